This design comes from an exercise in tuning for small area on the open sky130 flow, not from production work.
Where RTL was checked, it was by simulation tests only, not by an equivalence proof against the original.
Runs are listed by start time; runs that overlapped did not see each other's results, and the first one shown may already differ from the original design.
Some runs may be left out. An edit can pass the tests and still lose a function that they never use.
For run 8, only the layout was checked, not whether the RTL still works.
No activity file was given, so power comes from the tool's default toggle rates. No driver is modelled on the clock port, so clocking that relies on it looks cheaper here than on a real chip.

### design/flow/config.mk
export PLATFORM = sky130hd
export DESIGN_NAME = spi_dev
export DESIGN_NICKNAME = spi_dev
export VERILOG_FILES = /design/flow/design.v
export SDC_FILE = /design/flow/constraint.sdc
export NUM_CORES = 4
export LEC_CHECK = 0
export CAP_MARGIN = 20
export CORE_MARGIN = 2
export CORE_UTILIZATION = 40
export SLEW_MARGIN = 20
### design/flow/constraint.sdc
create_clock -name core_clock -period 10.0 [get_ports {clk}]
set_input_delay 2.0000 -clock core_clock [delete_from_list [all_inputs] [get_ports {clk}]]
set_output_delay 2.0000 -clock core_clock [all_outputs]
set_load 0.01 [all_outputs]
### design/flow/design.v
module spi_dev (
		input  wire        clk,         
		input  wire        reset,       
		input  wire [1:0]  address,     
		input  wire [3:0]  byteenable,  
		input  wire        chipselect,  
		input  wire        read,        
		output reg  [31:0] readdata,    
		input  wire        write,       
		input  wire [31:0] writedata,   
		output wire        sclk,        
		output wire        tx,          
		input  wire        rx,          
		output wire        cs0,         
		output wire        cs1,         
		output wire        cs2,         
		output wire        cs3          
	);
    wire [31:0] status;
    reg [31:0] control;
    reg [31:0] brd;
	 wire [31:0] RX_data_out;
	 wire [31:0] RX_data_in;
	 wire [31:0] TX_data; 
	 wire TX_FIFO_WRITE;
	 wire TX_FIFO_READ;
	 wire RX_FIFO_WRITE;
	 wire RX_FIFO_READ;
	 wire TX_CLEAR_OV;
	 wire RX_CLEAR_OV;
	 wire RX_RESET;
	 wire TX_RESET;
	 wire BAUD_CLOCK;
	 wire CS_ASSERT;
	 wire SEL_CS_AUTO, SEL_CS_ENABLE, SEL_CS;
	 wire [1:0] SEL_MODE;
	 wire [3:0] CS;
    parameter DATA_REG     = 2'b00;
    parameter STATUS_REG   = 2'b01;
    parameter CONTROL_REG  = 2'b10;
    parameter BRD_REG      = 2'b11;
    always @ (*)
    begin
        if (read & chipselect)
            case (address)
                DATA_REG: 
                    readdata = RX_data_out;
                STATUS_REG:
                    readdata = status;
                CONTROL_REG: 
                    readdata = control;
                BRD_REG: 
                    readdata = brd;
            endcase
        else
            readdata = 32'b0;
    end        
    always @ (posedge clk or posedge reset)
    begin
        if (reset)
        begin
				control[4:0] 	<= 5'b11111;	   
				control[8:5] 	<= 4'b1111;		   
				control[12:9] 	<= 4'b0000;		   
				control[14:13] <= 2'b00;		   
				control[15] 	<= 1'b1;			   
				control[17:16] <= 2'b00;		   
				control[19:18] <= 2'b00;		   
				control[21:20] <= 2'b00;		   
				control[23:22] <= 2'b00;		   
				control[31:24] <= 2'b00;		   
				brd[31:0]		<= 32'h00000280;  
        end
        else
        begin
            if (write & chipselect)
            begin
                case (address)
                    CONTROL_REG: 
                        control <= writedata;
                    BRD_REG: 
                        brd <= writedata;
                endcase
            end
        end
    end
	assign status[31:16] = 16'b0;
	assign status[7:6] = 2'b00;
	assign cs0 = ~CS[0];
	assign cs1 = ~CS[1];
	assign cs2 = ~CS[2];
	assign cs3 = ~CS[3];
	assign RX_FIFO_READ = read & chipselect & (address == DATA_REG);
	assign TX_FIFO_WRITE = write & chipselect & (address == DATA_REG);
	assign TX_CLEAR_OV = write & chipselect & (address == STATUS_REG) & writedata[3];
	assign RX_CLEAR_OV = write & chipselect & (address == STATUS_REG) & writedata[0];
	assign TX_RESET = write & chipselect & (address == STATUS_REG) & writedata[7];
	assign RX_RESET = write & chipselect & (address == STATUS_REG) & writedata[6];
	clock_generator clock_generator (.clk(clk), .reset(reset), 
												.enable(control[15]), .brd(brd), .baud_out(BAUD_CLOCK));
	edge_triggered_FIFO TX_FIFO(.Read(TX_FIFO_READ),
									    .Write(TX_FIFO_WRITE),
									    .ClearOV(TX_CLEAR_OV),
									    .Clock(clk), .Reset(reset|TX_RESET),
								       .DataIn(writedata), .DataOut(TX_data), .store_count(status[15:12]),
								       .Full(status[4]), .Empty(status[5]), .OV(status[3]));
	edge_triggered_FIFO RX_FIFO(.Read(RX_FIFO_READ),
									    .Write(RX_FIFO_WRITE),
									    .ClearOV(RX_CLEAR_OV),
									    .Clock(clk), .Reset(reset|RX_RESET),
								       .DataIn(RX_data_in), .DataOut(RX_data_out), .store_count(status[11:8]),
								       .Full(status[1]), .Empty(status[2]), .OV(status[0]));
	cs_sclk_manager manager(.SCLK_IN(BAUD_CLOCK),
									.SCLK_ENABLE(TX_FIFO_READ),
									.CS_ASSERT(CS_ASSERT),
									.MODE(control[23:16]),
									.CS_SELECT(control[14:13]),
									.CS_AUTO(control[8:5]),
									.CS_ENABLE(control[12:9]),
									.SEL_CS_AUTO(SEL_CS_AUTO),
									.SEL_CS_ENABLE(SEL_CS_ENABLE),
									.SEL_CS(SEL_CS),
									.SEL_MODE(SEL_MODE),
									.CS(CS),
									.SCLK_OUT(sclk)
									);
	serializer TX_RX_serializer(.CLK(clk),
										 .SCLK((~BAUD_CLOCK & (SEL_MODE[1] ^ SEL_MODE[0])) | (BAUD_CLOCK & ~(SEL_MODE[1] ^ SEL_MODE[0]))),
									    .RESET(reset),
									    .SEND(~status[5]),
									    .CS_AUTO(SEL_CS_AUTO),
									    .CS_ENABLE(SEL_CS_ENABLE),
									    .MODE(SEL_MODE),
									    .WORD_SIZE(control[4:0]),
										 .RX(rx),
										 .RX_FIFO_WRITE(RX_FIFO_WRITE),
										 .DATA_OUT(RX_data_in),
										 .TX(tx),
									    .TX_FIFO_READ(TX_FIFO_READ),
										 .DATA_IN(TX_data),
									    .CS_ASSERT(CS_ASSERT)
									    );
endmodule
module clock_generator(
	input clk, reset, enable,
	input[31:0] brd,
	output reg baud_out
	);
	reg clk_div_2_out;
	reg[31:0] count;
	reg[31:0] target; 
	always @ (posedge clk)
	begin
		if(reset || !enable)
		begin
			clk_div_2_out <= 1'b0;
			baud_out <= 1'b0;
			count <= 32'b0;
			target <= brd;
		end
		else
		begin
			clk_div_2_out <= !clk_div_2_out;
			count <= count + 32'b10000000;
			if (count[31:7] == target[31:7])
			begin
				 target <= target + brd;
				 baud_out <= !baud_out;
			end
		end
	end
endmodule
module edge_detect(
	input signal_in, clock,
	output reg signal_out
	);
	reg previous_state;
	always @ (posedge clock)
	begin
		if((signal_in != previous_state) & signal_in)
			signal_out <= 1;	 
		else
			signal_out <= 0;	 
		previous_state <= signal_in;
	end
endmodule
module edge_triggered_FIFO(
	input  Read, Write, Clock, Reset, ClearOV,
	input  [31:0] DataIn,
	output [31:0] DataOut,
	output [3:0] store_count,			
	output Full, Empty, OV);
	wire read_edge, write_edge, clearOV_edge;
	edge_detect read_edge_detect(.signal_in(Read), .clock(Clock),
										  .signal_out(read_edge));
	edge_detect write_edge_detect(.signal_in(Write), .clock(Clock),
											.signal_out(write_edge));
	edge_detect clearOV_edge_detect(.signal_in(ClearOV), .clock(Clock),
											  .signal_out(clearOV_edge));
	FIFO FIFO(.Read(read_edge), .Write(write_edge), 
				 .Clock(Clock), .Reset(Reset), .ClearOV(clearOV_edge),
				 .DataIn(DataIn), .DataOut(DataOut), .store_count(store_count),
				 .Full(Full), .Empty(Empty), .OV(OV));
endmodule
module FIFO(
	input  Read, Write, Clock, Reset, ClearOV,
	input  [31:0] DataIn,
	output wire [31:0] DataOut,
	output reg [3:0] store_count,
	output wire Full, Empty, OV
	);
	reg [31:0] Stack [15:0];  
	reg [1:0] state;
	reg [3:0] ReadPtr, WritePtr;
	parameter EMPTY = 2'b00, NEUTRAL = 2'b01, FULL = 2'b10, OVR = 2'b11;
	assign Empty = state==EMPTY;
	assign Full = (state==FULL)|(state==OVR);
	assign OV = state==OVR;
	assign DataOut = Stack[ReadPtr];
	reg [1:0] n_state;
	reg [3:0] n_ReadPtr, n_WritePtr, n_count;
	reg we_a, we_b;
	always @ (*)
	begin
		n_state = state; n_ReadPtr = ReadPtr; n_WritePtr = WritePtr; n_count = store_count;
		we_a = 1'b0; we_b = 1'b0;
		case(state)
			EMPTY:
			begin
				if(Read)  begin n_state = EMPTY; end																												   
				if(Write) begin n_state = NEUTRAL; we_a = 1'b1; n_WritePtr = n_WritePtr+1'b1; n_count = n_count+1'b1; end  
			end
			NEUTRAL:
			begin
				if(Read  && (n_count == 1))  begin n_state = EMPTY; n_ReadPtr = n_ReadPtr+1'b1; n_count = n_count-1'b1; end 									  
				if(Write && (n_count < 14))  begin n_state = NEUTRAL; we_a = 1'b1; n_WritePtr = n_WritePtr+1'b1; n_count = n_count+1'b1; end  
				if(Read  && (n_count > 1))   begin n_state = NEUTRAL; n_ReadPtr  = n_ReadPtr+1'b1; n_count = n_count-1'b1; end 								  
				if(Write && (n_count == 14)) begin n_state = FULL; if (we_a) we_b = 1'b1; else we_a = 1'b1; n_WritePtr = n_WritePtr+1'b1; n_count = n_count+1'b1; end     
			end
			FULL: 
			begin
				if(Read)  begin n_state = NEUTRAL; n_ReadPtr = n_ReadPtr+1'b1; n_count = n_count-1'b1; end  
				if(Write) begin n_state = OVR; end																				    
			end
			OVR: 
			begin
				if(Read || Write) begin n_state = OVR; end   
				if(ClearOV) 		begin n_state = FULL; end  
			end
		endcase
	end
	always @ (posedge Clock, posedge Reset)
	begin 
		if(Reset)
		begin
			state <= EMPTY;
			ReadPtr <= 4'd0; WritePtr <= 4'd0; store_count <= 4'd0;
		end
		else
		begin
			state <= n_state;
			ReadPtr <= n_ReadPtr; WritePtr <= n_WritePtr; store_count <= n_count;
		end
	end
	always @ (posedge Clock)
	begin
		if(!Reset)
		begin
			if(we_a) Stack[WritePtr] <= DataIn;
			if(we_b) Stack[WritePtr+4'd1] <= DataIn;
		end
	end
endmodule
module cs_sclk_manager(
	input SCLK_IN,
	input SCLK_ENABLE,
	input CS_ASSERT,
	input [7:0] MODE,
	input [1:0] CS_SELECT,
	input [3:0] CS_AUTO, CS_ENABLE,
	output reg SEL_CS_AUTO, SEL_CS_ENABLE, SEL_CS,
	output reg [1:0] SEL_MODE,
	output reg [3:0] CS,
	output SCLK_OUT
	);
	parameter DEV0 = 2'b00, DEV1 = 2'b01, DEV2 = 2'b10, DEV3 = 2'b11;
	integer i;
	always @ (*)
	begin
		for (i = 0; i < 4; i = i + 1)
		begin 
			CS[i] = (CS_ENABLE[i] & ~CS_AUTO[i]) | (CS_AUTO[i] & CS_ASSERT & (i == CS_SELECT));
		end
		case(CS_SELECT)
			DEV0: begin SEL_CS_AUTO = CS_AUTO[0]; SEL_CS_ENABLE = CS_ENABLE[0]; SEL_CS = CS[0]; SEL_MODE = MODE[1:0]; end
			DEV1: begin SEL_CS_AUTO = CS_AUTO[1]; SEL_CS_ENABLE = CS_ENABLE[1]; SEL_CS = CS[1]; SEL_MODE = MODE[3:2]; end
			DEV2: begin SEL_CS_AUTO = CS_AUTO[2]; SEL_CS_ENABLE = CS_ENABLE[2]; SEL_CS = CS[2]; SEL_MODE = MODE[5:4]; end
			DEV3: begin SEL_CS_AUTO = CS_AUTO[3]; SEL_CS_ENABLE = CS_ENABLE[3]; SEL_CS = CS[3]; SEL_MODE = MODE[7:6]; end	
		endcase
	end
	assign SCLK_OUT = (((SCLK_IN & SCLK_ENABLE) & ~SEL_MODE[1]) | (~(SCLK_IN & SCLK_ENABLE) & SEL_MODE[1]));
endmodule
module serializer(
	input CLK, SCLK, RESET, SEND,
	input CS_AUTO, CS_ENABLE,
	input [1:0] MODE,
	input [4:0] WORD_SIZE,
	input [31:0] DATA_IN,
	input RX,
	output RX_FIFO_WRITE,
	output reg [31:0] DATA_OUT,
	output reg TX_FIFO_READ,
	output reg TX,
	output reg CS_ASSERT
	);
	reg [4:0] count;
	reg [31:0] latch_data;
	reg [1:0] state;
	reg last_sclk;
	parameter IDLE_STATE = 2'b00, CS_ASSERT_STATE = 2'b01, TX_RX_STATE = 2'b10;
	assign RX_FIFO_WRITE = ~TX_FIFO_READ;
	always @ (posedge CLK)
	begin
		if(RESET)
		begin
		state <= IDLE_STATE;
		TX_FIFO_READ <= 1'b0; CS_ASSERT <= 1'b0; TX <= 1'b0; DATA_OUT <= 32'b0;
		end
		else
		begin
			if (SCLK != last_sclk)
			begin
				if (SCLK)
				begin
					case(state)
						IDLE_STATE:
						begin
							TX_FIFO_READ <= 0; count <= WORD_SIZE; CS_ASSERT <= 0; latch_data <= DATA_IN;
							if(SEND & CS_AUTO) begin state <= CS_ASSERT_STATE; end
							if(SEND & ~CS_AUTO) begin state <= TX_RX_STATE; end
						end
						CS_ASSERT_STATE:
						begin
							TX_FIFO_READ <= 0; count <= WORD_SIZE; CS_ASSERT <= 1;
							state <= TX_RX_STATE;
						end
						TX_RX_STATE: 
						begin
							DATA_OUT[count] <= RX; TX_FIFO_READ <= 1; CS_ASSERT <= 1;
							if(count == 0) begin state <= IDLE_STATE; end
							else begin state <= TX_RX_STATE; count <= count-1'b1; end
						end
						default:
						begin
							state <= IDLE_STATE;
						end
					endcase
				end
				else
				begin
					if(state == TX_RX_STATE) begin TX <= latch_data[count]; end
						else begin TX <= 0; end
				end
			end
		end
		last_sclk <= SCLK;
	end
endmodule
### design/flow/run.sh
#!/bin/bash
# synth_recipe.tcl (not shown) runs the flow's synth.tcl, then flattens the netlist and writes it again
# the make line also repeats each setting of config.mk as NAME=value (left out here)
make -C /OpenROAD-flow-scripts/flow DESIGN_CONFIG=/design/flow/config.mk WORK_HOME=/design/flow/orfs CLKGATE_MAP_FILE= SYNTH_SCRIPT=/design/flow/synth_recipe.tcl finish
==> impl_results.md, run 1 <==
- P_int: 10380 uW
- P_sw: 4476 uW
- Area delta synth->final: 13.49%
- Least-Margin Pin Slew: 1.072 ns
- Post-synth EDFFs: 1093
- Setup Buffers After CTS: 0
- Hold Buf Count CTS: 0
- Die width: 369.2 microns
- Max-slew violations: 0
- Register area share after synthesis: 68.72%
- Outcome: complete, no violations
- Startpoint Class: flop
- DRC: 0
- Setup violations, final: 0
- Cts bufs inserted: 120
- Yosys reg bits: 1261
- Vias: 27920
- Synth top area share: 61.52%
- FF/Latch Area: 36680 sq um
- Clk pwr share: 31.1%
- CP cell instances: ha_1, and4bb_1, a32oi_1, or2_2, and2_1, xnor2_1, ha_1, and2_1, o31ai_4, mux2i_1, ha_1, nand3_1, a211o_4, a211oi_2, o21ai_2, buf_4, o32ai_4, buf_4
- Largest net degree at the start of global routing: 96
- Post-synth ARST share: 7.296%
- Core footprint: 133000 sq um
- Critical path arrival: 7.48 ns
- Most used cell, CP: ha_1
- Die Span Y: 369.2 microns
- Vias/cell: 5.635
- HPWL after detailed placement: 74.03 mm
- Routed WL: 128.7 mm
- Fillers: 11340
- Vias in the first global route: 27970
- I/O Pins: 82
- Peak supply drop: 0.1638 mV
- Most frequent cells in the layout: edfxtp_1, mux4_2, nand2_1, clkbuf_16, nor2_1
- Share of power burned in registers: 43.4%
- Top_reg_cell synth: edfxtp_1
- Clock slew at reported path FFs: 0.06 ns
- Multi-input gate area: 16120 sq um
- Layout cells sized above 1: 23.90%
- Cells after Synth: 2970
- Cts repair resizes: 0
- Htree depth: 3
- Worst-path fanout max: 19
- Critical Path Sink Type: flop
- Kind of critical path: reg2reg
- Layout Cells excl Fill: 4954
- Commonest non-fill, non-tap cell in the layout: edfxtp_1
- Worst path slowest cell: o32ai_4
- Worst-Skew Late Latency: 0.73 ns
- Mapped cell area: 53350 sq um
- Fin nets: 3208
- # placed instances: 4723
- GRT Residual Overflow: 0
- Initial Util: 40.13%
- CTS root buf: clkbuf_16
- Post-synthesis cell type count: 84
- Routed wire per std cell: 25.98 microns
- Critical path required time: 10.36 ns
- Highest cell delay on the worst timing path: 0.92 ns
- PD cells: 245.4 nW/um^2
- Synth area leader: edfxtp_1
- Total leakage power: 0.01852 uW
- Sw Ratio: 30.12%
- Yosys warnings: 6
- FMAX: 140.5 MHz
- Iter 0 DRT Violations: 2403
- Maximum capacitance violations: 0
- Post-Syn Nets: 3101
- Hold WC Path Type: reg2reg
- Fin Clk Skew: 0.02267 ns
- GRT Util Overall: 18.93%
- Hold Vio Cnt, Final: 0
- Routed Antenna Nets: 0
- Port-buffer cells: 77
- Max clock buf depth: 3
- Final Wtd Congestion: 0.8376
- TritonRoute pass-1 iters: 7
- RSZ-0062 raised after global routing: false
- Die footprint: 136300 sq um
- Mean Syn Cell Area: 17.96 sq um
- Slew headroom: 27.75%
- Clock sink total: 1261
- Setup TNS: 0 ns
- Synth top area cells: edfxtp_1, mux4_2, dfrtp_1, dfxtp_1, ha_1
- Comb pwr share: 25.5%
- First-pass GRT wire length: 189.5 mm
- Tcrit/Tclk final: 71.18%
- CTS tree: built
- Post-layout min period: 7.118 ns
- Initial antenna violation count: 10
- Row count: 134
[Yosys cell counts (all sizes together), types with 19 or more instances]
library cell,instances
xnor2,55
nor3,32
nand3,37
ha,86
dfrtp,80
nor2b,30
a32o,26
mux4,342
mux2i,19
inv,66
a22oi,21
xor2,50
nor2,120
o21ai,76
a21oi,85
dfxtp,76
clkbuf,98
buf,57
edfxtp,1093
mux2,84
nand2,152
[final cells by class]
class	instances	share of cell area [%]
clock inverter	80	1.256
inverter	68	0.4257
sequential	1261	60.58
clock buffer	149	5.375
multi-input combinational	1486	26.62
antenna	2	0.008266
timing repair buffer	140	2.079
tap	1768	3.654
[routing by layer]
layer	global-route usage (%)	up-vias	share of wire, %
met2	31.16	772	49
met1	25.81	14710	42
li1	-	12230	-
met4	4.466	8	2.2
met5	0	-	0.044
met3	3.969	200	7.2
[power groups by stage]
stage               combinational (uW)  clock (uW)  sequential, uW
floorplan                         2960           0            6250
global placement                  3780           0            6570
detailed placement                3800           0            6580
CTS                               3820        4700            6470
global route                      4120        4910            6510
finish                            3790        4620            6450
[sequential cells by signal, summed over array words and instances, names as in the netlist, 5 cells and up]
signal and cells:
clock_generator.target 32, clock_generator.count 25, brd 32, TX_RX_serializer.DATA_OUT 32, TX_RX_serializer.count 5, RX_FIFO.FIFO.Stack 512
control 32, TX_RX_serializer.latch_data 32, TX_FIFO.FIFO.Stack 512
[kinds of logic after synthesis]
| family | synth area share, % |
|---|---|
| xor gates and xnor gates | 1.815 |
| DFF | 68.72 |
| and+or+nand+nor | 4.219 |
| AOI/OAI and AO/OA | 4.960 |
| buffers and inverters | 1.667 |
| muxes | 16.57 |
| adders and majority gates | 2.054 |
[critical path: cells and delay by family (launching register included)]
family	cells	cell delay [ns]
buf+inv	2	0.81
xor+xnor	1	0.21
simple gates	5	1.58
fa+ha+maj	3	0.74
compound gates	6	2.30
flops	1	0.67
mux	1	0.38
[worst paths after layout]
path / from / endpoint / slack, ns / cells past startpoint
setup / recovery: RX_FIFO.FIFO.store_count[0] / RX_FIFO.FIFO.Stack[4][13] / 2.88 / 18
hold / removal: TX_FIFO.read_edge_detect.previous_state / TX_FIFO.read_edge_detect.signal_out / 0.39 / 1
setup reg to reg: RX_FIFO.FIFO.store_count[0] / RX_FIFO.FIFO.Stack[4][13] / 2.88 / 18
hold reg to reg: TX_FIFO.read_edge_detect.previous_state / TX_FIFO.read_edge_detect.signal_out / 0.39 / 1
max in group asynchronous: reset / brd[18] / 6.93 / 4
min in group asynchronous: reset / brd[11] / 1.84 / 3
[stage by stage]
step / util, % / setup WS (ns) / area (sq um) / hold slack (ns) / power (uW)
CTS: 45.53 / 2.870 / 60540 / 0.3894 / 14990
global placement: 42.51 / 3.053 / 56520 / 0.3683 / 10340
global route: 45.53 / 2.562 / 60540 / 0.4027 / 15540
floorplan: - / 2.693 / 53350 / 0.3627 / 9208
detailed placement: 42.51 / 2.923 / 56520 / 0.3770 / 10380
finish: 45.54 / 2.883 / 60540 / 0.3878 / 14860
==> run 2, diff against run 1 <==
==> design/flow/design.v (replaced) <==
module spi_dev (
		input  wire        clk,
		input  wire        reset,
		input  wire [1:0]  address,
		input  wire [3:0]  byteenable,
		input  wire        chipselect,
		input  wire        read,
		output reg  [31:0] readdata,
		input  wire        write,
		input  wire [31:0] writedata,
		output wire        sclk,
		output wire        tx,
		input  wire        rx,
		output wire        cs0,
		output wire        cs1,
		output wire        cs2,
		output wire        cs3
	);
	reg  [31:0] control;
	reg  [31:0] brd;
	wire wr = write & chipselect;
	wire rd = read & chipselect;
	always @ (posedge clk or posedge reset)
	begin
		if (reset)
		begin
			control <= 32'h000081FF;
			brd     <= 32'h00000280;
		end
		else
		begin
			if (wr & (address == 2'd2)) control <= writedata;
			if (wr & (address == 2'd3)) brd <= writedata;
		end
	end
	wire TX_FIFO_WRITE = wr & (address == 2'd0);
	wire RX_FIFO_READ  = rd & (address == 2'd0);
	wire st_wr         = wr & (address == 2'd1);
	wire TX_CLEAR_OV   = st_wr & writedata[3];
	wire RX_CLEAR_OV   = st_wr & writedata[0];
	wire TX_RESET      = st_wr & writedata[7];
	wire RX_RESET      = st_wr & writedata[6];
	reg [24:0] bg_e;
	reg [6:0]  bg_f;
	reg        BAUD_CLOCK;
	wire       bg_match = (bg_e == 25'd0);
	wire [7:0] bg_s = {1'b0, brd[6:0]} + {1'b0, bg_f};
	always @ (posedge clk)
	begin
		if (reset | ~control[15])
		begin
			bg_e <= brd[31:7];
			bg_f <= brd[6:0];
			BAUD_CLOCK <= 1'b0;
		end
		else if (bg_match)
		begin
			bg_e <= brd[31:7] - {24'd0, ~bg_s[7]};
			bg_f <= bg_s[6:0];
			BAUD_CLOCK <= ~BAUD_CLOCK;
		end
		else
			bg_e <= bg_e - 25'd1;
	end
	wire        TX_FIFO_READ;
	wire [31:0] TX_data;
	wire [31:0] RX_data_in;
	wire [31:0] RX_rd;
	wire [3:0]  tx_cnt, rx_cnt;
	wire        tx_full, tx_empty, tx_ov, rx_full, rx_empty, rx_ov;
	fifo TX_FIFO(.clk(clk), .areset(reset | TX_RESET),
		.rd_in(TX_FIFO_READ), .wr_in(TX_FIFO_WRITE), .clr_in(TX_CLEAR_OV),
		.din(writedata), .oe(1'b1), .dout(TX_data), .count(tx_cnt),
		.full(tx_full), .empty(tx_empty), .ov(tx_ov));
	fifo RX_FIFO(.clk(clk), .areset(reset | RX_RESET),
		.rd_in(RX_FIFO_READ), .wr_in(~TX_FIFO_READ), .clr_in(RX_CLEAR_OV),
		.din(RX_data_in), .oe(RX_FIFO_READ), .dout(RX_rd), .count(rx_cnt),
		.full(rx_full), .empty(rx_empty), .ov(rx_ov));
	wire [31:0] status = {16'd0, tx_cnt, rx_cnt, 2'b00, tx_empty, tx_full, tx_ov, rx_empty, rx_full, rx_ov};
	always @ (*)
	begin
		readdata = RX_rd
			| (status  & {32{rd & (address == 2'd1)}})
			| (control & {32{rd & (address == 2'd2)}})
			| (brd     & {32{rd & (address == 2'd3)}});
	end
	wire [1:0] CS_SELECT = control[14:13];
	wire [3:0] CS_AUTO   = control[8:5];
	wire [3:0] CS_ENABLE = control[12:9];
	wire       CS_ASSERT;
	reg  [1:0] SEL_MODE;
	reg        SEL_CS_AUTO, SEL_CS_ENABLE;
	wire [3:0] CS;
	genvar g;
	generate
		for (g = 0; g < 4; g = g + 1)
		begin : csg
			assign CS[g] = (CS_ENABLE[g] & ~CS_AUTO[g]) | (CS_AUTO[g] & CS_ASSERT & (CS_SELECT == g));
		end
	endgenerate
	always @ (*)
	begin
		case (CS_SELECT)
			2'd0: begin SEL_CS_AUTO = CS_AUTO[0]; SEL_CS_ENABLE = CS_ENABLE[0]; SEL_MODE = control[17:16]; end
			2'd1: begin SEL_CS_AUTO = CS_AUTO[1]; SEL_CS_ENABLE = CS_ENABLE[1]; SEL_MODE = control[19:18]; end
			2'd2: begin SEL_CS_AUTO = CS_AUTO[2]; SEL_CS_ENABLE = CS_ENABLE[2]; SEL_MODE = control[21:20]; end
			default: begin SEL_CS_AUTO = CS_AUTO[3]; SEL_CS_ENABLE = CS_ENABLE[3]; SEL_MODE = control[23:22]; end
		endcase
	end
	assign cs0 = ~CS[0];
	assign cs1 = ~CS[1];
	assign cs2 = ~CS[2];
	assign cs3 = ~CS[3];
	assign sclk = (BAUD_CLOCK & TX_FIFO_READ) ^ SEL_MODE[1];
	wire SCLK = BAUD_CLOCK ^ SEL_MODE[1] ^ SEL_MODE[0];
	reg [4:0]  ser_count;
	reg [31:0] latch_data;
	reg [1:0]  ser_state;
	reg        last_sclk;
	reg        TX_FIFO_READ_r, CS_ASSERT_r, TX_r;
	reg [31:0] DATA_OUT;
	assign TX_FIFO_READ = TX_FIFO_READ_r;
	assign CS_ASSERT = CS_ASSERT_r;
	assign tx = TX_r;
	assign RX_data_in = DATA_OUT;
	localparam IDLE_STATE = 2'b00, CS_ASSERT_STATE = 2'b01, TX_RX_STATE = 2'b10;
	always @ (posedge clk)
	begin
		if (reset)
		begin
			ser_state <= IDLE_STATE;
			TX_FIFO_READ_r <= 1'b0; CS_ASSERT_r <= 1'b0; TX_r <= 1'b0; DATA_OUT <= 32'b0;
		end
		else if (SCLK != last_sclk)
		begin
			if (SCLK)
			begin
				case (ser_state)
					IDLE_STATE:
					begin
						TX_FIFO_READ_r <= 1'b0; ser_count <= control[4:0]; CS_ASSERT_r <= 1'b0; latch_data <= TX_data;
						if (~tx_empty & SEL_CS_AUTO) ser_state <= CS_ASSERT_STATE;
						if (~tx_empty & ~SEL_CS_AUTO) ser_state <= TX_RX_STATE;
					end
					CS_ASSERT_STATE:
					begin
						TX_FIFO_READ_r <= 1'b0; ser_count <= control[4:0]; CS_ASSERT_r <= 1'b1;
						ser_state <= TX_RX_STATE;
					end
					TX_RX_STATE:
					begin
						DATA_OUT[ser_count] <= rx; TX_FIFO_READ_r <= 1'b1; CS_ASSERT_r <= 1'b1;
						if (ser_count == 5'd0) ser_state <= IDLE_STATE;
						else ser_count <= ser_count - 5'd1;
					end
					default:
						ser_state <= IDLE_STATE;
				endcase
			end
			else
			begin
				if (ser_state == TX_RX_STATE) TX_r <= latch_data[ser_count];
				else TX_r <= 1'b0;
			end
		end
		last_sclk <= SCLK;
	end
endmodule
module fifo(
	input  clk, areset,
	input  rd_in, wr_in, clr_in,
	input  [31:0] din,
	input  oe,
	output [31:0] dout,
	output reg [3:0] count,
	output full, empty, ov
	);
	reg rd_p, wr_p, clr_p, Read, Write, ClearOV;
	always @ (posedge clk)
	begin
		rd_p <= rd_in; wr_p <= wr_in; clr_p <= clr_in;
		Read <= rd_in & ~rd_p;
		Write <= wr_in & ~wr_p;
		ClearOV <= clr_in & ~clr_p;
	end
	localparam EMPTY = 2'b00, NEUTRAL = 2'b01, FULL = 2'b10, OVR = 2'b11;
	reg [1:0]  state;
	reg [3:0]  rp;
	reg [3:0]  wp;
	assign empty = state == EMPTY;
	assign full  = state[1];
	assign ov    = state == OVR;
	reg [1:0] n_state;
	reg [3:0] n_count;
	reg       n_rinc, n_winc, we_a, we_b;
	always @ (*)
	begin
		n_state = state; n_count = count; n_rinc = 1'b0; n_winc = 1'b0;
		we_a = 1'b0; we_b = 1'b0;
		case (state)
			EMPTY:
			begin
				if (Write) begin n_state = NEUTRAL; we_a = 1'b1; n_count = n_count + 1'b1; end
			end
			NEUTRAL:
			begin
				if (Read  && (n_count == 1))  begin n_state = EMPTY; n_rinc = 1'b1; n_count = n_count - 1'b1; end
				if (Write && (n_count < 14))  begin n_state = NEUTRAL; we_a = 1'b1; n_count = n_count + 1'b1; end
				if (Read  && (n_count > 1))   begin n_state = NEUTRAL; n_rinc = 1'b1; n_count = n_count - 1'b1; end
				if (Write && (n_count == 14)) begin n_state = FULL; if (we_a) we_b = 1'b1; else we_a = 1'b1; n_count = n_count + 1'b1; end
			end
			FULL:
			begin
				if (Read)  begin n_state = NEUTRAL; n_rinc = 1'b1; n_count = n_count - 1'b1; end
				if (Write) begin n_state = OVR; end
			end
			OVR:
			begin
				if (ClearOV) n_state = FULL;
			end
		endcase
	end
	always @ (posedge clk or posedge areset)
	begin
		if (areset)
		begin
			state <= EMPTY; count <= 4'd0; wp <= 4'd0; rp <= 4'd0;
		end
		else
		begin
			state <= n_state; count <= n_count;
			wp <= wp + {3'b000, we_a} + {3'b000, we_b};
			rp <= rp + n_rinc;
		end
	end
	reg [511:0] st;
	wire [15:0] wdec = 16'd1 << wp;
	wire [15:0] wen  = ({16{we_a}} & wdec) | ({16{we_b}} & {wdec[14:0], wdec[15]});
	genvar i;
	generate
		for (i = 0; i < 16; i = i + 1)
		begin : row
			always @ (posedge clk)
				if (wen[i] & ~areset) st[i*32 +: 32] <= din;
		end
	endgenerate
	wire [15:0] rsel = (16'd1 << rp) & {16{oe}};
	reg  [31:0] d;
	integer k;
	always @ (*)
	begin
		d = 32'd0;
		for (k = 0; k < 16; k = k + 1)
			d = d | (st[k*32 +: 32] & {32{rsel[k]}});
	end
	assign dout = d;
endmodule
--- a/design/flow/config.mk
+++ b/design/flow/config.mk
@@ -9,3 +9,4 @@
 export CORE_MARGIN = 2
 export CORE_UTILIZATION = 40
+export CTS_BUF_LIST = sky130_fd_sc_hd__clkbuf_4
 export SLEW_MARGIN = 20
==> run 2 against run 1 <==
Clock-buffer cell count is 307 higher. Register-to-register slack improved by 0.22 ns. Final cell count increased by 6.1%. Via count increased by 11%. Sequential share of layout area increased by 3.5 points. Synthesized area shrank 8.4%. Maximum frequency down 13%. Design area fell by 7.5%. Worst hold slack worse by 0.015 ns. Critical path type is now in2out. First-iteration DRC count is 36% higher. Still clean. Global-route usage increased by 3.7 points.
==> impl_results.md, run 2 <==
- Register area share after synthesis: 73.47% (+4.8 points)
- Mapped cell area: 48870 sq um (-8.4%)
- Post-synthesis cell type count: 91 (+8.3%)
- Clock slew at reported path FFs: 0.06 ns (about the same)
- Mux share of post-synthesis cell area: 3.868% (-13 points)
- Fin nets: 3528 (+10%)
- Layout cells sized above 1: 21.79% (-2.1 points)
- Cells after Synth: 3102 (+4.4%)
- Critical Path Sink Type: output pin
- DRC: 0 (unchanged)
- Top_reg_cell synth: edfxtp_1
- Yosys reg bits: 1236 (-2.0%)
- TritonRoute pass-1 iters: 6 (-1)
- Synth top area share: 65.62% (+4.1 points)
- Comb pwr share: 19.2% (-6.3 points)
- Clk pwr share: 32.2% (+1.1 points)
- I/O Pins: 82 (unchanged)
- Final Wtd Congestion: 0.8477 (+1.2%)
- Mean Syn Cell Area: 15.76 sq um (-12%)
- Placed inst area: 52200 sq um (-7.7%)
- Synth area leader: edfxtp_1
- Largest net degree at the start of global routing: 66 (-31%)
- Routed Antenna Nets: 0 (unchanged)
- HPWL after detailed placement: 80.81 mm (+9.2%)
- Hold WC Path Type: reg2reg
- Met1 WL: 58.47 mm (+8.6%)
- P_sw: 3854 uW (-14%)
- Hold Vio Cnt, Final: 0 (unchanged)
- Fin Clk Skew: 0.09010 ns (+0.06743 ns)
- GRT Util Overall: 22.67% (+3.7 points)
- RSZ-0062 raised after global routing: false
- Simple-Gate Fraction of Synth Area: 6.372% (+2.2 points)
- Startpoint Class: input pin
- Port-buffer cells: 77 (unchanged)
- Post-synth EDFFs: 1068 (-2.3%)
- Die width: 353.5 microns (-4.2%)
- Synth Area in Compound Gates: 12.15% (+7.2 points)
- Routed wire per std cell: 27.26 microns (+4.9%)
- Area delta synth->final: 14.60%
- Clock sink total: 1236 (-2.0%)
- Least-Margin Pin Slew: 1.102 ns (+0.02920 ns)
- Kind of critical path: in2out
- Vias: 30960 (+11%)
- Hold slack: 0.3730 ns (-0.01479 ns)
- Main combinational cell family by area after synthesis: compound AO/OA/AOI/OAI gates
- Sw Ratio: 29.91% (-0.21 points)
- Setup violations, final: 0 (unchanged)
- Initial Util: 40.21% (+0.080 points)
- Commonest non-fill, non-tap cell in the layout: edfxtp_1
- Slew headroom: 26.56% (-1.2 points)
- Core footprint: 121600 sq um (-8.6%)
- GRT Residual Overflow: 0 (unchanged)
- Yosys warnings: 2 (-4)
- Synth top area cells: edfxtp_1, dfrtp_1, dfxtp_1, a22o_1, a221oi_1
- Initial antenna violation count: 8 (-2)
- DR WL met2: 69.68 mm (+11%)
- Synth Area in XOR/XNOR: 0.9140% (-0.90 points)
- Area share of fa/ha/maj cells after synthesis: 1.454% (-0.60 points)
- First-pass GRT wire length: 207.3 mm (+9.4%)
- Peak supply drop: 0.1205 mV (-26%)
- Post-layout min period: 8.213 ns (+1.095 ns)
- Routed WL: 143.3 mm (+11%)
- PD cells: 230.0 nW/um^2 (-6.3%)
- Htree depth: 5 (+2)
- Vias/cell: 5.888 (+4.5%)
- Routed met3 length: 11.88 mm (+28%)
- Synth cell count leaders: edfxtp_1, nor2_1, a22o_1
- Largest regs: RX_FIFO.st x512, TX_FIFO.st x512
- Critical path required time: 8.00 ns (-2.36 ns)
- Share of power burned in registers: 48.6% (+5.2 points)
- Critical path arrival: 6.21 ns (-1.27 ns)
- Post-synth ARST share: 7.443% (+0.15 points)
- Max-slew violations: 0 (unchanged)
- Worst-path fanout max: 24 (+5)
- Hold Buf Count CTS: 0 (unchanged)
- CTS root buf: clkbuf_4
- Count leader, synth: edfxtp_1
- Iter 0 DRT Violations: 3258 (+36%)
- CTS tree: built
- Vias in the first global route: 30350 (+8.5%)
- Outcome: complete, no violations
- Cell area after layout: 56010 sq um (-7.5%)
- Tcrit/Tclk final: 82.13% (+11 points)
- Cts repair resizes: 0 (unchanged)
- Maximum capacitance violations: 0 (unchanged)
- P_int: 9030 uW (-13%)
- Row count: 128 (-4.5%)
- Worst-Skew Late Latency: 1.24 ns (+0.51 ns)
- Cts bufs inserted: 320 (+170%)
- Setup Buffers After CTS: 0 (unchanged)
- Setup TNS: 0 ns (unchanged)
- Die footprint: 125000 sq um (-8.3%)
- FMAX: 121.8 MHz (-13%)
- Highest metal used: met5
- Post-Syn Nets: 3201 (+3.2%)
- Die Span Y: 353.5 microns (-4.2%)
- Max clock buf depth: 4 (+1)
- Most frequent cells in the layout: edfxtp_1, clkbuf_4, a22o_1, a221oi_1, nor2_1
- Total leakage power: 0.01864 uW (+0.68%)
## run 2: changes by cell type in the layout (fill, tap and decap cells not counted), sizes merged, moves of 28 or more
| cell | before | now |
|---|---|---|
| clkbuf | 149 | 456 |
| nor2 | 120 | 167 |
| mux2i | 19 | 50 |
| buf | 65 | 93 |
| a222oi | 0 | 33 |
| mux4 | 342 | 16 |
| a22oi | 21 | 131 |
| ha | 86 | 52 |
| nor3 | 32 | 61 |
| a22o | 18 | 161 |
| nand4 | 16 | 58 |
| a221oi | 4 | 147 |
## run 2: final timing paths
| path | start | end | slack [ns] | cells after the start |
|---|---|---|---|---|
| min in group asynchronous | reset | TX_FIFO.rp[0] | 1.26 | 4 |
| max in group asynchronous | chipselect | RX_FIFO.rp[0] | 6.86 | 6 |
| min reg2reg | TX_FIFO.rd_p | TX_FIFO.Read | 0.37 | 1 |
| min | TX_FIFO.rd_p | TX_FIFO.Read | 0.37 | 1 |
| max | address[1] | readdata[27] | 1.79 | 11 |
| max reg2reg | TX_FIFO.count[1] | TX_FIFO.st[348] | 3.10 | 19 |
## run 2: metrics by stage
stage,worst slack [ns],util [%],cells,power [uW]
floorplan,1.945,-,3102,7839
global placement,1.730,42.92,4730,8784
detailed placement,1.951,42.94,4732,8818
CTS,1.931,46.04,5250,12950
global route,1.639,46.07,5255,13450
finish,1.787,46.07,5258,12880
## run 2: power by group through the flow
stage / Sequential (uW) / Clock [uW] / Combinational (uW)
CTS: 6250 / 4230 / 2470
global placement: 6360 / 0 / 2430
global route: 6290 / 4490 / 2670
floorplan: 6150 / 0 / 1690
detailed placement: 6360 / 0 / 2450
finish: 6260 / 4150 / 2470
## run 2: cell type report
cell class | count | area (sq um)
antenna | 8 | 20.02
clock buffer | 456 | 3423
clock inverter | 62 | 346.6
fill | 10690 | 65550
inverter | 62 | 232.7
multi-input combinational | 1640 | 12570
sequential | 1236 | 35910
tap | 1625 | 2033
timing repair buffer | 169 | 1461
## run 2: worst max-delay path, stage by stage
cell             delay, ns
clkdlybuf4s50_1       0.68
nand4bb_1             0.34
inv_1                 0.15
nand3b_1              0.38
nor3_2                0.07
buf_4                 0.31
a222oi_1              0.45
nand4_1               0.21
a2111oi_0             0.82
nand3_1               0.24
clkdlybuf4s50_1       0.55
## run 2: logic make-up (layout without fill, tap and decap cells)
kind of cell | Yosys count | count (layout)
flops | 1236 | 1236
compound gates | 762 | 762
simple gates | 616 | 616
buf+inv | 226 | 749
mux | 156 | 156
fa+ha+maj | 55 | 55
xor+xnor | 51 | 51
other cells | 0 | 8
## run 2: per-layer routing
layer	track usage (%)	vias to the layer above
li1	-	13440
met1	30.12	15850
met2	37.45	1428
met3	4.237	238
met4	7.711	6
met5	0	-
==> run 3, diff against run 2 <==
==> design/flow/config.mk (replaced) <==
export PLATFORM = sky130hd
export DESIGN_NAME = spi_dev
export DESIGN_NICKNAME = spi_dev
export VERILOG_FILES = /design/flow/design.v
export SDC_FILE = /design/flow/constraint.sdc
export NUM_CORES = 4
export LEC_CHECK = 0
export CAP_MARGIN = 10
export CORE_MARGIN = 2
export CORE_UTILIZATION = 65
export CTS_BUF_LIST = sky130_fd_sc_hd__clkbuf_16
export CTS_CLUSTER_DIAMETER = 100
export CTS_CLUSTER_SIZE = 25
export SLEW_MARGIN = 10
==> run 3 against run 2 <==
Sequential power is essentially flat. Critical path type unchanged. Largest power group unchanged. Maximum frequency shrank 1.4%. Synthesized cell count unchanged. Via count is 4.1% lower. Wire length fell by 7.8%. Non-clock buffer count decreased by 4. Combinational power about the same.
==> impl_results.md, run 3 <==
- Vias: 29700 (-4.1%)
- Vias in the first global route: 28750 (-5.3%)
- Setup violations, final: 0 (unchanged)
- Initial Util: 65.65% (+25 points)
- GRT Util Overall: 34.26% (+12 points)
- Hold WC Path Type: reg2reg
- Largest regs: RX_FIFO.st x512, TX_FIFO.st x512
- Cts bufs inserted: 55 (-83%)
- Synth Area in XOR/XNOR: 0.9140% (unchanged)
- Synth top area cells: edfxtp_1, dfrtp_1, dfxtp_1, a22o_1, a221oi_1
- Post-layout min period: 8.332 ns (+0.1189 ns)
- Layout Cells excl Fill: 4179 (-21%)
- Yosys warnings: 2 (unchanged)
- Layout cells sized above 1: 11.57% (-10 points)
- DRC: 0 (unchanged)
- Final Wtd Congestion: 0.8751 (+3.2%)
- Startpoint Class: input pin
- Maximum capacitance violations: 0 (unchanged)
- RSZ-0062 raised after global routing: false
- Fin Clk Skew: 0.05634 ns (-0.03376 ns)
- Comb pwr share: 21.9% (+2.7 points)
- Pre-CTS setup slack: 1.735 ns (-0.2163 ns)
- Top_reg_cell synth: edfxtp_1
- Kind of critical path: in2out
- Least-Margin Pin Slew: 1.215 ns (+0.1132 ns)
- First-pass GRT wire length: 192.6 mm (-7.1%)
- # placed instances: 4072 (-14%)
- HPWL after detailed placement: 78.33 mm (-3.1%)
- Fin nets: 3259 (-7.6%)
- Slew headroom: 18.84% (-7.7 points)
- Clock sink total: 1236 (unchanged)
- Synth area leader: edfxtp_1
- Initial antenna violation count: 6 (-2)
- Share of power burned in registers: 55.5% (+6.9 points)
- Critical Path Sink Type: output pin
- Max-slew violations: 0 (unchanged)
- Die footprint: 77400 sq um (-38%)
- Largest net degree at the start of global routing: 65 (-1.5%)
- Critical path arrival: 6.33 ns (+0.12 ns)
- Hold Buf Count CTS: 0 (unchanged)
- Routed WL: 132.1 mm (-7.8%)
- R2R setup slack: 3.18 ns (+0.08 ns)
- Register area share after synthesis: 73.47% (unchanged)
- Post-synthesis cell type count: 91 (unchanged)
- Area delta synth->final: 8.323%
- Setup Buffers After CTS: 0 (unchanged)
- FMAX: 120.0 MHz (-1.4%)
- Fillers: 4748 (-56%)
- Setup TNS: 0 ns (unchanged)
- Post-Syn Nets: 3201 (unchanged)
- Final total power: 11240 uW (-13%)
- GRT Residual Overflow: 0 (unchanged)
- Post-synth ARST share: 7.443% (unchanged)
- Die width: 278.2 microns (-21%)
- Hold slack: 0.3920 ns (+0.01896 ns)
- Clock slew at reported path FFs: 0.10 ns (+0.04 ns)
- I/O Pins: 82 (unchanged)
- Die Span Y: 278.2 microns (-21%)
- Synth Area in Compound Gates: 12.15% (unchanged)
- Total leakage power: 0.01730 uW (-7.2%)
- Worst-Skew Late Latency: 0.68 ns (-0.56 ns)
- Simple-Gate Fraction of Synth Area: 6.372% (unchanged)
- Outcome: complete, no violations
- Synth cell count leaders: edfxtp_1, nor2_1, a22o_1
- CTS root buf: clkbuf_16
- Mapped cell area: 48870 sq um (unchanged)
- FF/Latch Area: 35910 sq um (unchanged)
- Routed wire per std cell: 31.61 microns (+16%)
- Yosys reg bits: 1236 (unchanged)
- Critical path required time: 8.00 ns (about the same)
- Commonest non-fill, non-tap cell in the layout: edfxtp_1
- Max clock buf depth: 3 (-1)
- R2r worst-path depth: 19 (unchanged)
- Cts repair resizes: 0 (unchanged)
- Routed Antenna Nets: 0 (unchanged)
- Htree depth: 2 (-3)
- Count leader, synth: edfxtp_1
- Iter 0 DRT Violations: 4081 (+25%)
- TritonRoute pass-1 iters: 8 (+2)
- Clk pwr share: 22.6% (-9.6 points)
- Sw Ratio: 30.11% (+0.19 points)
- Multi-input gate area: 12550 sq um (-0.19%)
- Main combinational cell family by area after synthesis: compound AO/OA/AOI/OAI gates
- Row count: 100 (-22%)
- Hold Vio Cnt, Final: 0 (unchanged)
- Peak supply drop: 0.1705 mV (+42%)
- Cells after Synth: 3102 (unchanged)
- Area share of fa/ha/maj cells after synthesis: 1.454% (unchanged)
- Synth top area share: 65.62% (unchanged)
- PD cells: 212.4 nW/um^2 (-7.7%)
- Mean Syn Cell Area: 15.76 sq um (unchanged)
- Tcrit/Tclk final: 83.32% (+1.2 points)
- Core footprint: 74450 sq um (-39%)
- Vias/cell: 7.108 (+21%)
- WHS Path Cells: 1 (unchanged)
- PnR worst setup slack: 1.668 ns (-0.1189 ns)
- CTS tree: built
- Post-synth EDFFs: 1068 (unchanged)
- Mux share of post-synthesis cell area: 3.868% (unchanged)
- Worst-path fanout max: 19 (-21%)
- P_sw: 3385 uW (-12%)
- Port-buffer cells: 77 (unchanged)
- P_int: 7860 uW (-13%)
- Most frequent cells in the layout: edfxtp_1, a22o_1, a221oi_1, nor2_1, nand2_1
==> run 3: cell counts after synthesis <==
No cell type changed its count.
==> run 3: worst max-delay path, cell delays in order <==
cell and delay [ns]:
clkdlybuf4s50_1 0.68, nand4bb_1 0.29, inv_1 0.13, nand3b_1 0.90, nor2_2 0.27, buf_4 0.36
a2111oi_0 0.96, nand3_1 0.17, clkdlybuf4s50_1 0.55
==> run 3: path summary, 6_finish.rpt <==
kind,start,endpoint
setup / recovery,address[0],readdata[14]
hold / removal,RX_FIFO.wr_p,RX_FIFO.Write
setup reg to reg,TX_FIFO.count[1],TX_FIFO.st[166]
hold reg to reg,RX_FIFO.wr_p,RX_FIFO.Write
max in group asynchronous,chipselect,RX_FIFO.rp[0]
min in group asynchronous,reset,TX_FIFO.count[3]
==> run 3: layout make-up <==
class / count / area share, %
clock inverters: 48 / 0.4112
inverters: 62 / 0.4396
repair buffers: 165 / 2.694
flip-flops and latches: 1236 / 67.84
diodes: 4 / 0.01891
clock buffers: 55 / 2.600
multi-input cells: 1640 / 23.71
well taps: 969 / 2.290
==> run 3: power by group through the flow <==
stage                     combinational, uW  clock, uW  sequential, uW
after floorplan                        1690          0            6150
after global placement                 2370          0            6330
after detailed placement               2420          0            6350
after CTS                              2440       2550            6230
after global routing                   2640       2720            6280
final                                  2460       2540            6240
==> run 3: layer usage <==
metal | global-route usage, % | up-vias | share of wire (%)
met3 | 4.483 | 268 | 8.6
met4 | 10.05 | 4 | 3.2
met2 | 59.96 | 1603 | 51
met1 | 45.35 | 15210 | 37
met5 | 0 | - | 0.020
li1 | - | 12610 | -
==> run 3: logic make-up (layout without fill, tap and decap cells) <==
group,after synthesis,after routing
XOR/XNOR,51,51
other,0,4
AND/OR/NAND/NOR,616,616
multiplexers,156,156
adder cells (fa/ha/maj),55,55
buffers and inverters,226,330
flip-flops,1236,1236
AO/OA/AOI/OAI,762,762
==> run 3: metrics by stage <==
stage          utilization, %  area, sq um
6_report                71.11        52940
2_1_floorplan               -        48870
4_1_cts                 71.09        52920
3_5_place_dp            68.95        51330
5_1_grt                 71.11        52940
3_3_place_gp            68.95        51330
==> run 4, diff against run 3 <==
--- a/design/flow/config.mk
+++ b/design/flow/config.mk
@@ -6,9 +6,9 @@
 export NUM_CORES = 4
 export LEC_CHECK = 0
-export CAP_MARGIN = 10
+export CAP_MARGIN = 20
 export CORE_MARGIN = 2
-export CORE_UTILIZATION = 65
+export CORE_UTILIZATION = 40
 export CTS_BUF_LIST = sky130_fd_sc_hd__clkbuf_16
 export CTS_CLUSTER_DIAMETER = 100
 export CTS_CLUSTER_SIZE = 25
-export SLEW_MARGIN = 10
+export SLEW_MARGIN = 20
==> run 4 against run 3 <==
Global-route usage shrank 12 points. Critical path depth rose by 2. First-iteration DRC count fell by 16%. Sequential share of layout area decreased by 1.1 points. Clock power is 3% higher. Worst setup slack got worse by 0.034 ns. Register-to-register slack worse by 0.07 ns. Via count is 1.5% lower. Total power is 0.91% higher. Largest power group unchanged.
==> impl_results.md, run 4 <==
- Outcome: complete, no violations
- Fin nets: 3263 (+0.12%)
- Clock sink total: 1236 (unchanged)
- TritonRoute pass-1 iters: 6 (-2)
- Synth cell count leaders: edfxtp_1, nor2_1, a22o_1
- Final total power: 11350 uW (+0.91%)
- Post-synthesis cell type count: 91 (unchanged)
- Area delta synth->final: 10.16%
- CTS root buf: clkbuf_16
- Die Span Y: 353.5 microns (+27%)
- Iter 0 DRT Violations: 3425 (-16%)
- Kind of critical path: in2out
- Synth area leader: edfxtp_1
- Mean Syn Cell Area: 15.76 sq um (unchanged)
- Yosys reg bits: 1236 (unchanged)
- Cell area after layout: 53840 sq um (+1.7%)
- Critical path required time: 8.00 ns (about the same)
- Die width: 353.5 microns (+27%)
- Post-layout min period: 8.366 ns (+0.03433 ns)
- Initial Util: 40.21% (-25 points)
- Total leakage power: 0.01732 uW (+0.16%)
- Max-slew violations: 0 (unchanged)
- Initial antenna violation count: 8 (+2)
- Synth top area share: 65.62% (unchanged)
- Startpoint Class: input pin
- Yosys warnings: 2 (unchanged)
- Worst-path fanout max: 24 (+5)
- Commonest non-fill, non-tap cell in the layout: edfxtp_1
- PD cells: 210.8 nW/um^2 (-0.77%)
- Die footprint: 125000 sq um (+61%)
- Setup TNS: 0 ns (unchanged)
- Critical Path Sink Type: output pin
- Core footprint: 121600 sq um (+63%)
- FMAX: 119.5 MHz (-0.41%)
- Synth top area cells: edfxtp_1, dfrtp_1, dfxtp_1, a22o_1, a221oi_1
- Post-Syn Nets: 3201 (unchanged)
- Top_reg_cell synth: edfxtp_1
- Routed WL: 140.4 mm (+6.3%)
- CTS tree: built
- Vias: 29260 (-1.5%)
- Peak supply drop: 0.1371 mV (-20%)
- Routed Antenna Nets: 0 (unchanged)
- Clock slew at reported path FFs: 0.09 ns (about the same)
- First-pass GRT wire length: 201.8 mm (+4.8%)
- Hold Vio Cnt, Final: 0 (unchanged)
- Most frequent cells in the layout: edfxtp_1, a22o_1, a221oi_1, nor2_1, nand2_1
- Maximum capacitance violations: 0 (unchanged)
- GRT Util Overall: 21.93% (-12 points)
- Hold Buf Count CTS: 0 (unchanged)
- Post-synth EDFFs: 1068 (unchanged)
- Critical path arrival: 6.37 ns (+0.04 ns)
- RSZ-0062 raised after global routing: false
- Largest net degree at the start of global routing: 66 (+1.5%)
- Htree depth: 2 (unchanged)
- Setup Buffers After CTS: 0 (unchanged)
- Mapped cell area: 48870 sq um (unchanged)
- Row count: 128 (+28%)
- Register area share after synthesis: 73.47% (unchanged)
- Max clock buf depth: 3 (unchanged)
- GRT Residual Overflow: 0 (unchanged)
- Tcrit/Tclk final: 83.66% (+0.34 points)
- Routed wire per std cell: 29.01 microns (-8.2%)
- Count leader, synth: edfxtp_1
- Cts bufs inserted: 55 (unchanged)
- I/O Pins: 82 (unchanged)
- Fin Clk Skew: 0.02060 ns (-0.03574 ns)
- DRC: 0 (unchanged)
- Setup violations, final: 0 (unchanged)
- Layout cells sized above 1: 11.84% (+0.27 points)
- Vias in the first global route: 28100 (-2.3%)
- Vias/cell: 6.043 (-15%)
- Hold slack: 0.3853 ns (-0.006689 ns)
- Placed inst area: 52200 sq um (+1.7%)
- Post-synth ARST share: 7.443% (unchanged)
- Least-Margin Pin Slew: 1.149 ns (-0.06632 ns)
- Hold WC Path Type: reg2reg
- Cts repair resizes: 0 (unchanged)
- Port-buffer cells: 77 (unchanged)
- Worst-Skew Late Latency: 0.68 ns (about the same)
- Slew headroom: 22.84% (+4.0 points)
- Cells after Synth: 3102 (unchanged)
- Largest regs: RX_FIFO.st x512, TX_FIFO.st x512
- HPWL after detailed placement: 80.81 mm (+3.2%)
- Final Wtd Congestion: 0.8477 (-3.1%)
## run 4: cell counts after synthesis
No cell type changed its count.
## run 4: logic make-up after synthesis
kind of cell	synth area share (%)
buf+inv	1.769
mux	3.868
xor+xnor	0.9140
compound gates	12.15
flops	73.47
fa+ha+maj	1.454
simple gates	6.372
## run 4: power breakdown
part | internal (uW) | switching (uW)
sequential | 5890 | 359
clock | 1040 | 1580
combinational | 954 | 1520
## run 4: path summary, 6_finish.rpt
path / startpoint / end / slack (ns) / cells past startpoint
hold / removal: TX_FIFO.rd_p / TX_FIFO.Read / 0.39 / 1
hold reg to reg: TX_FIFO.rd_p / TX_FIFO.Read / 0.39 / 1
min in group asynchronous: reset / TX_FIFO.count[3] / 1.80 / 4
setup reg to reg: TX_FIFO.count[1] / TX_FIFO.st[342] / 3.11 / 19
setup / recovery: address[1] / readdata[27] / 1.63 / 11
max in group asynchronous: chipselect / RX_FIFO.rp[0] / 6.34 / 6
## run 4: per-stage QoR
stage / setup slack [ns] / std cells / utilization [%]
finish: 1.634 / 4842 / 44.29
floorplan: 1.945 / 3102 / -
global placement: 1.730 / 4730 / 42.92
detailed placement: 1.951 / 4732 / 42.94
CTS: 1.900 / 4835 / 44.26
global route: 1.587 / 4836 / 44.28
## run 4: area by class of cell
class,instances,area [sq um]
Antenna cell,7,17.52
Multi-Input combinational cell,1640,12570
Fill cell,10720,67720
Clock inverter,46,185.2
Sequential cell,1236,35910
Timing Repair Buffer,169,1461
Clock buffer,57,1426
Inverter,62,232.7
Tap cell,1625,2033
## run 4: per-layer routing
layer / vias up / wire length, microns / global-route usage, %
li1: 12610 / - / -
met1: 15330 / 58530 / 30.24
met2: 1135 / 68700 / 37.16
met3: 171 / 10490 / 3.088
met4: 8 / 2677 / 4.366
met5: - / 45 / 0
## run 4: worst max-delay path: stages
cell and delay [ns]:
clkdlybuf4s50_1 0.68, nand4bb_1 0.35, inv_1 0.15, nand3b_1 0.38, nor3_2 0.07, buf_4 0.31, a222oi_1 0.46, nand4_1 0.22
a2111oi_0 0.96, nand3_1 0.21, clkdlybuf4s50_1 0.55
==> run 5, diff against run 4 <==
--- a/design/flow/design.v
+++ b/design/flow/design.v
@@ -46,9 +46,12 @@
 	wire       bg_match = (bg_e == 25'd0);
 	wire [7:0] bg_s = {1'b0, brd[6:0]} + {1'b0, bg_f};
+	wire       bg_rst = reset | ~control[15];
+	wire [24:0] bg_x = (bg_rst | bg_match) ? brd[31:7] : bg_e;
+	wire       bg_b = ~bg_rst & ~(bg_match & bg_s[7]);
 	always @ (posedge clk)
 	begin
-		if (reset | ~control[15])
-		begin
-			bg_e <= brd[31:7];
+		bg_e <= bg_x - {24'd0, bg_b};
+		if (bg_rst)
+		begin
 			bg_f <= brd[6:0];
 			BAUD_CLOCK <= 1'b0;
@@ -56,10 +59,7 @@
 		else if (bg_match)
 		begin
-			bg_e <= brd[31:7] - {24'd0, ~bg_s[7]};
 			bg_f <= bg_s[6:0];
 			BAUD_CLOCK <= ~BAUD_CLOCK;
 		end
-		else
-			bg_e <= bg_e - 25'd1;
 	end
 	wire        TX_FIFO_READ;
==> design/flow/flow/run.sh (new file) <==
#!/bin/bash
# The standard layout (standard.sh), with three changes:
#  - synthesis maps logic with flow/abc_area.script in place of ORFS's abc speed script
#    (synth_recipe.tcl is sourced unchanged; only the abc call's -script is swapped)
#  - clock-tree synthesis without dummy loads, with larger sink clusters of clkbuf_16
#  - port buffers are buf_1
set -euo pipefail
HERE=$PWD
cat > my_synth.tcl <<EOF
proc abc {args} {
  set i [lsearch -exact \$args -script]
  if {\$i >= 0} { lset args [expr {\$i + 1}] $HERE/flow/abc_area.script }
  yosys abc {*}\$args
}
source $HERE/synth_recipe.tcl
EOF
sed "s#SYNTH_SCRIPT=[^ ]*#SYNTH_SCRIPT=$HERE/my_synth.tcl#" standard.sh > my_standard.sh
export CTS_ARGS="-sink_clustering_enable -repair_clock_nets -dont_use_dummy_load -sink_clustering_size 25 -sink_clustering_max_diameter 100 -buf_list sky130_fd_sc_hd__clkbuf_16"
export BUFFER_PORTS_ARGS="-buffer_cell sky130_fd_sc_hd__buf_1"
bash my_standard.sh > standard.log 2>&1
==> design/flow/flow/abc_area.script (new file) <==
&get -n
&st
&syn2
&dch
&nf -R 1000
&st
&syn2
&dch
&nf -R 1000
&st
&syn2
&dch
&nf -R 1000
&put
topo
dnsize -c
==> design/flow/standard.sh (new file) <==
#!/bin/bash
# synth_recipe.tcl (not shown) runs the flow's synth.tcl, then flattens the netlist and writes it again
# the make line also repeats each setting of config.mk as NAME=value (left out here)
make -C /OpenROAD-flow-scripts/flow DESIGN_CONFIG=/design/flow/config.mk WORK_HOME=/design/flow/orfs CLKGATE_MAP_FILE= SYNTH_SCRIPT=/design/flow/synth_recipe.tcl "${@:-finish}"
removed: design/flow/run.sh
==> run 5 against run 4 <==
Non-clock buffer count is 12 lower. Design area decreased by 4.9%. Clock skew grew 0.027 ns. Global-route usage fell by 0.10 points. Sequential share of layout area increased by 3.4 points. Sequential power rose by 4.5%. Synthesized cell count decreased by 11%. Flip-flop and latch count did not move. Core utilization shrank 0.055 points. Synthesized area fell by 4.8%. Final cell count shrank 7.2%. Critical endpoint is now RX_FIFO.st[204]. Largest cell class unchanged. Highest routed layer unchanged.
==> impl_results.md, run 5 <==
- Final Wtd Congestion: 0.8491 (+0.17%)
- Maximum capacitance violations: 0 (unchanged)
- PD cells: 226.1 nW/um^2 (+7.3%)
- Post-synth EDFFs: 1068 (unchanged)
- Iter 0 DRT Violations: 4006 (+17%)
- Fin nets: 3060 (-6.2%)
- CTS root buf: clkbuf_16
- Setup violations, final: 0 (unchanged)
- Clock slew at reported path FFs: 0.10 ns (about the same)
- Hold Vio Cnt, Final: 0 (unchanged)
- Routed Antenna Nets: 0 (unchanged)
- Post-synth ARST share: 7.443% (unchanged)
- Die width: 345.1 microns (-2.4%)
- Post-Syn Nets: 2846 (-11%)
- Synth cell count leaders: edfxtp_1, a222oi_1, nand2_1
- Cts bufs inserted: 55 (unchanged)
- Largest net degree at the start of global routing: 67 (+1.5%)
- Kind of critical path: reg2reg
- Peak supply drop: 0.1420 mV (+3.6%)
- I/O Pins: 82 (unchanged)
- Share of power burned in registers: 56.4% (+1.3 points)
- Vias/cell: 6.176 (+2.2%)
- HPWL after detailed placement: 72.77 mm (-10%)
- P_sw: 3593 uW (+3.9%)
- Most frequent cells in the layout: edfxtp_1, a222oi_1, nand2_1, nor2_1
- Vias in the first global route: 26410 (-6.0%)
- Critical Path Sink Type: flop
- First-pass GRT wire length: 191.1 mm (-5.3%)
- Row count: 125 (-2.3%)
- Core footprint: 115700 sq um (-4.8%)
- Met3 Use GR: 2.946% (-0.14 points)
- Worst-Skew Late Latency: 0.68 ns (about the same)
- Htree depth: 2 (unchanged)
- Post-layout min period: 7.255 ns (-1.111 ns)
- Total leakage power: 0.01595 uW (-8.0%)
- Routed WL: 133.2 mm (-5.2%)
- Highest cell delay on the worst timing path: 0.58 ns (-0.38 ns)
- Area delta synth->final: 10.03%
- Met1 usage: 30.22% (about the same)
- Synth top area share: 68.92% (+3.3 points)
- Critical path required time: 10.31 ns (+2.31 ns)
- Commonest non-fill, non-tap cell in the layout: edfxtp_1
- Max clock buf depth: 3 (unchanged)
- Critical path arrival: 7.57 ns (+1.20 ns)
- Post-synthesis cell type count: 58 (-36%)
- TritonRoute pass-1 iters: 6 (unchanged)
- Hold Buf Count CTS: 0 (unchanged)
- DRC: 0 (unchanged)
- Mean Syn Cell Area: 16.93 sq um (+7.4%)
- Outcome: complete, no violations
- Routed wire per std cell: 29.66 microns (+2.2%)
- Startpoint Class: flop
- FMAX: 137.8 MHz (+15%)
- Synth area leader: edfxtp_1
- Layout cells sized above 1: 7.497% (-4.3 points)
- Port-buffer cells: 77 (unchanged)
- Slew headroom: 23.87% (+1.0 points)
- Setup Buffers After CTS: 0 (unchanged)
- Vias: 27740 (-5.2%)
- CTS tree: built
- Setup TNS: 0 ns (unchanged)
- Cells after Synth: 2749 (-11%)
- Synth top area cells: edfxtp_1, a222oi_1, dfrtp_1, dfxtp_1, mux2_1
- Global route hottest layer: met2
- P_int: 7984 uW (+1.2%)
- GRT Residual Overflow: 0 (unchanged)
- Final total power: 11580 uW (+2.0%)
- Register area share after synthesis: 77.17% (+3.7 points)
- Sw Ratio: 31.04% (+0.55 points)
- Initial antenna violation count: 7 (-1)
- RSZ-0062 raised after global routing: false
- Tcrit/Tclk final: 72.55% (-11 points)
- Fin Clk Skew: 0.04799 ns (+0.02739 ns)
- Top_reg_cell synth: edfxtp_1
- GRT Util Overall: 21.82% (-0.10 points)
- Yosys reg bits: 1236 (unchanged)
- Most used cell, CP: nand2_1
- Worst path slowest cell: nor2_4
- Clk pwr share: 21.5% (-1.6 points)
- Count leader, synth: edfxtp_1
- Least-Margin Pin Slew: 1.138 ns (-0.01088 ns)
- Fillers: 10170 (-5.1%)
- Die Span Y: 345.1 microns (-2.4%)
- Worst-path fanout max: 19 (-21%)
- Max-slew violations: 0 (unchanged)
- Die footprint: 119100 sq um (-4.7%)
- Met2 Resource Use GR: 36.78% (-0.38 points)
- Clock sink total: 1236 (unchanged)
- Initial Util: 40.20% (about the same)
- Comb pwr share: 22.0% (+0.2 points)
- Largest regs: RX_FIFO.st x512, TX_FIFO.st x512
- Cts repair resizes: 0 (unchanged)
- Hold WC Path Type: reg2reg
- Yosys warnings: 2 (unchanged)
- Mapped cell area: 46530 sq um (-4.8%)
-- run 5: changes by cell type after synthesis, sizes merged, moves of 20 or more --
cell / before / now
buf: 27 / 0
a222oi: 33 / 222
mux2: 90 / 64
a21oi: 85 / 57
and3: 5 / 25
clkbuf: 137 / 0
and4: 1 / 29
a22o: 161 / 55
a22oi: 131 / 78
a221oi: 147 / 60
nand2: 137 / 178
clkinv: 0 / 50
inv: 62 / 0
-- run 5: cell families after synthesis --
group / count (synthesis) / share of synthesized area [%]
fa+ha+maj: 53 / 1.474
flops: 1236 / 77.17
buf+inv: 50 / 0.4033
simple gates: 637 / 6.631
compound gates: 620 / 10.92
mux: 98 / 2.361
xor+xnor: 55 / 1.035
-- run 5: routing by layer --
layer | routed length (microns) | share of wire [%]
met1 | 54890 | 41
met2 | 64850 | 49
met3 | 10760 | 8.1
met4 | 2678 | 2.0
met5 | 13 | 0.0098
-- run 5: power by group through the flow --
stage	sequential, uW	clock [uW]	combinational [uW]
floorplan	6520	0	1530
global placement	6640	0	2510
detailed placement	6650	0	2540
CTS	6530	2530	2550
global route	6590	2690	2770
finish	6530	2490	2550
-- run 5: path summary, 6_finish.rpt --
kind	from	endpoint	slack [ns]	depth (start not counted)
min in group asynchronous	writedata[6]	RX_FIFO.count[3]	1.66	4
min	TX_FIFO.rd_p	TX_FIFO.Read	0.38	1
max	RX_FIFO.count[1]	RX_FIFO.st[204]	2.74	25
min reg2reg	TX_FIFO.rd_p	TX_FIFO.Read	0.38	1
max in group asynchronous	reset	control[14]	7.44	4
max reg2reg	RX_FIFO.count[1]	RX_FIFO.st[204]	2.74	25
-- run 5: area by class of cell --
type,instances,area (sq um),area share (%)
inverter,50,187.7,0.3666
multi-input combinational,1463,10910,21.31
tap,1524,1907,3.724
sequential,1236,35910,70.14
timing repair buffer,157,890.9,1.740
clock buffer,55,1376,2.688
antenna,6,15.01,0.02933
-- run 5: per-stage QoR --
step / hold slack [ns] / utilization (%) / std cells / setup WS [ns] / instance area (sq um)
after CTS: 0.3835 / 44.22 / 4485 / 2.773 / 51180
final: 0.3823 / 44.24 / 4491 / 2.745 / 51200
after global routing: 0.3981 / 44.23 / 4487 / 2.007 / 51190
after global placement: 0.3688 / 43.04 / 4430 / 2.873 / 49810
after floorplan: 0.3627 / - / 2749 / 0.7188 / 46530
after detailed placement: 0.3692 / 43.04 / 4430 / 2.837 / 49810
-- run 5: worst max-delay path: cells and delay by family, from the launching register on --
family | cells | cell delay (ns)
buf+inv | 3 | 0.76
fa+ha+maj | 3 | 0.63
flops | 1 | 0.50
xor+xnor | 1 | 0.39
compound gates | 7 | 2.11
simple gates | 11 | 2.46
==> run 6, diff against run 5 <==
--- a/design/flow/config.mk
+++ b/design/flow/config.mk
@@ -12,3 +12,4 @@
 export CTS_CLUSTER_DIAMETER = 100
 export CTS_CLUSTER_SIZE = 25
+export GPL_TIMING_DRIVEN = 0
 export SLEW_MARGIN = 20
==> run 6 against run 5 <==
Still clean. Non-clock buffer count up 98. Synthesized area unchanged. Maximum frequency down 0.53%. Via count up 1.9%. Die area unchanged. Clock power about the same. Clock skew up 0.017 ns. Largest cell class unchanged.
==> impl_results.md, run 6 <==
- Outcome: complete, no violations
- Simple-Gate Fraction of Synth Area: 6.631% (unchanged)
- Top_reg_cell synth: edfxtp_1
- Max clock buf depth: 3 (unchanged)
- Cell area after layout: 53280 sq um (+4.1%)
- Clock sink total: 1236 (unchanged)
- Iter 0 DRT Violations: 3899 (-2.7%)
- Die Span Y: 345.1 microns (unchanged)
- CTS root buf: clkbuf_16
- Critical path arrival: 5.29 ns (-2.28 ns)
- Htree depth: 2 (unchanged)
- Mapped cell area: 46530 sq um (unchanged)
- PD cells: 221.4 nW/um^2 (-2.1%)
- Total leakage power: 0.01685 uW (+5.7%)
- Layout cells sized above 1: 10.52% (+3.0 points)
- Kind of critical path: in2out
- Routed Antenna Nets: 0 (unchanged)
- Critical Path Sink Type: output pin
- Hold WC Path Type: reg2reg
- Vias/cell: 6.162 (-0.23%)
- Synth top area cells: edfxtp_1, a222oi_1, dfrtp_1, dfxtp_1, mux2_1
- FMAX: 137.1 MHz (-0.53%)
- Worst-path fanout max: 7 (-12)
- Synth area leader: edfxtp_1
- Core footprint: 115700 sq um (unchanged)
- Hold Vio Cnt, Final: 0 (unchanged)
- I/O Pins: 82 (unchanged)
- Post-layout min period: 7.294 ns (+0.03890 ns)
- Largest regs: RX_FIFO.st x512, TX_FIFO.st x512
- Cells after Synth: 2749 (unchanged)
- Register area share after synthesis: 77.17% (unchanged)
- Mux share of post-synthesis cell area: 2.361% (unchanged)
- Count leader, synth: edfxtp_1
- Worst-Skew Late Latency: 0.67 ns (about the same)
- Synth Area in Compound Gates: 10.92% (unchanged)
- Maximum capacitance violations: 0 (unchanged)
- Post-synthesis cell type count: 58 (unchanged)
- Cts repair resizes: 0 (unchanged)
- Layout Cells excl Fill: 4589 (+2.2%)
- RSZ-0062 raised after global routing: false
- Initial Util: 40.20% (unchanged)
- HPWL after detailed placement: 92.05 mm (+27%)
- Post-synth ARST share: 7.443% (unchanged)
- Fin Clk Skew: 0.06486 ns (+0.01686 ns)
- Area delta synth->final: 14.50%
- # placed instances: 4528 (+2.2%)
- First-pass GRT wire length: 192.3 mm (+0.63%)
- Mean Syn Cell Area: 16.93 sq um (unchanged)
- Fin nets: 3159 (+3.2%)
- Startpoint Class: input pin
- Die footprint: 119100 sq um (unchanged)
- Largest net degree at the start of global routing: 68 (+1.5%)
- Final Wtd Congestion: 0.8250 (-2.8%)
- Max-slew violations: 0 (unchanged)
- Hold Buf Count CTS: 0 (unchanged)
- Least-Margin Pin Slew: 1.123 ns (-0.01461 ns)
- Yosys reg bits: 1236 (unchanged)
- Tcrit/Tclk final: 72.94% (+0.39 points)
- Area share of fa/ha/maj cells after synthesis: 1.474% (unchanged)
- Synth top area share: 68.92% (unchanged)
- Vias: 28280 (+1.9%)
- Vias in the first global route: 26790 (+1.4%)
- Post-Syn Nets: 2846 (unchanged)
- Setup Buffers After CTS: 0 (unchanged)
- Yosys warnings: 2 (unchanged)
- Row count: 125 (unchanged)
- PnR worst setup slack: 2.706 ns (-0.03890 ns)
- Routed wire per std cell: 29.43 microns (-0.76%)
- Initial antenna violation count: 12 (+5)
- Synth Area in XOR/XNOR: 1.035% (unchanged)
- Pre-CTS setup slack: 2.758 ns (-0.07892 ns)
- Post-synth EDFFs: 1068 (unchanged)
- Port-buffer cells: 77 (unchanged)
- Setup TNS: 0 ns (unchanged)
- TritonRoute pass-1 iters: 9 (+3)
- Most frequent cells in the layout: edfxtp_1, a222oi_1, nand2_1, nor2_1, dfrtp_1
- Setup violations, final: 0 (unchanged)
- Commonest non-fill, non-tap cell in the layout: edfxtp_1
- Peak supply drop: 0.1688 mV (+19%)
- Final Core Density: 46.03% (+1.8 points)
- Main combinational cell family by area after synthesis: compound AO/OA/AOI/OAI gates
- DRC: 0 (unchanged)
- GRT Residual Overflow: 0 (unchanged)
- Routed WL: 135.1 mm (+1.4%)
- Cts bufs inserted: 56 (+1.8%)
- Critical path required time: 8.00 ns (-2.31 ns)
- Slew headroom: 25.13% (+1.3 points)
- Synth cell count leaders: edfxtp_1, a222oi_1, nand2_1
- Die width: 345.1 microns (unchanged)
- CTS tree: built
- Placed inst area: 51860 sq um (+4.1%)
- Clock slew at reported path FFs: 0.10 ns (about the same)
- GRT Util Overall: 22.03% (+0.21 points)
-- run 6: cell counts after synthesis --
No cell type changed its count.
-- run 6: routing by layer --
| metal | vias up | track usage (%) | share of wire [%] |
|---|---|---|---|
| li1 | 12110 | - | - |
| met1 | 14540 | 29.34 | 39 |
| met2 | 1391 | 37.13 | 49 |
| met3 | 226 | 3.878 | 9.2 |
| met4 | 12 | 6.194 | 2.7 |
| met5 | - | 0 | 0.053 |
-- run 6: logic make-up (layout without fill, tap and decap cells) --
family,count (synthesis),in the layout
mux,98,98
fa+ha+maj,53,53
other cells,0,5
flops,1236,1236
compound gates,620,620
simple gates,637,637
buf+inv,50,361
xor+xnor,55,55
-- run 6: worst paths after layout --
path                                   from               end  slack, ns  cells after the start
max in group asynchronous      writedata[7]  TX_FIFO.state[1]       7.61                      3
min                            RX_FIFO.rd_p      RX_FIFO.Read       0.39                      1
min reg2reg                    RX_FIFO.rd_p      RX_FIFO.Read       0.39                      1
max                              chipselect      readdata[21]       2.71                     12
min in group asynchronous             write  RX_FIFO.count[1]       1.58                      4
max reg2reg                RX_FIFO.count[1]   RX_FIFO.st[347]       2.80                     27
-- run 6: stage by stage --
stage / hold slack, ns / power [uW]
3_3_place_gp: 0.3720 / 9087
6_report: 0.3876 / 11790
5_1_grt: 0.4228 / 12260
2_1_floorplan: 0.3627 / 8044
4_1_cts: 0.3876 / 11820
3_5_place_dp: 0.3721 / 9387
-- run 6: critical path, cell delays in order --
cell,delay [ns]
buf_1,0.24
nand2_1,0.28
or3_1,0.43
or3_1,0.49
nor3_2,0.59
buf_4,0.33
buf_6,0.16
a22o_1,0.13
a221oi_1,0.05
and4_1,0.24
nand3_1,0.16
buf_1,0.17
-- run 6: power breakdown --
group | switching, uW | internal (uW) | leakage (uW)
clock | 1490 | 1000 | 0.000690
combinational | 1760 | 995 | 0.00491
sequential | 385 | 6160 | 0.0113
-- run 6: layout make-up --
cell class / count / area [sq um]
Tap cell: 1524 / 1907
Fill cell: 9835 / 62460
Timing Repair Buffer: 255 / 2929
Inverter: 50 / 192.7
Sequential cell: 1236 / 35910
Clock buffer: 56 / 1401
Multi-Input combinational cell: 1463 / 10920
Antenna cell: 5 / 12.51
==> run 7, diff against run 6 <==
--- a/design/flow/flow/run.sh
+++ b/design/flow/flow/run.sh
@@ -16,5 +16,5 @@
 EOF
 sed "s#SYNTH_SCRIPT=[^ ]*#SYNTH_SCRIPT=$HERE/my_synth.tcl#" standard.sh > my_standard.sh
-export CTS_ARGS="-sink_clustering_enable -repair_clock_nets -dont_use_dummy_load -sink_clustering_size 25 -sink_clustering_max_diameter 100 -buf_list sky130_fd_sc_hd__clkbuf_16"
+export CTS_ARGS="-sink_clustering_enable -repair_clock_nets -dont_use_dummy_load -sink_clustering_size 30 -sink_clustering_max_diameter 100 -buf_list sky130_fd_sc_hd__clkbuf_16"
 export BUFFER_PORTS_ARGS="-buffer_cell sky130_fd_sc_hd__buf_1"
 bash my_standard.sh > standard.log 2>&1
--- a/design/flow/config.mk
+++ b/design/flow/config.mk
@@ -8,8 +8,8 @@
 export CAP_MARGIN = 20
 export CORE_MARGIN = 2
-export CORE_UTILIZATION = 40
+export CORE_UTILIZATION = 55
 export CTS_BUF_LIST = sky130_fd_sc_hd__clkbuf_16
 export CTS_CLUSTER_DIAMETER = 100
 export CTS_CLUSTER_SIZE = 25
-export GPL_TIMING_DRIVEN = 0
+export PLACE_DENSITY = 0.75
 export SLEW_MARGIN = 20
==> run 7 against run 6 <==
Combinational power is 8.3% lower. Synthesized cell count stayed put. Design area is 5.3% lower. Clock skew is 0.034 ns lower. Clock-buffer cell count is 9 lower. Maximum frequency is 1.8% higher. First-iteration DRC count is 15% higher. Total power is 3.7% lower. Largest cell class unchanged. Largest power group unchanged.
==> impl_results.md, run 7 <==
- Outcome: complete, no violations
- Routed wire per std cell: 30.96 microns (+5.2%)
- Fin Clk Skew: 0.03040 ns (-0.03446 ns)
- Initial antenna violation count: 7 (-5)
- GRT Util Overall: 28.96% (+6.9 points)
- Max clock buf depth: 3 (unchanged)
- Htree depth: 2 (unchanged)
- Critical path arrival: 5.16 ns (-0.13 ns)
- Worst-path fanout max: 18 (+11)
- Synth Area in XOR/XNOR: 1.035% (unchanged)
- Mux share of post-synthesis cell area: 2.361% (unchanged)
- Port-buffer cells: 77 (unchanged)
- R2R setup slack: 3.21 ns (+0.41 ns)
- Vias in the first global route: 27690 (+3.4%)
- Main combinational cell family by area after synthesis: compound AO/OA/AOI/OAI gates
- Hold Buf Count CTS: 0 (unchanged)
- GRT Residual Overflow: 0 (unchanged)
- Setup violations, final: 0 (unchanged)
- Layout cells sized above 1: 7.153% (-3.4 points)
- Iter 0 DRT Violations: 4502 (+15%)
- Die width: 294.9 microns (-15%)
- Critical Path Sink Type: output pin
- Die footprint: 86950 sq um (-27%)
- Startpoint Class: input pin
- Area share of fa/ha/maj cells after synthesis: 1.474% (unchanged)
- Initial Util: 55.60% (+15 points)
- First-pass GRT wire length: 182.7 mm (-5.0%)
- Cts repair resizes: 0 (unchanged)
- Cts bufs inserted: 47 (-16%)
- Area delta synth->final: 8.457%
- Simple-Gate Fraction of Synth Area: 6.631% (unchanged)
- Post-Syn Nets: 2846 (unchanged)
- Maximum capacitance violations: 0 (unchanged)
- Die Span Y: 294.9 microns (-15%)
- Synth Area in Compound Gates: 10.92% (unchanged)
- Setup TNS: 0 ns (unchanged)
- Post-synth EDFFs: 1068 (unchanged)
- Peak supply drop: 0.1686 mV (-0.13%)
- Critical path required time: 8.00 ns (about the same)
- Post-layout min period: 7.164 ns (-0.1305 ns)
- Register area share after synthesis: 77.17% (unchanged)
- Vias: 28350 (+0.24%)
- Hold slack: 0.3861 ns (-0.001421 ns)
- Post-synth ARST share: 7.443% (unchanged)
- R2R Path End: RX_FIFO.st[216]
- Slew headroom: 28.93% (+3.8 points)
- Top delay family on crit path: simple AND/OR/NAND/NOR gates
- CP cell instances: buf_1, nand2_1, or3_1, or3_1, nor2_4, buf_4, a22o_1, a221oi_1, and4_1, nand3_1, buf_1
- Most frequent cells in the layout: edfxtp_1, a222oi_1, nand2_1, nor2_1, dfrtp_1
- Hold_sp: RX_FIFO.rd_p
- CTS tree: built
- TritonRoute pass-1 iters: 9 (unchanged)
- Final total power: 11360 uW (-3.7%)
- HPWL after detailed placement: 69.69 mm (-24%)
- Mapped cell area: 46530 sq um (unchanged)
- Count leader, synth: edfxtp_1
- RR Startpoint: RX_FIFO.count[0]
- Clock sink total: 1236 (unchanged)
- Hold Vio Cnt, Final: 0 (unchanged)
- Worst-Skew Late Latency: 0.65 ns (-0.02 ns)
- Setup Buffers After CTS: 0 (unchanged)
- Least-Margin Pin Slew: 1.066 ns (-0.05699 ns)
- RSZ-0062 raised after global routing: false
- Largest net degree at the start of global routing: 67 (-1.5%)
- Final Wtd Congestion: 0.8931 (+8.3%)
- Yosys reg bits: 1236 (unchanged)
- CTS root buf: clkbuf_16
- Clock slew at reported path FFs: 0.09 ns (about the same)
- Worst path slowest cell: nor2_4
- I/O Pins: 82 (unchanged)
- R2r worst-path depth: 24 (-11%)
- Cells after Synth: 2749 (unchanged)
- Hold WC Path Type: reg2reg
- Post-synthesis cell type count: 58 (unchanged)
- DRC: 0 (unchanged)
- Vias/cell: 6.935 (+13%)
- Mean Syn Cell Area: 16.93 sq um (unchanged)
- Row count: 106 (-15%)
- Tcrit/Tclk final: 71.64% (-1.3 points)
- CP Buf/Inv Count: 3 (-1)
- Synth cell count leaders: edfxtp_1, a222oi_1, nand2_1
- Max-slew violations: 0 (unchanged)
- Largest regs: RX_FIFO.st x512, TX_FIFO.st x512
- WHS Path Cells: 1 (unchanged)
- Kind of critical path: in2out
- Hold Path Sink: RX_FIFO.Read
- Routed WL: 126.6 mm (-6.3%)
- Synth area leader: edfxtp_1
- Top_reg_cell synth: edfxtp_1
- Routed Antenna Nets: 0 (unchanged)
- Total leakage power: 0.01583 uW (-6.0%)
- Yosys warnings: 2 (unchanged)
- Core footprint: 83690 sq um (-28%)
- Commonest non-fill, non-tap cell in the layout: edfxtp_1
- Highest cell delay on the worst timing path: 0.53 ns (-0.06 ns)
- PD cells: 225.1 nW/um^2 (+1.7%)
- FMAX: 139.6 MHz (+1.8%)
- Fin nets: 3049 (-3.5%)
- Synth top area share: 68.92% (unchanged)
- Synth top area cells: edfxtp_1, a222oi_1, dfrtp_1, dfxtp_1, mux2_1
==> run 7: changes by cell type in the layout (fill, tap and decap cells not counted), sizes merged <==
cell	change
diode	-2
clkbuf	-8
inv	+1
clkinv	-1
buf	-102
==> run 7: area by class of cell <==
| cell class | instances | area (sq um) |
|---|---|---|
| antenna | 3 | 7.507 |
| clock buffer | 47 | 1176 |
| fill | 5977 | 33220 |
| inverter | 50 | 187.7 |
| multi-input combinational | 1463 | 10900 |
| sequential | 1236 | 35910 |
| tap | 1134 | 1419 |
| timing repair buffer | 154 | 868.3 |
==> run 7: cell families (layout without fill, tap and decap cells) <==
kind of cell / Yosys count / in the layout
other: 0 / 3
buffers and inverters: 50 / 251
adder cells (fa/ha/maj): 53 / 53
AO/OA/AOI/OAI: 620 / 620
AND/OR/NAND/NOR: 637 / 637
multiplexers: 98 / 98
flip-flops: 1236 / 1236
XOR/XNOR: 55 / 55
==> run 7: worst max path at each step <==
stage	start	endpoint	slack, ns	cells past startpoint
after detailed placement	chipselect	readdata[31]	2.93	11
after global routing	RX_FIFO.count[0]	RX_FIFO.st[216]	2.62	24
after floorplan	reset	bg_e[24]	0.72	15
after CTS	chipselect	readdata[31]	2.92	11
after global placement	chipselect	readdata[31]	2.97	11
final	chipselect	readdata[31]	2.84	11
==> run 7: where the power goes <==
part	leakage (uW)	internal, uW	switching (uW)
combinational	0.00400	831	1700
sequential	0.0113	6170	377
clock	0.000579	850	1430
==> run 7: layer usage <==
layer | GRT usage (%) | wire length [microns] | vias to the layer above | share of wire (%)
li1 | - | - | 11850 | -
met1 | 37.65 | 44350 | 14270 | 35
met2 | 50.31 | 62940 | 1920 | 50
met5 | 0 | 23 | - | 0.018
met4 | 9.731 | 4398 | 4 | 3.5
met3 | 4.080 | 14840 | 308 | 12
==> run 7: per-stage QoR <==
stage | std cells | util [%] | setup slack, ns | area (sq um)
CTS | 4084 | 60.29 | 2.920 | 50460
detailed placement | 4037 | 58.89 | 2.933 | 49280
floorplan | 2749 | - | 0.7188 | 46530
global placement | 4037 | 58.89 | 2.974 | 49280
global route | 4086 | 60.30 | 2.621 | 50460
finish | 4087 | 60.30 | 2.836 | 50470
==> run 8, diff against run 7 <==
--- a/design/flow/design.v
+++ b/design/flow/design.v
@@ -245,5 +245,5 @@
 		end
 	endgenerate
-	wire [15:0] rsel = (16'd1 << rp) & {16{oe}};
+	wire [15:0] rsel = 16'd1 << rp;
 	reg  [31:0] d;
 	integer k;
@@ -254,4 +254,4 @@
 			d = d | (st[k*32 +: 32] & {32{rsel[k]}});
 	end
-	assign dout = d;
+	assign dout = d & {32{oe}};
 endmodule
--- a/design/flow/flow/run.sh
+++ b/design/flow/flow/run.sh
@@ -16,5 +16,5 @@
 EOF
 sed "s#SYNTH_SCRIPT=[^ ]*#SYNTH_SCRIPT=$HERE/my_synth.tcl#" standard.sh > my_standard.sh
-export CTS_ARGS="-sink_clustering_enable -repair_clock_nets -dont_use_dummy_load -sink_clustering_size 30 -sink_clustering_max_diameter 100 -buf_list sky130_fd_sc_hd__clkbuf_16"
+export CTS_ARGS="-sink_clustering_enable -repair_clock_nets -dont_use_dummy_load -sink_clustering_size 25 -sink_clustering_max_diameter 100 -buf_list sky130_fd_sc_hd__clkbuf_16"
 export BUFFER_PORTS_ARGS="-buffer_cell sky130_fd_sc_hd__buf_1"
 bash my_standard.sh > standard.log 2>&1
--- a/design/flow/config.mk
+++ b/design/flow/config.mk
@@ -8,8 +8,7 @@
 export CAP_MARGIN = 20
 export CORE_MARGIN = 2
-export CORE_UTILIZATION = 55
+export CORE_UTILIZATION = 40
 export CTS_BUF_LIST = sky130_fd_sc_hd__clkbuf_16
 export CTS_CLUSTER_DIAMETER = 100
 export CTS_CLUSTER_SIZE = 25
-export PLACE_DENSITY = 0.75
 export SLEW_MARGIN = 20
==> run 8 against run 7 <==
Still clean. Non-clock buffer count rose by 12. Clock power rose by 9.2%. Clock skew rose by 0.0051 ns. Synthesized cell count fell by 0.18%. Total power rose by 5.8%. Die area rose by 37%. Maximum frequency rose by 7.7%. Highest routed layer unchanged.
==> impl_results.md, run 8 <==
- Critical Path Sink Type: flop
- DRC: 0 (unchanged)
- Cts bufs inserted: 55 (+17%)
- I/O Pins: 82 (unchanged)
- Largest net degree at the start of global routing: 67 (unchanged)
- Fin Clk Skew: 0.03552 ns (+0.005115 ns)
- Setup Buffers After CTS: 0 (unchanged)
- Share of power burned in registers: 54.0% (-3.6 points)
- Die Span Y: 345.3 microns (+17%)
- Highest cell delay on the worst timing path: 0.56 ns (+0.03 ns)
- Post-synth ARST share: 7.443% (unchanged)
- Mean Syn Cell Area: 16.98 sq um (+0.32%)
- Critical path arrival: 6.92 ns (+1.76 ns)
- Routed WL: 134.2 mm (+6.0%)
- Routed met3 length: 12.48 mm (-16%)
- Hold Vio Cnt, Final: 0 (unchanged)
- Max-slew violations: 0 (unchanged)
- Met1 WL: 53.49 mm (+21%)
- Hold Buf Count CTS: 0 (unchanged)
- Clock sink total: 1236 (unchanged)
- Synth top area cells: edfxtp_1, dfrtp_1, a222oi_1, dfxtp_1, a22oi_1
- Port-buffer cells: 77 (unchanged)
- GRT Residual Overflow: 0 (unchanged)
- Most frequent cells in the layout: edfxtp_1, a222oi_1, nand2_1, a22oi_1, nor2_1
- FMAX: 150.3 MHz (+7.7%)
- # placed instances: 4433 (+9.8%)
- Layout Cells excl Fill: 4491 (+9.9%)
- Total leakage power: 0.01652 uW (+4.3%)
- Slew headroom: 29.78% (+0.86 points)
- Post-synth EDFFs: 1068 (unchanged)
- PnR worst setup slack: 3.346 ns (+0.5102 ns)
- Largest regs: RX_FIFO.st x512, TX_FIFO.st x512
- Die footprint: 119200 sq um (+37%)
- Die width: 345.3 microns (+17%)
- Vias/cell: 6.162 (-11%)
- Top_reg_cell synth: edfxtp_1
- Vias: 27670 (-2.4%)
- Setup TNS: 0 ns (unchanged)
- Worst-path fanout max: 23 (+5)
- Outcome: complete, no violations
- Max clock buf depth: 3 (unchanged)
- Iter 0 DRT Violations: 3917 (-13%)
- Row count: 125 (+18%)
- Post-layout min period: 6.654 ns (-0.5102 ns)
- Yosys reg bits: 1236 (unchanged)
- Core footprint: 115900 sq um (+38%)
- P_sw: 3902 uW (+11%)
- TritonRoute pass-1 iters: 6 (-3)
- Vias in the first global route: 26710 (-3.6%)
- Highest metal used: met5
- Routed Antenna Nets: 0 (unchanged)
- Critical path required time: 10.27 ns (+2.27 ns)
- Count leader, synth: edfxtp_1
- Routed wire per std cell: 29.88 microns (-3.5%)
- Top delay family on crit path: simple AND/OR/NAND/NOR gates
- Cells after Synth: 2744 (-0.18%)
- CTS root buf: clkbuf_16
- Setup violations, final: 0 (unchanged)
- Commonest non-fill, non-tap cell in the layout: edfxtp_1
- PD cells: 234.1 nW/um^2 (+4.0%)
- Peak supply drop: 0.2081 mV (+23%)
- CP Buf/Inv Count: 4 (+1)
- RSZ-0062 raised after global routing: false
- Layout cells sized above 1: 8.061% (+0.91 points)
- Area delta synth->final: 10.13%
- Startpoint Class: flop
- First-pass GRT wire length: 191.2 mm (+4.7%)
- Clk pwr share: 20.7% (+0.6 points)
- Comb pwr share: 25.3% (+3.0 points)
- Worst-Skew Late Latency: 0.66 ns (about the same)
- Pre-CTS setup slack: 3.449 ns (+0.5165 ns)
- Final total power: 12010 uW (+5.8%)
- Post-Syn Nets: 2841 (-0.18%)
- Kind of critical path: reg2reg
- Maximum capacitance violations: 0 (unchanged)
- Hold slack: 0.3928 ns (+0.006712 ns)
- Cts repair resizes: 0 (unchanged)
- Initial antenna violation count: 2 (-5)
- GRT Util Overall: 21.99% (-7.0 points)
- Least-Margin Pin Slew: 1.053 ns (-0.01285 ns)
- Final Wtd Congestion: 0.8052 (-9.8%)
- Mapped cell area: 46600 sq um (+0.14%)
- Synth area leader: edfxtp_1
- HPWL after detailed placement: 71.70 mm (+2.9%)
- Register area share after synthesis: 77.07% (-0.11 points)
- DR WL met2: 65.27 mm (+3.7%)
- Post-synthesis cell type count: 56 (-3.4%)
- Synth cell count leaders: edfxtp_1, a222oi_1, nand2_1
- Worst path slowest cell: buf_4
- Most used cell, CP: nand2_1
- Tcrit/Tclk final: 66.54% (-5.1 points)
- Clock slew at reported path FFs: 0.10 ns (about the same)
- Synth top area share: 68.83% (-0.096 points)
- P_int: 8111 uW (+3.4%)
- CTS tree: built
- Initial Util: 40.21% (-15 points)
- Fin nets: 3064 (+0.49%)
- Sw Ratio: 32.48% (+1.6 points)
- Htree depth: 2 (unchanged)
- Hold WC Path Type: reg2reg
- Yosys warnings: 2 (unchanged)
## run 8: changes by cell type in the layout (fill, tap and decap cells not counted), sizes merged, moves of 9 or more
cell / previous run / this run
buf: 153 / 164
nor2: 160 / 142
nand3: 71 / 46
a22oi: 78 / 136
a221oi: 60 / 47
clkbuf: 48 / 57
nor3: 47 / 64
a22o: 55 / 45
o21ai: 61 / 76
nand2: 178 / 167
a222oi: 222 / 197
a221o: 1 / 10
## run 8: through the flow
step | instance area, sq um | util, %
2_1_floorplan | 46600 | -
6_report | 51320 | 44.28
3_3_place_gp | 49920 | 43.08
4_1_cts | 51300 | 44.26
5_1_grt | 51310 | 44.28
3_5_place_dp | 49920 | 43.08
## run 8: layout make-up
cell class / count / area [sq um]
timing repair buffer: 166 / 958.4
multi-input combinational: 1461 / 10980
tap: 1524 / 1907
antenna: 2 / 5.005
sequential: 1236 / 35910
inverter: 47 / 176.4
fill: 10070 / 64580
clock buffer: 55 / 1376
## run 8: cell families (layout without fill, tap and decap cells)
logic type / after synthesis / count (layout) / share of synthesized area, %
XOR/XNOR: 56 / 56 / 1.053
multiplexers: 98 / 98 / 2.570
adder cells (fa/ha/maj): 53 / 53 / 1.472
AO/OA/AOI/OAI: 664 / 664 / 11.32
other: 0 / 2 / 0
AND/OR/NAND/NOR: 590 / 590 / 6.146
buffers and inverters: 47 / 268 / 0.3786
flip-flops: 1236 / 1236 / 77.07
## run 8: final timing paths
kind | startpoint | end | slack, ns | cells past startpoint
min in group asynchronous | writedata[6] | RX_FIFO.state[0] | 1.65 | 4
setup / recovery | RX_FIFO.count[1] | RX_FIFO.st[248] | 3.35 | 25
setup reg to reg | RX_FIFO.count[1] | RX_FIFO.st[248] | 3.35 | 25
hold / removal | RX_FIFO.clr_p | RX_FIFO.ClearOV | 0.39 | 1
max in group asynchronous | reset | brd[26] | 7.42 | 4
hold reg to reg | RX_FIFO.clr_p | RX_FIFO.ClearOV | 0.39 | 1
## run 8: worst register-to-register path: stages (launching register included)
cell and delay [ns]:
dfrtp_1 0.50, clkinv_1 0.12, ha_1 0.17, nand2_1 0.07, nor3_1 0.50, nor2_1 0.09
a21oi_1 0.35, nand2b_1 0.19, o21a_1 0.26, xnor2_1 0.34, clkinv_1 0.16, ha_1 0.20
o211ai_1 0.17, nand2_1 0.18, nand2_1 0.10, o21ai_0 0.14, clkinv_1 0.10, ha_1 0.14
nand3_1 0.09, nor2b_1 0.46, and3_1 0.34, o21ai_0 0.10, a21oi_1 0.17, nand2_1 0.24
nor2_4 0.50, buf_4 0.57
## run 8: per-layer routing
metal / global-route usage [%] / up-vias
met5: 0 / -
met4: 5.227 / 2
met3: 4.556 / 174
met2: 36.85 / 1248
met1: 29.39 / 14370
li1: - / 11880
## run 8: power by group through the flow
| stage | Clock [uW] | Sequential (uW) | Combinational, uW |
|---|---|---|---|
| floorplan | 0 | 6490 | 1750 |
| global placement | 0 | 6590 | 3000 |
| detailed placement | 0 | 6610 | 3010 |
| CTS | 2510 | 6490 | 3020 |
| global route | 2680 | 6540 | 3260 |
| finish | 2490 | 6490 | 3040 |
==> run 9, diff against run 8 <==
--- a/design/flow/design.v
+++ b/design/flow/design.v
@@ -245,5 +245,5 @@
 		end
 	endgenerate
-	wire [15:0] rsel = 16'd1 << rp;
+	wire [15:0] rsel = (16'd1 << rp) & {16{oe}};
 	reg  [31:0] d;
 	integer k;
@@ -254,4 +254,4 @@
 			d = d | (st[k*32 +: 32] & {32{rsel[k]}});
 	end
-	assign dout = d & {32{oe}};
+	assign dout = d;
 endmodule
--- a/design/flow/flow/run.sh
+++ b/design/flow/flow/run.sh
@@ -16,5 +16,5 @@
 EOF
 sed "s#SYNTH_SCRIPT=[^ ]*#SYNTH_SCRIPT=$HERE/my_synth.tcl#" standard.sh > my_standard.sh
-export CTS_ARGS="-sink_clustering_enable -repair_clock_nets -dont_use_dummy_load -sink_clustering_size 25 -sink_clustering_max_diameter 100 -buf_list sky130_fd_sc_hd__clkbuf_16"
+export CTS_ARGS="-sink_clustering_enable -repair_clock_nets -dont_use_dummy_load -sink_clustering_size 30 -sink_clustering_max_diameter 100 -buf_list sky130_fd_sc_hd__clkbuf_16"
 export BUFFER_PORTS_ARGS="-buffer_cell sky130_fd_sc_hd__buf_1"
 bash my_standard.sh > standard.log 2>&1
--- a/design/flow/config.mk
+++ b/design/flow/config.mk
@@ -6,9 +6,10 @@
 export NUM_CORES = 4
 export LEC_CHECK = 0
-export CAP_MARGIN = 20
+export CAP_MARGIN = 5
 export CORE_MARGIN = 2
-export CORE_UTILIZATION = 40
+export CORE_UTILIZATION = 55
 export CTS_BUF_LIST = sky130_fd_sc_hd__clkbuf_16
 export CTS_CLUSTER_DIAMETER = 100
 export CTS_CLUSTER_SIZE = 25
-export SLEW_MARGIN = 20
+export PLACE_DENSITY = 0.75
+export SLEW_MARGIN = 5
==> run 9 against run 8 <==
Die area shrank 27%. Design area shrank 1.7%. Clock skew shrank 0.0051 ns. First-iteration DRC count grew 15%. Clock power shrank 8.4%. Final cell count shrank 9.0%. Core utilization grew 16 points. Flip-flop and latch count is the same. Worst hold slack lost 0.0067 ns. Clock-buffer cell count shrank 8. Non-clock buffer count shrank 12. Wire length shrank 5.7%. Critical endpoint is now readdata[31]. Largest power group unchanged.
==> impl_results.md, run 9 <==
- Outcome: complete, no violations
- Die footprint: 86950 sq um (-27%)
- Clock sink total: 1236 (unchanged)
- Top_reg_cell synth: edfxtp_1
- Routed Antenna Nets: 0 (unchanged)
- Critical path arrival: 5.16 ns (-1.76 ns)
- Routed wire per std cell: 30.96 microns (+3.6%)
- Core footprint: 83690 sq um (-28%)
- Yosys warnings: 2 (unchanged)
- PD cells: 225.1 nW/um^2 (-3.9%)
- # placed instances: 4037 (-8.9%)
- Post-layout min period: 7.164 ns (+0.5102 ns)
- Synth area leader: edfxtp_1
- Row count: 106 (-15%)
- Count leader, synth: edfxtp_1
- Crit path from: chipselect
- Final total power: 11360 uW (-5.5%)
- Setup violations, final: 0 (unchanged)
- RR Startpoint: RX_FIFO.count[0]
- Post-synth ARST share: 7.443% (unchanged)
- Register area share after synthesis: 77.17% (+0.11 points)
- Worst-path fanout max: 18 (-22%)
- Final Wtd Congestion: 0.8931 (+11%)
- Htree depth: 2 (unchanged)
- Startpoint Class: input pin
- Worst-Skew Late Latency: 0.65 ns (about the same)
- Clock slew at reported path FFs: 0.09 ns (about the same)
- Tcrit/Tclk final: 71.64% (+5.1 points)
- Fin nets: 3049 (-0.49%)
- Hold WC Path Type: reg2reg
- Commonest non-fill, non-tap cell in the layout: edfxtp_1
- First-pass GRT wire length: 182.7 mm (-4.5%)
- Setup TNS: 0 ns (unchanged)
- Kind of critical path: in2out
- Synth cell count leaders: edfxtp_1, a222oi_1, nand2_1
- Layout Cells excl Fill: 4087 (-9.0%)
- Port-buffer cells: 77 (unchanged)
- Most frequent cells in the layout: edfxtp_1, a222oi_1, nand2_1, nor2_1, dfrtp_1
- I/O Pins: 82 (unchanged)
- DRC: 0 (unchanged)
- Critical Path Sink Type: output pin
- Maximum capacitance violations: 0 (unchanged)
- Vias: 28350 (+2.4%)
- Slew headroom: 28.93% (-0.86 points)
- Post-Syn Nets: 2846 (+0.18%)
- Cells after Synth: 2749 (+0.18%)
- Vias in the first global route: 27690 (+3.7%)
- Total leakage power: 0.01583 uW (-4.1%)
- Hold Buf Count CTS: 0 (unchanged)
- Synth top area share: 68.92% (+0.096 points)
- Die Span Y: 294.9 microns (-15%)
- Fin Clk Skew: 0.03040 ns (-0.005115 ns)
- Hold Vio Cnt, Final: 0 (unchanged)
- Cts bufs inserted: 47 (-15%)
- Least-Margin Pin Slew: 1.066 ns (+0.01285 ns)
- Critical path required time: 8.00 ns (-2.27 ns)
- Mean Syn Cell Area: 16.93 sq um (-0.32%)
- FMAX: 139.6 MHz (-7.1%)
- HPWL after detailed placement: 69.69 mm (-2.8%)
- GRT Residual Overflow: 0 (unchanged)
- RSZ-0062 raised after global routing: false
- Largest regs: RX_FIFO.st x512, TX_FIFO.st x512
- Vias/cell: 6.935 (+13%)
- Layout cells sized above 1: 7.153% (-0.91 points)
- Worst path slowest cell: nor2_4
- Mapped cell area: 46530 sq um (-0.14%)
- Area delta synth->final: 8.457%
- Post-synthesis cell type count: 58 (+3.6%)
- Largest net degree at the start of global routing: 67 (unchanged)
- Die width: 294.9 microns (-15%)
- Routed WL: 126.6 mm (-5.7%)
- Hold_sp: RX_FIFO.rd_p
- Max-slew violations: 0 (unchanged)
- Max clock buf depth: 3 (unchanged)
- Post-synth EDFFs: 1068 (unchanged)
- Peak supply drop: 0.1686 mV (-19%)
- CP cell instances: buf_1, nand2_1, or3_1, or3_1, nor2_4, buf_4, a22o_1, a221oi_1, and4_1, nand3_1, buf_1
- GRT Util Overall: 28.96% (+7.0 points)
- Hold slack: 0.3861 ns (-0.006712 ns)
- Initial Util: 55.60% (+15 points)
- CTS tree: built
- Yosys reg bits: 1236 (unchanged)
- Setup Buffers After CTS: 0 (unchanged)
- Highest cell delay on the worst timing path: 0.53 ns (-0.03 ns)
- Synth top area cells: edfxtp_1, a222oi_1, dfrtp_1, dfxtp_1, mux2_1
- TritonRoute pass-1 iters: 9 (+3)
- CTS root buf: clkbuf_16
- Cts repair resizes: 0 (unchanged)
- Iter 0 DRT Violations: 4502 (+15%)
- Initial antenna violation count: 7 (+5)
-- run 9: kinds of logic after synthesis --
group                      Yosys count  share of synthesized area (%)
AOI/OAI and AO/OA                  620                          10.92
xor gates and xnor gates            55                          1.035
adders and majority gates           53                          1.474
buffers and inverters               50                         0.4033
DFF                               1236                          77.17
muxes                               98                          2.361
and+or+nand+nor                    637                          6.631
-- run 9: report_power, final --
part | switching, uW | internal (uW) | total [uW] | leakage, uW
clock | 1430 | 850 | 2280 | 0.000579
combinational | 1700 | 831 | 2530 | 0.00400
sequential | 377 | 6170 | 6540 | 0.0113
-- run 9: worst paths after layout --
kind | end | slack (ns) | cells past startpoint
min | RX_FIFO.Read | 0.39 | 1
max reg2reg | RX_FIFO.st[216] | 3.21 | 24
max in group asynchronous | TX_FIFO.wp[1] | 7.37 | 4
min reg2reg | RX_FIFO.Read | 0.39 | 1
min in group asynchronous | RX_FIFO.wp[2] | 1.85 | 3
max | readdata[31] | 2.84 | 11
-- run 9: critical path: cells and delay by family --
family                 cells  cell delay, ns
AND/OR/NAND/NOR            6            2.02
AO/OA/AOI/OAI              2            0.23
buffers and inverters      3            0.85
-- run 9: per-layer routing --
metal  GRT usage (%)  vias to the layer above  share of wire [%]
met3           4.080                      308                 12
met5               0                        -              0.018
met2           50.31                     1920                 50
met4           9.731                        4                3.5
li1                -                    11850                  -
met1           37.65                    14270                 35
-- run 9: cell type report --
cell class                      instances  area, sq um
Antenna cell                            3        7.507
Clock buffer                           47         1176
Fill cell                            5977        33220
Inverter                               50        187.7
Multi-Input combinational cell       1463        10900
Sequential cell                      1236        35910
Tap cell                             1134         1419
Timing Repair Buffer                  154        868.3
-- run 9: per-stage QoR --
step / area [sq um] / util, % / setup slack, ns
2_1_floorplan: 46530 / - / 0.7188
3_3_place_gp: 49280 / 58.89 / 2.974
3_5_place_dp: 49280 / 58.89 / 2.933
4_1_cts: 50460 / 60.29 / 2.920
5_1_grt: 50460 / 60.30 / 2.621
6_report: 50470 / 60.30 / 2.836
==> run 10, diff against run 9 <==
==> design/flow/flow/abc_area.script (replaced) <==
&get -n
&st
&syn2
&dch
&nf -R 1000
&st
&syn2
&dch
&nf -R 1000
&st
&syn2
&dch
&nf -R 1000
&put
buffer -c
topo
stime -c
upsize -c
dnsize -c
--- a/design/flow/config.mk
+++ b/design/flow/config.mk
@@ -6,5 +6,5 @@
 export NUM_CORES = 4
 export LEC_CHECK = 0
-export CAP_MARGIN = 5
+export CAP_MARGIN = 20
 export CORE_MARGIN = 2
 export CORE_UTILIZATION = 55
@@ -13,3 +13,3 @@
 export CTS_CLUSTER_SIZE = 25
 export PLACE_DENSITY = 0.75
-export SLEW_MARGIN = 5
+export SLEW_MARGIN = 20
==> run 10 against run 9 <==
Still clean. Clock skew rose by 0.050 ns. Via count rose by 0.38%. Clock power barely moved. Total power rose by 0.32%. Maximum frequency rose by 2.6%. Sequential share of layout area fell by 0.20 points. Synthesized area rose by 1.6%. Clock-buffer cell count did not move. Critical endpoint is now readdata[26]. Largest cell class unchanged. Largest power group unchanged.
==> impl_results.md, run 10 <==
- GRT Residual Overflow: 0 (unchanged)
- First-pass GRT wire length: 184.7 mm (+1.1%)
- Max clock buf depth: 3 (unchanged)
- Core footprint: 85150 sq um (+1.7%)
- Kind of critical path: in2out
- Post-synthesis cell type count: 81 (+40%)
- Yosys warnings: 2 (unchanged)
- Critical path arrival: 4.98 ns (-0.18 ns)
- Routed WL: 126.8 mm (+0.23%)
- Comb pwr share: 22.6% (+0.3 points)
- Synth top area cells: edfxtp_1, a222oi_1, dfrtp_1, dfxtp_1, mux2_2
- Maximum capacitance violations: 0 (unchanged)
- Fin nets: 3050 (+0.033%)
- Max-slew violations: 0 (unchanged)
- Setup Buffers After CTS: 0 (unchanged)
- CTS tree: built
- Fin Clk Skew: 0.08082 ns (+0.05042 ns)
- P_sw: 3522 uW (+0.34%)
- Worst-path fanout max: 19 (+1)
- Post-Syn Nets: 3002 (+5.5%)
- I/O Pins: 82 (unchanged)
- Die footprint: 88330 sq um (+1.6%)
- Fillers: 6193 (+3.6%)
- Clk pwr share: 19.9% (-0.2 points)
- GRT Util Overall: 28.32% (-0.64 points)
- Peak supply drop: 0.1718 mV (+1.9%)
- Most frequent cells in the layout: edfxtp_1, a222oi_1, nand2_1, nor2_1, dfrtp_1
- Post-synth EDFFs: 1068 (unchanged)
- Yosys reg bits: 1236 (unchanged)
- Vias in the first global route: 27840 (+0.53%)
- Initial antenna violation count: 3 (-4)
- Post-synth ARST share: 7.443% (unchanged)
- Register area share after synthesis: 75.95% (-1.2 points)
- Mean Syn Cell Area: 16.28 sq um (-3.8%)
- Routed wire per std cell: 30.96 microns (about the same)
- Cts repair resizes: 0 (unchanged)
- CTS root buf: clkbuf_16
- Sw Ratio: 30.91% (about the same)
- Htree depth: 2 (unchanged)
- Routed Antenna Nets: 0 (unchanged)
- Critical Path Sink Type: output pin
- Port-buffer cells: 77 (unchanged)
- Commonest non-fill, non-tap cell in the layout: edfxtp_1
- Initial Util: 55.53% (-0.071 points)
- Cts bufs inserted: 47 (unchanged)
- Hold Path Sink: TX_FIFO.ClearOV
- Synth top area share: 67.83% (-1.1 points)
- Vias/cell: 6.945 (+0.14%)
- Share of power burned in registers: 57.5% (about the same)
- Setup TNS: 0 ns (unchanged)
- Total leakage power: 0.01605 uW (+1.4%)
- RSZ-0062 raised after global routing: false
- PnR worst setup slack: 3.017 ns (+0.1806 ns)
- Synth cell count leaders: edfxtp_1, a222oi_1, nand2_1
- Multi-input gate area: 11020 sq um (+1.1%)
- Worst-Skew Late Latency: 0.66 ns (about the same)
- Slew headroom: 21.38% (-7.5 points)
- Die Span Y: 297.2 microns (+0.79%)
- Setup violations, final: 0 (unchanged)
- WHS Path Cells: 1 (unchanged)
- Largest net degree at the start of global routing: 74 (+10%)
- Critical path required time: 8.00 ns (about the same)
- Area delta synth->final: 7.029%
- Synth area leader: edfxtp_1
- Count leader, synth: edfxtp_1
- Pre-CTS setup slack: 3.053 ns (+0.1201 ns)
- Top_reg_cell synth: edfxtp_1
- Row count: 107 (+0.94%)
- Iter 0 DRT Violations: 4824 (+7.2%)
- R2R setup slack: 3.86 ns (+0.65 ns)
- Mapped cell area: 47280 sq um (+1.6%)
- RR Startpoint: RX_FIFO.count[0]
- Layout cells sized above 1: 10.30% (+3.1 points)
- Hold slack: 0.3922 ns (+0.006059 ns)
- Hold_sp: TX_FIFO.clr_p
- P_int: 7872 uW (+0.31%)
- Die width: 297.2 microns (+0.79%)
- Final total power: 11390 uW (+0.32%)
- R2r worst-path depth: 22 (-8.3%)
- FF/Latch Area: 35910 sq um (unchanged)
- Tcrit/Tclk final: 69.83% (-1.8 points)
- Cells after Synth: 2905 (+5.7%)
- Post-layout min period: 6.983 ns (-0.1806 ns)
- Clock sink total: 1236 (unchanged)
- Outcome: complete, no violations
- PD cells: 225.2 nW/um^2 (about the same)
- TritonRoute pass-1 iters: 10 (+1)
- Hold WC Path Type: reg2reg
- Clock slew at reported path FFs: 0.12 ns (+0.03 ns)
- HPWL after detailed placement: 69.89 mm (+0.29%)
- Vias: 28450 (+0.38%)
- Final Wtd Congestion: 0.8908 (-0.26%)
- Hold Buf Count CTS: 0 (unchanged)
- DRC: 0 (unchanged)
- Hold Vio Cnt, Final: 0 (unchanged)
- Startpoint Class: input pin
- FMAX: 143.2 MHz (+2.6%)
- Largest regs: RX_FIFO.st x512, TX_FIFO.st x512
- Least-Margin Pin Slew: 1.179 ns (+0.1131 ns)
- R2R Path End: RX_FIFO.st[272]
run 10: cell count changes in the layout (fill, tap and decap cells not counted), moves of 47 or more:
cell and delta:
mux2_1 -64, clkinv_1 -48, inv_1 +47, mux2_2 +64
run 10: final cells by class:
cell class | count | share of cell area, %
Antenna cell | 2 | 0.009890
Sequential cell | 1236 | 70.96
Clock buffer | 47 | 2.324
Inverter | 50 | 0.3709
Timing Repair Buffer | 155 | 1.726
Multi-Input combinational cell | 1463 | 21.78
Tap cell | 1144 | 2.829
run 10: stage by stage:
stage | util, % | instance area, sq um | std cells
6_report | 59.43 | 50600 | 4097
2_1_floorplan | - | 47280 | 2905
3_5_place_dp | 58.05 | 49420 | 4048
3_3_place_gp | 58.04 | 49420 | 4047
4_1_cts | 59.43 | 50600 | 4095
5_1_grt | 59.43 | 50600 | 4096
run 10: layer usage:
metal	routed length [microns]	vias to the layer above	part of all wire [%]	global-route usage, %
met1	44650	14310	35	37.67
met4	5227	2	4.1	10.61
met3	15040	317	12	4.207
met5	13	-	0.010	0
li1	-	11860	-	-
met2	61920	1963	49	47.65
run 10: worst max-delay path by stage:
stage	start	to	slack [ns]
6_report	chipselect	readdata[26]	3.02
5_1_grt	chipselect	readdata[17]	2.91
2_1_floorplan	reset	bg_e[24]	2.86
3_3_place_gp	chipselect	readdata[26]	3.07
3_5_place_dp	chipselect	readdata[26]	3.05
4_1_cts	chipselect	readdata[26]	3.04
run 10: power groups by stage:
| stage | clock network [uW] | logic [uW] | registers, uW |
|---|---|---|---|
| after floorplan | 0 | 1660 | 6460 |
| after global placement | 0 | 2430 | 6610 |
| after detailed placement | 0 | 2520 | 6650 |
| after CTS | 2270 | 2540 | 6540 |
| after global routing | 2440 | 2750 | 6600 |
| final | 2270 | 2580 | 6550 |
run 10: critical path, cell delays in order:
cell and delay [ns]:
buf_1 0.14, nand2_1 0.14, or3_1 0.43, inv_1 0.13, nand3_1 0.27, nor2_4 0.54, buf_4 0.45, a222oi_1 0.31
and4_1 0.27, nand4_1 0.12, buf_1 0.17
run 10: cell families after synthesis:
family                   after synthesis  synth area share [%]
buffers and inverters                206                 1.694
multiplexers                          98                 2.323
AO/OA/AOI/OAI                        620                 10.78
XOR/XNOR                              55                 1.035
AND/OR/NAND/NOR                      637                 6.767
flip-flops                          1236                 75.95
adder cells (fa/ha/maj)               53                 1.450
==> run 11, diff against run 10 <==
==> design/flow/flow/abc_area.script (replaced) <==
&get -n
&st
&syn2
&dch
&nf -R 1000
&st
&syn2
&dch
&nf -R 1000
&st
&syn2
&dch
&nf -R 1000
&put
topo
dnsize -c
--- a/design/flow/config.mk
+++ b/design/flow/config.mk
@@ -8,8 +8,8 @@
 export CAP_MARGIN = 20
 export CORE_MARGIN = 2
-export CORE_UTILIZATION = 55
+export CORE_UTILIZATION = 60
 export CTS_BUF_LIST = sky130_fd_sc_hd__clkbuf_16
 export CTS_CLUSTER_DIAMETER = 100
 export CTS_CLUSTER_SIZE = 25
-export PLACE_DENSITY = 0.75
+export PLACE_DENSITY = 0.85
 export SLEW_MARGIN = 20
==> run 11 against run 10 <==
Synthesized area down 1.6%. Flip-flop and latch count unchanged. Non-clock buffer count down 2. Via count up 2.1%.
==> impl_results.md, run 11 <==
- Post-synthesis cell type count: 58 (-28%)
- GRT Util Overall: 31.67% (+3.3 points)
- Hold Vio Cnt, Final: 0 (unchanged)
- Routed WL: 126.5 mm (-0.28%)
- Initial Util: 60.36% (+4.8 points)
- Register area share after synthesis: 77.17% (+1.2 points)
- # placed instances: 3942 (-2.6%)
- Critical path required time: 8.00 ns (about the same)
- R2r worst-path depth: 24 (+9.1%)
- Max-slew violations: 0 (unchanged)
- Commonest non-fill, non-tap cell in the layout: edfxtp_1
- WHS Path Cells: 1 (unchanged)
- Yosys warnings: 2 (unchanged)
- Initial antenna violation count: 8 (+5)
- RSZ-0062 raised after global routing: false
- Worst-Skew Late Latency: 0.64 ns (-0.02 ns)
- Worst-path fanout max: 20 (+1)
- Routed wire per std cell: 31.66 microns (+2.3%)
- Die Span Y: 282.5 microns (-5.0%)
- FMAX: 138.7 MHz (-3.1%)
- Total leakage power: 0.01582 uW (-1.4%)
- Hold Buf Count CTS: 0 (unchanged)
- Vias: 29060 (+2.1%)
- Critical path arrival: 5.21 ns (+0.23 ns)
- Setup Buffers After CTS: 0 (unchanged)
- CTS tree: built
- Cells after Synth: 2749 (-5.4%)
- Cts bufs inserted: 47 (unchanged)
- First-pass GRT wire length: 183.0 mm (-0.93%)
- Vias/cell: 7.273 (+4.7%)
- Post-synth EDFFs: 1068 (unchanged)
- Multi-input gate area: 10830 sq um (-1.8%)
- Fillers: 5014 (-19%)
- Vias in the first global route: 28650 (+2.9%)
- Startpoint Class: input pin
- Layout cells sized above 1: 7.121% (-3.2 points)
- Die footprint: 79800 sq um (-9.7%)
- Post-Syn Nets: 2846 (-5.2%)
- Routed Antenna Nets: 0 (unchanged)
- PnR worst setup slack: 2.791 ns (-0.2258 ns)
- Cts repair resizes: 0 (unchanged)
- Mean Syn Cell Area: 16.93 sq um (+4.0%)
- Hold WC Path Type: reg2reg
- Max clock buf depth: 3 (unchanged)
- CTS root buf: clkbuf_16
- Iter 0 DRT Violations: 5356 (+11%)
- I/O Pins: 82 (unchanged)
- Post-synth ARST share: 7.443% (unchanged)
- Most frequent cells in the layout: edfxtp_1, a222oi_1, nand2_1, nor2_1, dfrtp_1
- Synth top area cells: edfxtp_1, a222oi_1, dfrtp_1, dfxtp_1, mux2_1
- Mapped cell area: 46530 sq um (-1.6%)
- Outcome: complete, no violations
- Least-Margin Pin Slew: 1.157 ns (-0.02227 ns)
- Fin Clk Skew: 0.04257 ns (-0.03824 ns)
- Critical Path Sink Type: output pin
- Layout Cells excl Fill: 3995 (-2.5%)
- Tcrit/Tclk final: 72.09% (+2.3 points)
- Largest regs: RX_FIFO.st x512, TX_FIFO.st x512
- DRC: 0 (unchanged)
- Setup violations, final: 0 (unchanged)
- Row count: 102 (-4.7%)
- Maximum capacitance violations: 0 (unchanged)
- PD cells: 225.8 nW/um^2 (+0.31%)
- Fin nets: 3048 (-0.066%)
- Clock slew at reported path FFs: 0.12 ns (about the same)
- Pre-CTS setup slack: 2.849 ns (-0.2033 ns)
- GRT Residual Overflow: 0 (unchanged)
- Synth cell count leaders: edfxtp_1, a222oi_1, nand2_1
- Setup TNS: 0 ns (unchanged)
- Top_reg_cell synth: edfxtp_1
- TritonRoute pass-1 iters: 8 (-2)
- Yosys reg bits: 1236 (unchanged)
- Slew headroom: 22.79% (+1.4 points)
- Final Wtd Congestion: 0.8682 (-2.5%)
- Kind of critical path: in2out
- Clock sink total: 1236 (unchanged)
- FF/Latch Area: 35910 sq um (unchanged)
- Die width: 282.5 microns (-5.0%)
- Post-layout min period: 7.209 ns (+0.2258 ns)
- Htree depth: 2 (unchanged)
- Peak supply drop: 0.2351 mV (+37%)
- Count leader, synth: edfxtp_1
- Port-buffer cells: 77 (unchanged)
- HPWL after detailed placement: 69.66 mm (-0.33%)
- Synth top area share: 68.92% (+1.1 points)
- Largest net degree at the start of global routing: 67 (-9.5%)
- Synth area leader: edfxtp_1
- Area delta synth->final: 8.053%
- Core footprint: 77080 sq um (-9.5%)
-- run 11: path summary, 6_finish.rpt --
check	startpoint	to	slack, ns
max	chipselect	readdata[16]	2.79
min	TX_FIFO.clr_p	TX_FIFO.ClearOV	0.38
max reg2reg	RX_FIFO.count[0]	RX_FIFO.st[201]	3.07
min reg2reg	TX_FIFO.clr_p	TX_FIFO.ClearOV	0.38
max in group asynchronous	writedata[7]	TX_FIFO.rp[0]	7.19
min in group asynchronous	writedata[6]	RX_FIFO.wp[1]	1.70
-- run 11: power by group --
part	internal, uW	total (uW)	switching (uW)
sequential	6170	6550	386
clock	850	2260	1410
combinational	829	2540	1720
total	7850	11400	3510
-- run 11: critical path: stages --
cell,delay (ns)
buf_1,0.14
nand2_1,0.14
or3_1,0.43
nor2_1,0.12
nand2_1,0.19
nor2_2,0.77
buf_4,0.52
a22o_1,0.20
a221oi_1,0.05
and4_1,0.28
nand3_1,0.18
buf_1,0.18
-- run 11: per-layer routing --
layer  up-vias  wire (microns)  track usage (%)  part of all wire (%)
li1      11860               -                -                     -
met1     14130           40610            40.30                    32
met2      2547           60610            52.46                    48
met3       511           18120            6.319                    14
met4         6            7114            15.53                   5.6
met5         -              40                0                 0.032
-- run 11: cells by family (layout without fill, tap and decap cells) --
family	count (synthesis)	count (layout)	share of synthesized area, %
flops	1236	1236	77.17
simple gates	637	637	6.631
compound gates	620	620	10.92
mux	98	98	2.361
xor+xnor	55	55	1.035
fa+ha+maj	53	53	1.474
buf+inv	50	250	0.4033
other cells	0	6	0
-- run 11: through the flow --
stage,util [%],hold WS [ns],area (sq um),total power [uW]
2_1_floorplan,-,0.3627,46530,8044
3_3_place_gp,63.68,0.3730,49090,8950
3_5_place_dp,63.68,0.3731,49090,9106
4_1_cts,65.21,0.3723,50260,11270
5_1_grt,65.22,0.3811,50270,11690
6_report,65.23,0.3764,50280,11360
-- run 11: layout make-up --
cell class	count	share of cell area, %
Inverter	50	0.3733
Tap cell	1040	2.588
Sequential cell	1236	71.42
Antenna cell	6	0.02986
Clock buffer	47	2.339
Timing Repair Buffer	153	1.712
Multi-Input combinational cell	1463	21.54
==> run 12, diff against run 11 <==
--- a/design/flow/config.mk
+++ b/design/flow/config.mk
@@ -8,8 +8,8 @@
 export CAP_MARGIN = 20
 export CORE_MARGIN = 2
-export CORE_UTILIZATION = 60
+export CORE_UTILIZATION = 70
 export CTS_BUF_LIST = sky130_fd_sc_hd__clkbuf_16
 export CTS_CLUSTER_DIAMETER = 100
 export CTS_CLUSTER_SIZE = 25
-export PLACE_DENSITY = 0.85
+export PLACE_DENSITY = 0.92
 export SLEW_MARGIN = 20
==> run 12 against run 11 <==
Still clean. Sequential power barely moved. Synthesized area is the same. Final cell count down 4.5%. Global-route usage increased by 7.1 points. First-iteration DRC count grew 18%. Clock-buffer cell count is the same. Clock skew increased by 0.0042 ns. Worst setup slack got worse by 0.20 ns. Via count is 2.4% higher. Critical path type unchanged.
==> impl_results.md, run 12 <==
- Layout Cells excl Fill: 3817 (-4.5%)
- Largest regs: RX_FIFO.st x512, TX_FIFO.st x512
- Setup Buffers After CTS: 0 (unchanged)
- Die footprint: 68550 sq um (-14%)
- Startpoint Class: input pin
- Commonest non-fill, non-tap cell in the layout: edfxtp_1
- FF/Latch Area: 35910 sq um (unchanged)
- Count leader, synth: edfxtp_1
- Initial antenna violation count: 5 (-3)
- Setup TNS: 0 ns (unchanged)
- Initial Util: 70.77% (+10 points)
- Register area share after synthesis: 77.17% (unchanged)
- Clock sink total: 1236 (unchanged)
- Final Wtd Congestion: 0.8814 (+1.5%)
- Critical Path Sink Type: output pin
- PnR worst setup slack: 2.592 ns (-0.1990 ns)
- Peak supply drop: 0.1703 mV (-28%)
- Pre-CTS setup slack: 2.801 ns (-0.04796 ns)
- Critical path arrival: 5.41 ns (+0.20 ns)
- Post-synthesis cell type count: 58 (unchanged)
- Post-layout min period: 7.408 ns (+0.1990 ns)
- Max clock buf depth: 3 (unchanged)
- Hold Vio Cnt, Final: 0 (unchanged)
- Hold Buf Count CTS: 0 (unchanged)
- CTS tree: built
- Layout cells sized above 1: 7.090% (-0.032 points)
- Core footprint: 65750 sq um (-15%)
- Hold WC Path Type: reg2reg
- Outcome: complete, no violations
- HPWL after detailed placement: 72.70 mm (+4.4%)
- Vias: 29770 (+2.4%)
- Worst-Skew Late Latency: 0.65 ns (about the same)
- Synth top area share: 68.92% (unchanged)
- Fillers: 3309 (-34%)
- Most frequent cells in the layout: edfxtp_1, a222oi_1, nand2_1, nor2_1, dfrtp_1
- Mapped cell area: 46530 sq um (unchanged)
- Multi-input gate area: 10830 sq um (about the same)
- Vias/cell: 7.798 (+7.2%)
- TritonRoute pass-1 iters: 13 (+5)
- Synth cell count leaders: edfxtp_1, a222oi_1, nand2_1
- Top_reg_cell synth: edfxtp_1
- Fin nets: 3047 (-0.033%)
- Iter 0 DRT Violations: 6323 (+18%)
- PD cells: 229.3 nW/um^2 (+1.5%)
- Routed Antenna Nets: 0 (unchanged)
- # placed instances: 3765 (-4.5%)
- Routed wire per std cell: 34.55 microns (+9.1%)
- Fin Clk Skew: 0.04680 ns (+0.004227 ns)
- Slew headroom: 21.31% (-1.5 points)
- Synth area leader: edfxtp_1
- Maximum capacitance violations: 0 (unchanged)
- RSZ-0062 raised after global routing: false
- Area delta synth->final: 7.569%
- Cts bufs inserted: 47 (unchanged)
- CTS root buf: clkbuf_16
- Final total power: 11480 uW (+1.1%)
- Post-Syn Nets: 2846 (unchanged)
- Least-Margin Pin Slew: 1.180 ns (+0.02345 ns)
- FMAX: 135.0 MHz (-2.7%)
- Row count: 94 (-7.8%)
- Total leakage power: 0.01582 uW (about the same)
- Clock slew at reported path FFs: 0.12 ns (about the same)
- GRT Residual Overflow: 0 (unchanged)
- I/O Pins: 82 (unchanged)
- Worst-path fanout max: 18 (-10%)
- Die Span Y: 261.8 microns (-7.3%)
- Cells after Synth: 2749 (unchanged)
- GRT Util Overall: 38.79% (+7.1 points)
- Largest net degree at the start of global routing: 74 (+10%)
- Critical path required time: 8.00 ns (about the same)
- Die width: 261.8 microns (-7.3%)
- Cts repair resizes: 0 (unchanged)
- DRC: 0 (unchanged)
- Kind of critical path: in2out
- Synth top area cells: edfxtp_1, a222oi_1, dfrtp_1, dfxtp_1, mux2_1
- Htree depth: 2 (unchanged)
- Vias in the first global route: 29820 (+4.1%)
- Tcrit/Tclk final: 74.08% (+2.0 points)
- Yosys warnings: 2 (unchanged)
- Routed WL: 131.9 mm (+4.2%)
- Post-synth ARST share: 7.443% (unchanged)
- First-pass GRT wire length: 190.6 mm (+4.1%)
- Mean Syn Cell Area: 16.93 sq um (unchanged)
- Yosys reg bits: 1236 (unchanged)
- Port-buffer cells: 77 (unchanged)
- Setup violations, final: 0 (unchanged)
- Post-synth EDFFs: 1068 (unchanged)
- Max-slew violations: 0 (unchanged)
run 12: cell counts after synthesis:
Identical to the previous run, type by type.
run 12: stage by stage:
stage / cell area (sq um) / hold WS [ns] / utilization, %
2_1_floorplan: 46530 / 0.3627 / -
3_3_place_gp: 48850 / 0.3695 / 74.30
3_5_place_dp: 48860 / 0.3734 / 74.32
4_1_cts: 50040 / 0.3790 / 76.10
5_1_grt: 50050 / 0.4010 / 76.12
6_report: 50050 / 0.3677 / 76.13
run 12: worst paths after layout:
kind                            cells after the start             start                to  slack [ns]
worst min register to register                      1     TX_FIFO.clr_p   TX_FIFO.ClearOV        0.37
min in group asynchronous                           4      writedata[6]     RX_FIFO.rp[2]        1.65
max in group asynchronous                           2      writedata[7]  TX_FIFO.count[1]        7.26
worst max register to register                     24  RX_FIFO.count[0]   RX_FIFO.st[200]        2.98
worst max-delay path                               11        chipselect      readdata[30]        2.59
worst min-delay path                                1     TX_FIFO.clr_p   TX_FIFO.ClearOV        0.37
run 12: kinds of logic (layout without fill, tap and decap cells):
group	after synthesis	count (layout)	share of synthesized area, %
AO/OA/AOI/OAI	620	620	10.92
XOR/XNOR	55	55	1.035
adder cells (fa/ha/maj)	53	53	1.474
buffers and inverters	50	249	0.4033
flip-flops	1236	1236	77.17
multiplexers	98	98	2.361
other	0	5	0
AND/OR/NAND/NOR	637	637	6.631
run 12: where the power goes:
part           leakage [uW]  internal, uW  total [uW]  switching (uW)
sequential           0.0113          6170        6570             403
combinational       0.00399           833        2610            1780
clock              0.000579           851        2290            1440
run 12: routing by layer:
layer / global-route usage, % / up-vias / wire length [microns]
li1: - / 11860 / -
met1: 47.72 / 14220 / 38930
met2: 64.15 / 2985 / 63390
met3: 8.690 / 698 / 20770
met4: 22.33 / 2 / 8753
met5: 0 / - / 22
run 12: cell type report:
type | instances | share of cell area (%)
diodes | 5 | 0.02500
clock buffers | 47 | 2.350
well taps | 864 | 2.160
multi-input cells | 1463 | 21.64
repair buffers | 152 | 1.705
flip-flops and latches | 1236 | 71.74
inverters | 50 | 0.3750
run 12: worst max-delay path: stages:
cell and delay, ns:
buf_1 0.15, nand2_1 0.15, or3_1 0.43, or3_1 0.51, nor2_4 0.75, buf_4 0.43, a22o_1 0.19, a221oi_1 0.05
and4_1 0.26, nand4_1 0.26, buf_1 0.20
==> run 13, diff against run 12 <==
==> design/flow/flow/abc_area.script (replaced) <==
&get -n
&st
&syn2
&dch
&nf -R 1000 -p -F 8 -A 4 -C 32
&st
&syn2
&dch
&nf -R 1000 -p -F 8 -A 4 -C 32
&put
topo
dnsize -c
--- a/design/flow/config.mk
+++ b/design/flow/config.mk
@@ -8,8 +8,8 @@
 export CAP_MARGIN = 20
 export CORE_MARGIN = 2
-export CORE_UTILIZATION = 70
+export CORE_UTILIZATION = 60
 export CTS_BUF_LIST = sky130_fd_sc_hd__clkbuf_16
 export CTS_CLUSTER_DIAMETER = 100
 export CTS_CLUSTER_SIZE = 25
-export PLACE_DENSITY = 0.92
+export PLACE_DENSITY = 0.85
 export SLEW_MARGIN = 20
==> run 13 against run 12 <==
Flip-flop and latch count stayed put. Still clean. Design area rose by 0.29%. Clock power about the same. Worst setup slack improved by 0.30 ns. Critical endpoint is now RX_FIFO.st[60]. Critical path type is now reg2reg. Wire length shrank 5.2%. Critical path depth rose by 12. Sequential share of layout area is 0.21 points lower. Combinational power shrank 4%.
==> impl_results.md, run 13 <==
- # placed instances: 3907 (+3.8%)
- Layout Cells excl Fill: 3959 (+3.7%)
- Worst path slowest cell: dfrtp_1
- Mapped cell area: 46460 sq um (-0.16%)
- Core footprint: 77080 sq um (+17%)
- Setup TNS: 0 ns (unchanged)
- Max clock buf depth: 3 (unchanged)
- Pre-CTS setup slack: 3.040 ns (+0.2389 ns)
- Least-Margin Pin Slew: 1.164 ns (-0.01669 ns)
- Port-buffer cells: 77 (unchanged)
- PnR worst setup slack: 2.888 ns (+0.2959 ns)
- R2r worst-path depth: 23 (-4.2%)
- Yosys reg bits: 1236 (unchanged)
- Routed wire per std cell: 31.57 microns (-8.6%)
- Most frequent cells in the layout: edfxtp_1, a222oi_1, nand2_1, a22oi_1, nor2_1
- Largest regs: RX_FIFO.st x512, TX_FIFO.st x512
- Hold Vio Cnt, Final: 0 (unchanged)
- Count leader, synth: edfxtp_1
- CP cell instances: ha_1, nand2_1, nor3_1, nor2_1, a21oi_1, nand2b_1, o21ai_0, clkinv_1, a21oi_1, clkinv_1, ha_1, o22ai_1, o21ai_0, xnor2_1, ha_1, nand3_1, nor2_1, nand2_1, a21o_1, mux2_1, or2_0, nor3_2, buf_4
- RR Startpoint: RX_FIFO.count[0]
- Clock sink total: 1236 (unchanged)
- Synth cell count leaders: edfxtp_1, a222oi_1, nand2_1
- Vias: 28860 (-3.0%)
- Final total power: 11240 uW (-2.1%)
- Post-Syn Nets: 2809 (-1.3%)
- Row count: 102 (+8.5%)
- Kind of critical path: reg2reg
- Initial Util: 60.27% (-11 points)
- Outcome: complete, no violations
- Fillers: 5013 (+51%)
- Synth top area share: 69.03% (+0.11 points)
- Synth area leader: edfxtp_1
- Tcrit/Tclk final: 71.12% (-3.0 points)
- Maximum capacitance violations: 0 (unchanged)
- Multi-input gate area: 10750 sq um (-0.77%)
- Synth top area cells: edfxtp_1, a222oi_1, dfrtp_1, dfxtp_1, a22oi_1
- Total leakage power: 0.01556 uW (-1.6%)
- HPWL after detailed placement: 68.29 mm (-6.1%)
- Post-synth EDFFs: 1068 (unchanged)
- Commonest non-fill, non-tap cell in the layout: edfxtp_1
- Iter 0 DRT Violations: 5206 (-18%)
- DRC: 0 (unchanged)
- Yosys warnings: 2 (unchanged)
- WHS Path Cells: 1 (unchanged)
- FF/Latch Area: 35910 sq um (unchanged)
- Largest net degree at the start of global routing: 70 (-5.4%)
- Hold Path Sink: TX_FIFO.ClearOV
- PD cells: 223.8 nW/um^2 (-2.4%)
- GRT Residual Overflow: 0 (unchanged)
- Die width: 282.3 microns (+7.8%)
- Routed Antenna Nets: 0 (unchanged)
- Layout cells sized above 1: 7.310% (+0.22 points)
- CTS root buf: clkbuf_16
- Routed WL: 125.0 mm (-5.2%)
- Most used cell, CP: ha_1
- Max-slew violations: 0 (unchanged)
- Critical path arrival: 7.39 ns (+1.98 ns)
- Top_reg_cell synth: edfxtp_1
- Post-layout min period: 7.112 ns (-0.2959 ns)
- Hold Buf Count CTS: 0 (unchanged)
- Placed inst area: 49000 sq um (+0.29%)
- R2R setup slack: 2.89 ns (-0.09 ns)
- Setup Buffers After CTS: 0 (unchanged)
- Initial antenna violation count: 8 (+3)
- Cells after Synth: 2712 (-1.3%)
- Cell area after layout: 50200 sq um (+0.29%)
- Post-synthesis cell type count: 55 (-5.2%)
- Vias/cell: 7.289 (-6.5%)
- CTS tree: built
- Post-synth ARST share: 7.443% (unchanged)
- Vias in the first global route: 28410 (-4.7%)
- Area delta synth->final: 8.055%
- Critical path required time: 10.27 ns (+2.27 ns)
- Startpoint Class: flop
- Highest cell delay on the worst timing path: 0.63 ns (-0.12 ns)
- R2R Path End: RX_FIFO.st[60]
- Cts repair resizes: 0 (unchanged)
- Final Wtd Congestion: 0.8670 (-1.6%)
- Critical Path Sink Type: flop
- Register area share after synthesis: 77.29% (+0.12 points)
- Hold WC Path Type: reg2reg
- Die Span Y: 282.3 microns (+7.8%)
- Hold_sp: TX_FIFO.clr_p
- Fin Clk Skew: 0.04521 ns (-0.001593 ns)
- Clock slew at reported path FFs: 0.09 ns (-0.03 ns)
- Peak supply drop: 0.1653 mV (-2.9%)
- I/O Pins: 82 (unchanged)
- FMAX: 140.6 MHz (+4.2%)
- Fin nets: 3013 (-1.1%)
- Die footprint: 79670 sq um (+16%)
- GRT Util Overall: 31.15% (-7.6 points)
- Slew headroom: 21.82% (+0.52 points)
- Htree depth: 2 (unchanged)
- Cts bufs inserted: 47 (unchanged)
- Setup violations, final: 0 (unchanged)
- First-pass GRT wire length: 180.7 mm (-5.2%)
- RSZ-0062 raised after global routing: false
- TritonRoute pass-1 iters: 10 (-3)
- Mean Syn Cell Area: 17.13 sq um (+1.2%)
- Worst-path fanout max: 32 (+14)
- Worst-Skew Late Latency: 0.65 ns (about the same)
run 13: changes by cell type after synthesis, moves of 8 or more:
cell / change
a21oi_1: +9
a221oi_1: -16
a22o_1: -11
a22oi_1: +26
a311oi_1: +9
nand2_1: -22
nand3_1: -24
nand4_1: +10
nor2_1: -26
nor2b_1: +8
or3_1: -8
run 13: critical path: cells and delay by family, from the launching register on:
kind                       cells  cell delay (ns)
muxes                          1             0.32
buffers and inverters          3             1.01
DFF                            1             0.63
and+or+nand+nor                9             1.99
xor gates and xnor gates       1             0.32
AOI/OAI and AO/OA              6             1.74
adders and majority gates      3             0.71
run 13: power breakdown:
part / internal, uW / switching (uW)
Sequential: 6120 / 357
Combinational: 842 / 1660
Clock: 849 / 1410
run 13: area by class of cell:
type                       instances  area share, %
antenna                            5        0.02492
tap                             1040          2.592
clock buffer                      47          2.343
timing repair buffer             155          1.745
multi-input combinational       1429          21.41
inverter                          47         0.3514
sequential                      1236          71.53
run 13: logic make-up (layout without fill, tap and decap cells):
kind of cell    Yosys count  in the layout  synth area share (%)
flops                  1236           1236                 77.29
compound gates          630            630                 10.97
simple gates            591            591                 6.404
mux                      99             99                 2.418
xor+xnor                 56             56                 1.056
fa+ha+maj                53             53                 1.476
buf+inv                  47            249                0.3797
other cells               0              5                     0
run 13: how the worst max path moves through the flow:
stage,start,endpoint,slack [ns],cells past startpoint
CTS,chipselect,readdata[24],3.04,11
floorplan,reset,bg_e[24],0.66,17
finish,RX_FIFO.count[0],RX_FIFO.st[60],2.89,23
detailed placement,RX_FIFO.count[0],RX_FIFO.st[57],3.04,23
global route,RX_FIFO.count[0],RX_FIFO.st[58],2.57,23
global placement,chipselect,readdata[24],3.14,11
run 13: metal layers:
metal	wire length, microns	track usage (%)	up-vias	part of all wire, %
met5	33	0	-	0.026
met4	6065	13.78	6	4.9
met3	17860	6.401	468	14
met2	60430	52.22	2501	48
met1	40620	39.64	14110	32
li1	-	-	11780	-
run 13: stage by stage:
stage / utilization [%] / hold WS [ns]
after floorplan: - / 0.3627
after global placement: 63.57 / 0.3711
after detailed placement: 63.57 / 0.3717
after CTS: 65.10 / 0.3980
after global routing: 65.12 / 0.4092
final: 65.12 / 0.3941

[re-timing with driven ports]
The results above use ideal ports. As a check the final layouts listed here were re-extracted and re-timed, cells and wires unchanged. Step 1 (the two cells are an assumption about what drives the block):
set clk [get_ports {clk}]
set_driving_cell -lib_cell sky130_fd_sc_hd__clkbuf_16 $clk
set_driving_cell -lib_cell sky130_fd_sc_hd__buf_2 [delete_from_list [all_inputs] $clk]
Step 2 also shifts input and output timing later by t, the mid clock arrival at the registers, as if the neighbouring blocks saw the same clock. Slacks: ideal / step 1 / step 2; pairs: ideal / step 1.
run | shift t [ns] | setup WS [ns] | worst hold slack (ns) | slew at the worst register clock pin (ns) | worst slew at a driven data input, ns
run 1 | 0.784 | 2.882 / 2.883 / 2.883 | 0.388 / 0.388 / 0.388 | 0.07 / 0.07 | 0.15
run 2 | 1.264 | 1.787 / 1.671 / 1.671 | 0.373 / 0.373 / 0.373 | 0.08 / 0.08 | 0.13
run 3 | 0.724 | 1.668 / 1.569 / 1.569 | 0.392 / 0.392 / 0.392 | 0.11 / 0.11 | 0.14
run 4 | 0.738 | 1.634 / 1.518 / 1.518 | 0.385 / 0.385 / 0.385 | 0.11 / 0.11 | 0.13
run 5 | 0.719 | 2.745 / 2.708 / 2.708 | 0.382 / 0.382 / 0.382 | 0.11 / 0.11 | 0.13
run 6 | 0.704 | 2.706 / 2.684 / 2.684 | 0.388 / 0.388 / 0.388 | 0.10 / 0.10 | 0.13
run 7 | 0.703 | 2.836 / 2.813 / 2.813 | 0.386 / 0.386 / 0.386 | 0.12 / 0.12 | 0.15
run 8 | 0.716 | 3.346 / 3.346 / 3.346 | 0.393 / 0.393 / 0.393 | 0.10 / 0.10 | 0.12
run 9 | 0.703 | 2.836 / 2.813 / 2.813 | 0.386 / 0.386 / 0.386 | 0.12 / 0.12 | 0.15
run 10 | 0.685 | 3.017 / 2.993 / 2.993 | 0.392 / 0.392 / 0.392 | 0.12 / 0.12 | 0.15
run 11 | 0.684 | 2.791 / 2.766 / 2.766 | 0.376 / 0.376 / 0.376 | 0.12 / 0.12 | 0.12
run 12 | 0.694 | 2.592 / 2.570 / 2.570 | 0.368 / 0.368 / 0.368 | 0.12 / 0.12 | 0.13
run 13 | 0.692 | 2.888 / 2.888 / 2.888 | 0.394 / 0.394 / 0.394 | 0.11 / 0.11 | 0.11
After both steps every run listed still meets setup and hold.
